This is an optimization exercise on Yosys and OpenROAD, whose aim is small area, not a production implementation.
Only simulation tests tie the RTL to the original design; equivalence was not proved.
Runs are listed by start time; runs that overlapped did not see each other's results, and the first one shown may already differ from the original design.
Some runs may be left out. An edit can pass the tests and still lose a function that they never use.

File: flow/config.mk
export PLATFORM = sky130hd
export DESIGN_NAME = TopModule
export DESIGN_NICKNAME = TopModule
export VERILOG_FILES = /design/flow/design.v
export SDC_FILE = /design/flow/constraint.sdc
export NUM_CORES = 4
export LEC_CHECK = 0
export CAP_MARGIN = 20
export CORE_MARGIN = 2
export CORE_UTILIZATION = 40
export SLEW_MARGIN = 20
File: flow/constraint.sdc
create_clock -name core_clock -period 10.0 [get_ports {clk}]
set_input_delay 2.0000 -clock core_clock [delete_from_list [all_inputs] [get_ports {clk}]]
set_output_delay 2.0000 -clock core_clock [all_outputs]
set_load 0.01 [all_outputs]
File: flow/design.v
module TopModule(scanline_horizontal,scanline_vertical,player_input,clk,rst,player_win,cpu_win,st,board1,board2,board3,board4,board5,board6,board7,board8,board9,cpu_en,cpu_select,turns,is_full,mode,mo1,mo0);
output [15:0]scanline_horizontal;
output [15:0]scanline_vertical;
output [1:0]board1,board2,board3,board4,board5,board6,board7,board8,board9;
output cpu_en;
output [8:0]cpu_select;
output player_win;
output cpu_win;
output [3:0]st;
output is_full;
output [3:0]turns;
output mo1,mo0;
input [8:0]player_input;
input clk,rst,mode;
wire player_en,player_done,cpu_done,clr,m_clk,ai_tick;
board b(clk,rst,player_input,cpu_select,board1,board2,board3,board4,board5,board6,board7,board8,board9,player_en,cpu_en,player_done,cpu_done,turns,clr);
board_full bf(board1,board2,board3,board4,board5,board6,board7,board8,board9,is_full);
controller ctrl(clk,rst,is_full,player_win,cpu_win,cpu_en,player_en,player_done,cpu_done,st,clr);
win_declarer wd(board1,board2,board3,board4,board5,board6,board7,board8,board9,player_win,cpu_win);
wave_to_scanline wts(board1,board2,board3,board4,board5,board6,board7,board8,board9,scanline_vertical,scanline_horizontal,clk,rst);
gameAI gAI(board1,board2,board3,board4,board5,board6,board7,board8,board9,cpu_en,cpu_select,rst,clk,ai_tick,turns,mode,mo1,mo0);
clkmod cm(clk,m_clk,rst,ai_tick);
endmodule
module board(clk,rst,select_player,select_cpu,board1,board2,board3,board4,board5,board6,board7,board8,board9,enable_player,enable_cpu,player_done,cpu_done,turns,clr);
input rst,clk;
input clr;
input [8:0]select_cpu;
input [8:0]select_player;
input enable_player, enable_cpu;
output reg [1:0]board1;
output reg [1:0]board2;
output reg [1:0]board3;
output reg [1:0]board4;
output reg [1:0]board5;
output reg [1:0]board6;
output reg [1:0]board7;
output reg [1:0]board8;
output reg [1:0]board9;
output reg player_done;
output reg cpu_done;
output reg [3:0]turns;
always@(posedge clk or posedge rst)
begin
	if(rst)
	begin
		board1<=2'b00;
		board2<=2'b00;
		board3<=2'b00;
		board4<=2'b00;
		board5<=2'b00;
		board6<=2'b00;
		board7<=2'b00;
		board8<=2'b00;
		board9<=2'b00;
		turns<=0;
		player_done<=0;
		cpu_done<=1;
	end
	else if(clr)
	begin
		board1<=2'b00;
		board2<=2'b00;
		board3<=2'b00;
		board4<=2'b00;
		board5<=2'b00;
		board6<=2'b00;
		board7<=2'b00;
		board8<=2'b00;
		board9<=2'b00;
		turns<=0;
		player_done<=0;
		cpu_done<=1;
	end
	else 
	begin
		if(select_player[1]==1'b1 && enable_player==1 && board2== 0)
		begin
			board2<={2'b01};
			player_done<=1;
			cpu_done<=0;
			turns<=turns+1;
		end
		else if(select_player[0]==1'b1&& enable_player==1&&board1== 0)
		begin
			board1<={2'b01};
			player_done<=1;
			cpu_done<=0;
			turns<=turns+1;
		end
		else if(select_player[2]==1'b1&& enable_player==1&&board3== 0)
		begin
			board3<={2'b01};
			player_done<=1;
			cpu_done<=0;
			turns<=turns+1;
		end
		else if(select_player[3]==1'b1&& enable_player==1&&board4== 0)
		begin
			board4<={2'b01};
			player_done<=1;
			cpu_done<=0;
			turns<=turns+1;
		end
		else if(select_player[4]==1'b1&& enable_player==1&&board5== 0)
		begin
			board5<={2'b01};
			player_done<=1;
			cpu_done<=0;
			turns<=turns+1;
		end
		else if(select_player[5]==1'b1&& enable_player==1&&board6== 0)
		begin
			board6<={2'b01};
			player_done<=1;
			cpu_done<=0;
			turns<=turns+1;
		end
		else if(select_player[6]==1'b1&& enable_player==1&&board7== 0)
		begin
			board7<={2'b01};
			player_done<=1;
			cpu_done<=0;
			turns<=turns+1;
		end
		else if(select_player[7]==1'b1&& enable_player==1&&board8== 0)
		begin
			board8<={2'b01};
			player_done<=1;
			cpu_done<=0;
			turns<=turns+1;
		end
		else if(select_player[8]==1'b1&& enable_player==1&&board9== 0)
		begin
			board9<={2'b01};
			player_done<=1;
			cpu_done<=0;
			turns<=turns+1;
		end
		else if(select_cpu[0]==1'b1&& enable_cpu==1&&board1== 0)
		begin
			board1<={2'b10};
			cpu_done<=1;
			player_done<=0;
		end
		else if(select_cpu[1]==1'b1&& enable_cpu==1&&board2== 0)
		begin
			board2<={2'b10};
			cpu_done<=1;
			player_done<=0;
		end
		else if(select_cpu[2]==1'b1&& enable_cpu==1&&board3== 0)
		begin
			board3<={2'b10};
			cpu_done<=1;
			player_done<=0;
		end
		else if(select_cpu[3]==1'b1&& enable_cpu==1&&board4== 0)
		begin
			board4<={2'b10};
			cpu_done<=1;
			player_done<=0;
		end
		else if(select_cpu[4]==1'b1&& enable_cpu==1&&board5== 0)
		begin
			board5<={2'b10};
			cpu_done<=1;
			player_done<=0;
		end
		else if(select_cpu[5]==1'b1&& enable_cpu==1&&board6== 0)
		begin
			board6<={2'b10};
			cpu_done<=1;
			player_done<=0;
		end
		else if(select_cpu[6]==1'b1&& enable_cpu==1&&board7== 0)
		begin
			board7<={2'b10};
			cpu_done<=1;
			player_done<=0;
		end
		else if(select_cpu[7]==1'b1&& enable_cpu==1&&board8==0)
		begin
			board8<={2'b10};
			cpu_done<=1;
			player_done<=0;
		end
		else if(select_cpu[8]==1'b1&& enable_cpu==1&&board9==0)
		begin
			board9<={2'b10};
			cpu_done<=1;
			player_done<=0;
		end
		else 
		begin
			board1<=board1;
			board2<=board2;
			board3<=board3;
			board4<=board4;
			board5<=board5;
			board6<=board6;
			board7<=board7;
			board8<=board8;
			board9<=board9;
		end
	end
end
endmodule 
module board_full(board1,board2,board3,board4,board5,board6,board7,board8,board9,is_full);
input [1:0]board1;
input [1:0]board2;
input [1:0]board3;
input [1:0]board4;
input [1:0]board5;
input [1:0]board6;
input [1:0]board7;
input [1:0]board8;
input [1:0]board9;
output is_full;
assign is_full = (board1[0]||board1[1])&&(board2[0]||board2[1])&&(board3[0]||board3[1])&&(board4[0]||board4[1])&&(board5[0]||board5[1])&&(board6[0]||board6[1])&&(board7[0]||board7[1])&&(board8[0]||board8[1])&&(board9[0]||board9[1]);
endmodule
module controller(clk,rst,full,player_win,cpu_win,cpu_input_en,player_input_en,player_done,cpu_done,state,clr);
parameter idle=2'b00;
parameter player=2'b01;
parameter cpu=2'b10;
parameter endgame=2'b11;
input clk,rst,full,player_win,cpu_win,player_done,cpu_done;
output reg cpu_input_en, player_input_en;
output reg[3:0]state;
output reg clr;
reg [1:0]cur_state,nxt_state;
always@(posedge clk or posedge rst)
begin
	if(rst)
	begin
		cur_state<=idle;
	end
	else 
	begin
		cur_state<=nxt_state;
	end
end
always@(posedge clk or posedge rst)
begin
	if(rst)
	begin
		state<=4'b0001;
		nxt_state<=player;
		cpu_input_en<=0;
		player_input_en<=0;
		clr<=1;
	end
	else
	begin
	if(cur_state==idle)
	begin
		state<=4'b0001;
		nxt_state<=player;
		cpu_input_en<=0;
		player_input_en<=0;
		clr<=1;
	end
	if(cur_state==player)
	begin
		clr<=0;
		state<=4'b0010;
		cpu_input_en<=0;
		player_input_en<=1;
		if (full==1 || player_win==1 || cpu_win==1)
		begin
			nxt_state<=endgame;
		end
		if(player_done==1 && full==0 && player_win==0 && cpu_win==0)
		begin
				nxt_state<=cpu;
		end
		if(player_done==0&& full==0 && player_win==0 && cpu_win==0)
		begin
				nxt_state<=player;
		end
	end
	if(cur_state==cpu)
	begin
		clr<=0;
		state<=4'b0100;
		cpu_input_en<=1;
		player_input_en<=0;
		if (full==1 || player_win==1 || cpu_win==1)
		begin
			nxt_state<=endgame;
		end
		if(cpu_done==1 && full==0 && player_win==0 && cpu_win==0)
		begin
			nxt_state<=player;
		end
		if(cpu_done==0&& full==0 && player_win==0 && cpu_win==0)
		begin
			nxt_state<=cpu;
		end
	end
	if(cur_state==endgame)
	begin
		clr<=0;
		state<=4'b1000;
		cpu_input_en<=0;
		player_input_en<=0;
	end
	end
end
endmodule
module win_declarer(board1,board2,board3,board4,board5,board6,board7,board8,board9,playerwin,cpuwin);
input [1:0]board1;
input [1:0]board2;
input [1:0]board3;
input [1:0]board4;
input [1:0]board5;
input [1:0]board6;
input [1:0]board7;
input [1:0]board8;
input [1:0]board9;
output reg playerwin;
output reg cpuwin;
always@(*)
begin
	if(board1[1]==1&&board2[1]==1&&board3[1]==1) 
	begin
		playerwin=0;
		cpuwin=1;
	end
	else if(board4[1]==1&&board5[1]==1&&board6[1]==1)
	begin
		playerwin=0;
		cpuwin=1;
	end
	else if(board7[1]==1&&board8[1]==1&&board9[1]==1) 
	begin
		playerwin=0;
		cpuwin=1;
	end
	else if(board1[1]==1&&board4[1]==1&&board7[1]==1)
	begin
		playerwin=0;
		cpuwin=1;
	end
	else if(board2[1]==1&&board5[1]==1&&board8[1]==1) 
	begin
		playerwin=0;
		cpuwin=1;
	end
	else if(board3[1]==1&&board6[1]==1&&board9[1]==1)
	begin
		playerwin=0;
		cpuwin=1;
	end
	else if(board1[1]==1&&board5[1]==1&&board9[1]==1)
	begin
		playerwin=0;
		cpuwin=1;
	end
	else if(board3[1]==1&&board5[1]==1&&board7[1]==1)
	begin
		playerwin=0;
		cpuwin=1;
	end
	else if(board1[0]==1&&board2[0]==1&&board3[0]==1) 
	begin
		playerwin=1;
		cpuwin=0;
	end
	else if(board4[0]==1&&board5[0]==1&&board6[0]==1)
	begin
		playerwin=1;
		cpuwin=0;
	end
	else if(board7[0]==1&&board8[0]==1&&board9[0]==1) 
	begin
		playerwin=1;
		cpuwin=0;
	end
	else if(board1[0]==1&&board4[0]==1&&board7[0]==1)
	begin
		playerwin=1;
		cpuwin=0;
	end
	else if(board2[0]==1&&board5[0]==1&&board8[0]==1) 
	begin
		playerwin=1;
		cpuwin=0;
	end
	else if(board3[0]==1&&board6[0]==1&&board9[0]==1)
	begin
		playerwin=1;
		cpuwin=0;
	end
	else if(board1[0]==1&&board5[0]==1&&board9[0]==1)
	begin
		playerwin=1;
		cpuwin=0;
	end
	else if(board3[0]==1&&board5[0]==1&&board7[0]==1)
	begin
		playerwin=1;
		cpuwin=0;
	end
	else
	begin
		playerwin=0;
		cpuwin=0;
	end
end
endmodule
module wave_to_scanline (board1,board2,board3,board4,board5,board6,board7,board8,board9,scanline_vertical,scanline_horizontal,clk,rst);
input [1:0]board1;
input [1:0]board2;
input [1:0]board3;
input [1:0]board4;
input [1:0]board5;
input [1:0]board6;
input [1:0]board7;
input [1:0]board8;
input [1:0]board9;
input clk,rst;
output reg[15:0]scanline_horizontal;
output reg[15:0]scanline_vertical;
reg [255:0]canvas;
reg [32:0]idx;
reg[4:0] scanline_counter;
reg [4:0]j;
always@(*)
begin
	canvas=255'b0;
	for(idx=0;idx<16;idx=idx+1)
	begin
		canvas[idx]=1;
	end
	for(idx=80;idx<96;idx=idx+1)
	begin
		canvas[idx]=1;
	end
	for(idx=160;idx<176;idx=idx+1)
	begin
		canvas[idx]=1;
	end
	for(idx=240;idx<256;idx=idx+1)
	begin
		canvas[idx]=1;
	end
	for(idx=0;idx<241;idx=idx+16)
	begin
		canvas[idx]=1;
	end
	for(idx=5;idx<246;idx=idx+16)
	begin
		canvas[idx]=1;
	end
	for(idx=10;idx<251;idx=idx+16)
	begin
		canvas[idx]=1;
	end
	for(idx=15;idx<256;idx=idx+16)
	begin
		canvas[idx]=1;
	end
	if(board1[0]==1)
	begin
		for(idx=17;idx<21;idx=idx+1)
		begin
			canvas[idx]=1;
		end
		for(idx=33;idx<37;idx=idx+1)
		begin
			canvas[idx]=1;
		end
		for(idx=49;idx<53;idx=idx+1)
		begin
			canvas[idx]=1;
		end
		for(idx=65;idx<69;idx=idx+1)
		begin
			canvas[idx]=1;
		end
	end
	if(board2[0]==1)
	begin
		for(idx=22;idx<26;idx=idx+1)
		begin
			canvas[idx]=1;
		end
		for(idx=38;idx<42;idx=idx+1)
		begin
			canvas[idx]=1;
		end
		for(idx=54;idx<58;idx=idx+1)
		begin
			canvas[idx]=1;
		end
		for(idx=70;idx<74;idx=idx+1)
		begin
			canvas[idx]=1;
		end
	end
	if(board3[0]==1)
	begin
		for(idx=27;idx<31;idx=idx+1)
		begin
			canvas[idx]=1;
		end
		for(idx=43;idx<47;idx=idx+1)
		begin
			canvas[idx]=1;
		end
		for(idx=59;idx<63;idx=idx+1)
		begin
			canvas[idx]=1;
		end
		for(idx=75;idx<79;idx=idx+1)
		begin
			canvas[idx]=1;
		end
	end
	if(board4[0]==1)
	begin
		for(idx=97;idx<101;idx=idx+1)
		begin
			canvas[idx]=1;
		end
		for(idx=113;idx<117;idx=idx+1)
		begin
			canvas[idx]=1;
		end
		for(idx=129;idx<133;idx=idx+1)
		begin
			canvas[idx]=1;
		end
		for(idx=145;idx<149;idx=idx+1)
		begin
			canvas[idx]=1;
		end
	end
	if(board5[0]==1)
	begin
		for(idx=102;idx<106;idx=idx+1)
		begin
			canvas[idx]=1;
		end
		for(idx=118;idx<123;idx=idx+1)
		begin
			canvas[idx]=1;
		end
		for(idx=134;idx<138;idx=idx+1)
		begin
			canvas[idx]=1;
		end
		for(idx=150;idx<154;idx=idx+1)
		begin
			canvas[idx]=1;
		end
	end
	if(board6[0]==1)
	begin
		for(idx=107;idx<111;idx=idx+1)
		begin
			canvas[idx]=1;
		end
		for(idx=123;idx<127;idx=idx+1)
		begin
			canvas[idx]=1;
		end
		for(idx=139;idx<143;idx=idx+1)
		begin
			canvas[idx]=1;
		end
		for(idx=155;idx<159;idx=idx+1)
		begin
			canvas[idx]=1;
		end
	end
	if(board7[0]==1)
	begin
		for(idx=177;idx<181;idx=idx+1)
		begin
			canvas[idx]=1;
		end
		for(idx=193;idx<197;idx=idx+1)
		begin
			canvas[idx]=1;
		end
		for(idx=209;idx<213;idx=idx+1)
		begin
			canvas[idx]=1;
		end
		for(idx=225;idx<229;idx=idx+1)
		begin
			canvas[idx]=1;
		end
	end
	if(board8[0]==1)
	begin
		for(idx=182;idx<186;idx=idx+1)
		begin
			canvas[idx]=1;
		end
		for(idx=198;idx<202;idx=idx+1)
		begin
			canvas[idx]=1;
		end
		for(idx=214;idx<218;idx=idx+1)
		begin
			canvas[idx]=1;
		end
		for(idx=230;idx<234;idx=idx+1)
		begin
			canvas[idx]=1;
		end
	end
	if(board9[0]==1)
	begin
		for(idx=187;idx<191;idx=idx+1)
		begin
			canvas[idx]=1;
		end
		for(idx=203;idx<207;idx=idx+1)
		begin
			canvas[idx]=1;
		end
		for(idx=219;idx<223;idx=idx+1)
		begin
			canvas[idx]=1;
		end
		for(idx=235;idx<239;idx=idx+1)
		begin
			canvas[idx]=1;
		end
	end
	if(board1[1]==1)
	begin
		canvas[17]=1;
		canvas[34]=1;
		canvas[51]=1;
		canvas[68]=1;
	end
	if(board2[1]==1)
	begin
		canvas[22]=1;
		canvas[39]=1;
		canvas[56]=1;
		canvas[73]=1;
	end
	if(board3[1]==1)
	begin
		canvas[27]=1;
		canvas[44]=1;
		canvas[61]=1;
		canvas[78]=1;
	end
	if(board4[1]==1)
	begin
		canvas[97]=1;
		canvas[114]=1;
		canvas[131]=1;
		canvas[148]=1;
	end
	if(board5[1]==1)
	begin
		canvas[102]=1;
		canvas[119]=1;
		canvas[136]=1;
		canvas[153]=1;
	end
	if(board6[1]==1)
	begin
		canvas[107]=1;
		canvas[124]=1;
		canvas[141]=1;
		canvas[158]=1;
	end
	if(board7[1]==1)
	begin
		canvas[177]=1;
		canvas[194]=1;
		canvas[211]=1;
		canvas[228]=1;
	end
	if(board8[1]==1)
	begin
		canvas[182]=1;
		canvas[199]=1;
		canvas[216]=1;
		canvas[233]=1;
	end
	if(board9[1]==1)
	begin
		canvas[187]=1;
		canvas[204]=1;
		canvas[221]=1;
		canvas[238]=1;
	end
end
always@(posedge clk or posedge rst)
begin
	if(rst)
	begin
		scanline_vertical<=16'b0000_0000_0000_0000;
		scanline_horizontal<=16'b0000_0000_0000_0000;
		scanline_counter<=5'd0;
	end
	else
	begin
		for(j=0;j<16;j=j+1)
		begin
			scanline_vertical[j[3:0]]<=(scanline_counter==j);
			scanline_horizontal[j[3:0]]<=canvas[{j[3:0],scanline_counter[3:0]}];
		end
		if(scanline_counter+5'd1==16)
			scanline_counter<=5'd0;
		else
			scanline_counter<=scanline_counter+5'd1;
	end
end
endmodule
module gameAI(board1,board2,board3,board4,board5,board6,board7,board8,board9,en,select,rst,clk,tick,turns,mode,mode_out1,mode_out0);
input [1:0]board1;
input [1:0]board2;
input [1:0]board3;
input [1:0]board4;
input [1:0]board5;
input [1:0]board6;
input [1:0]board7;
input [1:0]board8;
input [1:0]board9;
input en,rst,clk,tick;
input mode;
input [3:0]turns;
reg [8:0]outans;
output [8:0]select;
output mode_out1,mode_out0;
assign select = en?outans:9'b0_0000_0000;
assign mode_out1=mode;
assign mode_out0=~mode;
reg[1:0] random;
wire[1:0] random_nxt = random+2'd1;
always@(posedge clk or posedge rst)
begin
if(rst)
	begin
	outans<=9'b0_0000_0000;
	random<=2'b00;
	end
else if(tick)
begin
if(!en)
	begin
	outans<=9'b0_0000_0000;
	random<=random_nxt;
	end
else
	begin
		random<=random_nxt;
		if(turns==1)
		begin
			if(board5[0]==1)
			begin
				outans<={9'b1_0000_0000};
			end
			else
			begin
				outans<={9'b0_0001_0000};
			end
		end
		else 
		begin
			if(mode==1)
				begin
				if((board3[1]&&board2[1]&&(~board1[1])&&(~board1[0]))||(board4[1]&&board7[1]&&(~board1[1])&&(~board1[0]))||(board5[1]&&board9[1]&&(~board1[0])&&(~board1[1])))
				begin
					outans<={9'b0_0000_0001};
				end
				else if((board1[1]&&board3[1]&&(~board2[1])&&(~board2[0]))||(board5[1]&&board8[1]&&(~board2[1])&&(~board2[0])))
				begin
					outans<={9'b0_0000_0010};
				end
				else if((board1[1]&&board2[1]&&(~board3[1])&&(~board3[0]))||(board6[1]&&board9[1]&&(~board3[1])&&(~board3[0]))||(board5[1]&&board7[1]&&(~board3[0])&&(~board3[1])))
				begin
					outans<={9'b0_0000_0100};
				end
				else if((board1[1]&&board7[1]&&(~board4[1])&&(~board4[0]))||(board5[1]&&board6[1]&&(~board4[1])&&(~board4[0])))
				begin
					outans<={9'b0_0000_1000};
				end
				else if((board5[1]&&board4[1]&&(~board6[1])&&(~board6[0]))||(board9[1]&&board3[1]&&(~board6[1])&&(~board6[0])))
				begin
					outans<={9'b0_0010_0000};
				end
				else if((board3[1]&&board5[1]&&(~board7[1])&&(~board7[0]))||(board1[1]&&board4[1]&&(~board7[1])&&(~board7[0]))||(board8[1]&&board9[1]&&(~board7[0])&&(~board7[1])))
				begin
					outans<={9'b0_0100_0000};
				end
				else if((board2[1]&&board5[1]&&(~board8[1])&&(~board8[0]))||(board7[1]&&board9[1]&&(~board8[1])&&(~board8[0])))
				begin
					outans<={9'b0_1000_0000};
				end
				else if((board1[1]&&board7[1]&&(~board4[1])&&(~board4[0]))||(board5[1]&&board6[1]&&(~board4[1])&&(~board4[0]))||(board4[1]&&board7[1]&&(~board1[0])&&(~board1[1])))
				begin
					outans<={9'b0_0000_1000};
				end
				else if((board1[1]&&board9[1]&&(~board5[1])&&(~board5[0]))||(board2[1]&&board8[1]&&(~board5[1])&&(~board5[0]))||(board3[1]&&board7[1]&&(~board5[0])&&(~board5[1]))||(board4[1]&&board6[1]&&(~board5[1])&&(~board5[0]))||(board2[1]&&board8[1]&&(~board5[0])&&(~board5[1])))
				begin
					outans<={9'b0_0001_0000};
				end
				else if((board5[0]&&board9[0]&&(~board1[0])&&(~board1[1]))||(board2[0]&&board3[0]&&(~board1[0])&&(~board1[1]))||(board4[0]&&board7[0]&&(~board1[0])&&(~board1[1])))
				begin
					outans<={9'b0_0000_0001};
				end
				else if((board1[0]&&board3[0]&&(~board2[0])&&(~board2[1]))||(board5[0]&&board8[0]&&(~board2[0])&&(~board2[1])))
				begin
					outans<={9'b0_0000_0010};
				end
				else if((board1[0]&&board2[0]&&(~board3[0])&&(~board3[1]))||(board6[0]&&board9[0]&&(~board3[0])&&(~board3[1]))||(board5[0]&&board7[0]&&(~board3[0])&&(~board3[1])))
				begin
					outans<={9'b0_0000_0100};
				end
				else if((board1[0]&&board7[0]&&(~board4[0])&&(~board4[1]))||(board5[0]&&board6[0]&&(~board4[0])&&(~board4[1])))
				begin
					outans<={9'b0_0000_1000};
				end
				else if((board5[0]&&board4[0]&&(~board6[0])&&(~board6[1]))||(board9[0]&&board3[0]&&(~board6[0])&&(~board6[1])))
				begin
					outans<={9'b0_0010_0000};
				end
				else if((board3[0]&&board5[0]&&(~board7[0])&&(~board7[1]))||(board1[0]&&board4[0]&&(~board7[0])&&(~board7[1]))||(board8[0]&&board9[0]&&(~board7[0])&&(~board7[1])))
				begin
					outans<={9'b0_0100_0000};
				end
				else if((board2[0]&&board5[0]&&(~board8[0])&&(~board8[1]))||(board7[0]&&board9[0]&&(~board8[0])&&(~board8[1])))
				begin
					outans<={9'b0_1000_0000};
				end
				else if((board8[0]&&board7[0]&&(~board9[0])&&(~board9[1]))||(board3[0]&&board6[0]&&(~board9[0])&&(~board9[1]))||(board1[0]&&board5[0]&&(~board9[0])&&(~board9[1])))
				begin
					outans<={9'b1_0000_0000};
				end
				else if(turns==2)
				begin
					if((board1[0]&&board9[0]&&board5[1])||(board3[0]&&board7[0]&&board5[1]))
					begin
						outans<={9'b0_0000_0010};
					end
					if((board1[1]&&board5[0]&&board9[0]))
					begin
						outans<={9'b0_0000_0100};
					end
					if((board1[0]&&board5[0]&&board9[1]))
					begin
						outans<={9'b0_0100_0000};
					end
					if((board3[1]&&board5[0]&&board7[0]))
					begin
						outans<={9'b0_0000_0001};
					end
					if((board3[0]&&board5[0]&&board7[1]))
					begin
						outans<={9'b1_0000_0000};
					end
					if(board5[1]&&board2[0]&&board6[0])
					begin
						outans<={9'b0_0000_0100};
					end
					if(board5[1]&&board2[0]&&board4[0])
					begin
						outans<={9'b0_0000_0001};
					end
					if(board8[0]&&board4[0]&&board5[1])
					begin
						outans<={9'b0_0100_0000};
					end
					if(board8[0]&&board6[0]&&board5[1])
					begin
						outans<={9'b1_0000_0000};
					end
					if(board4[0]&&board5[1]&&board6[0])
					begin
						outans<={9'b0_0000_0010};
					end
					if(board2[0]&&board5[1]&&board8[0])
					begin
						outans<={9'b0_0010_0000};
					end
					if(board1[0]&&board5[1]&&board8[0])
					begin
						outans<={9'b1_0000_0000};
					end
					if(board7[0]&&board5[1]&&board6[0])
					begin
						outans<={9'b0_0000_0100};
					end
					if(board2[0]&&board5[1]&&board9[0])
					begin
						outans<={9'b0_0000_0001};
					end
					if(board3[0]&&board5[1]&&board4[0])
					begin
						outans<={9'b0_0100_0000};
					end
					if(board3[0]&&board5[1]&&board8[0])
					begin
						outans<={9'b0_0100_0000};
					end
					if(board1[0]&&board5[1]&&board6[0])
					begin
						outans<={9'b1_0000_0000};
					end
					if(board2[0]&&board5[1]&&board7[0])
					begin
						outans<={9'b0_0000_0100};
					end
					if(board9[0]&&board5[1]&&board4[0])
					begin
						outans<={9'b0_0000_0001};
					end
				end
				else 
				begin
				if(random_nxt==1)
				begin
					if(board5[0]==0&&board5[1]==0)
					begin
						outans<={9'b0_0001_0000};
					end
					else if(board3[0]==0&&board3[1]==0)
					begin
						outans<={9'b0_0000_0100};
					end
					else if(board7[0]==0&&board7[1]==0)
					begin
						outans<={9'b0_0100_0000};
					end
					else if(board1[0]==0&&board1[1]==0)
					begin
						outans<={9'b0_0000_0001};
					end
					else if(board9[0]==0&&board9[1]==0)
					begin
						outans<={9'b1_0000_0000};
					end
					else if(board4[0]==0&&board4[1]==0)
					begin
						outans<={9'b0_0000_1000};
					end
					else if(board6[0]==0&&board6[1]==0)
					begin
						outans<={9'b0_0010_0000};
					end
					else if(board2[0]==0&&board2[1]==0)
					begin
						outans<={9'b0_0000_0010};
					end
					else if(board8[0]==0&&board8[1]==0)
					begin
						outans<={9'b0_1000_0000};
					end
					else
					begin
						outans<={9'b0_0000_0000};
					end
				end
				else if(random_nxt==2)
				begin
					if(board5[0]==0&&board5[1]==0)
					begin
						outans<={9'b0_0001_0000};
					end
					else if(board7[0]==0&&board7[1]==0)
					begin
						outans<={9'b0_0100_0000};
					end
					else if(board1[0]==0&&board1[1]==0)
					begin
						outans<={9'b0_0000_0001};
					end
					else if(board9[0]==0&&board9[1]==0)
					begin
						outans<={9'b1_0000_0000};
					end
					else if(board3[0]==0&&board3[1]==0)
					begin
						outans<={9'b0_0000_0100};
					end
					else if(board2[0]==0&&board2[1]==0)
					begin
						outans<={9'b0_0000_0010};
					end
					else if(board8[0]==0&&board8[1]==0)
					begin
						outans<={9'b0_1000_0000};
					end
					else if(board4[0]==0&&board4[1]==0)
					begin
						outans<={9'b0_0000_1000};
					end
					else if(board6[0]==0&&board6[1]==0)
					begin
						outans<={9'b0_0010_0000};
					end
					else
					begin
						outans<={9'b0_0000_0000};
					end
				end
				else if(random_nxt==3)
				begin
					if(board5[0]==0&&board5[1]==0)
					begin
						outans<={9'b0_0001_0000};
					end
					else if(board9[0]==0&&board9[1]==0)
					begin
						outans<={9'b1_0000_0000};
					end
					else if(board3[0]==0&&board3[1]==0)
					begin
						outans<={9'b0_0000_0100};
					end
					else if(board7[0]==0&&board7[1]==0)
					begin
						outans<={9'b0_0100_0000};
					end
					else if(board1[0]==0&&board1[1]==0)
					begin
						outans<={9'b0_0000_0001};
					end
					else if(board2[0]==0&&board2[1]==0)
					begin
						outans<={9'b0_0000_0010};
					end
					else if(board4[0]==0&&board4[1]==0)
					begin
						outans<={9'b0_0000_1000};
					end
					else if(board6[0]==0&&board6[1]==0)
					begin
						outans<={9'b0_0010_0000};
					end
					else if(board8[0]==0&&board8[1]==0)
					begin
						outans<={9'b0_1000_0000};
					end
					else
					begin
						outans<={9'b0_0000_0000};
					end
				end
				else if(random_nxt==0)
				begin
					if(board5[0]==0&&board5[1]==0)
					begin
						outans<={9'b0_0001_0000};
					end
					else if(board1[0]==0&&board1[1]==0)
					begin
						outans<={9'b0_0000_0001};
					end
					else if(board3[0]==0&&board3[1]==0)
					begin
						outans<={9'b0_0000_0100};
					end
					else if(board9[0]==0&&board9[1]==0)
					begin
						outans<={9'b1_0000_0000};
					end
					else if(board7[0]==0&&board7[1]==0)
					begin
						outans<={9'b0_0100_0000};
					end
					else if(board4[0]==0&&board4[1]==0)
					begin
						outans<={9'b0_0000_1000};
					end
					else if(board6[0]==0&&board6[1]==0)
					begin
						outans<={9'b0_0010_0000};
					end
					else if(board2[0]==0&&board2[1]==0)
					begin
						outans<={9'b0_0000_0010};
					end
					else if(board8[0]==0&&board8[1]==0)
					begin
						outans<={9'b0_1000_0000};
					end
					else
					begin
						outans<={9'b0_0000_0000};
					end
				end
			end
			end
			else if(mode==0)
			begin
				if((board5[0]&&board9[0]&&(~board1[0])&&(~board1[1]))||(board2[0]&&board3[0]&&(~board1[0])&&(~board1[1]))||(board4[0]&&board7[0]&&(~board1[0])&&(~board1[1])))
				begin
					outans<={9'b0_0000_0001};
				end
				else if((board1[0]&&board3[0]&&(~board2[0])&&(~board2[1]))||(board5[0]&&board8[0]&&(~board2[0])&&(~board2[1])))
				begin
					outans<={9'b0_0000_0010};
				end
				else if((board1[0]&&board2[0]&&(~board3[0])&&(~board3[1]))||(board6[0]&&board9[0]&&(~board3[0])&&(~board3[1]))||(board5[0]&&board7[0]&&(~board3[0])&&(~board3[1])))
				begin
					outans<={9'b0_0000_0100};
				end
				else if((board1[0]&&board7[0]&&(~board4[0])&&(~board4[1]))||(board5[0]&&board6[0]&&(~board4[0])&&(~board4[1])))
				begin
					outans<={9'b0_0000_1000};
				end
				else if((board5[0]&&board4[0]&&(~board6[0])&&(~board6[1]))||(board9[0]&&board3[0]&&(~board6[0])&&(~board6[1])))
				begin
					outans<={9'b0_0010_0000};
				end
				else if((board3[0]&&board5[0]&&(~board7[0])&&(~board7[1]))||(board1[0]&&board4[0]&&(~board7[0])&&(~board7[1]))||(board8[0]&&board9[0]&&(~board7[0])&&(~board7[1])))
				begin
					outans<={9'b0_0100_0000};
				end
				else if((board2[0]&&board5[0]&&(~board8[0])&&(~board8[1]))||(board7[0]&&board9[0]&&(~board8[0])&&(~board8[1])))
				begin
					outans<={9'b0_1000_0000};
				end
				else if((board8[0]&&board7[0]&&(~board9[0])&&(~board9[1]))||(board3[0]&&board6[0]&&(~board9[0])&&(~board9[1]))||(board1[0]&&board5[0]&&(~board9[0])&&(~board9[1])))
				begin
					outans<={9'b1_0000_0000};
				end
				else if((board3[1]&&board2[1]&&(~board1[1])&&(~board1[0]))||(board4[1]&&board7[1]&&(~board1[1])&&(~board1[0]))||(board5[1]&&board9[1]&&(~board1[0])&&(~board1[1])))
				begin
					outans<={9'b0_0000_0001};
				end
				else if((board1[1]&&board3[1]&&(~board2[1])&&(~board2[0]))||(board5[1]&&board8[1]&&(~board2[1])&&(~board2[0])))
				begin
					outans<={9'b0_0000_0010};
				end
				else if((board1[1]&&board2[1]&&(~board3[1])&&(~board3[0]))||(board6[1]&&board9[1]&&(~board3[1])&&(~board3[0]))||(board5[1]&&board7[1]&&(~board3[0])&&(~board3[1])))
				begin
					outans<={9'b0_0000_0100};
				end
				else if((board1[1]&&board7[1]&&(~board4[1])&&(~board4[0]))||(board5[1]&&board6[1]&&(~board4[1])&&(~board4[0])))
				begin
					outans<={9'b0_0000_1000};
				end
				else if((board5[1]&&board4[1]&&(~board6[1])&&(~board6[0]))||(board9[1]&&board3[1]&&(~board6[1])&&(~board6[0])))
				begin
					outans<={9'b0_0010_0000};
				end
				else if((board3[1]&&board5[1]&&(~board7[1])&&(~board7[0]))||(board1[1]&&board4[1]&&(~board7[1])&&(~board7[0]))||(board8[1]&&board9[1]&&(~board7[0])&&(~board7[1])))
				begin
					outans<={9'b0_0100_0000};
				end
				else if((board2[1]&&board5[1]&&(~board8[1])&&(~board8[0]))||(board7[1]&&board9[1]&&(~board8[1])&&(~board8[0])))
				begin
					outans<={9'b0_1000_0000};
				end
				else if((board1[1]&&board7[1]&&(~board4[1])&&(~board4[0]))||(board5[1]&&board6[1]&&(~board4[1])&&(~board4[0]))||(board4[1]&&board7[1]&&(~board1[0])&&(~board1[1])))
				begin
					outans<={9'b0_0000_1000};
				end
				else if((board1[1]&&board9[1]&&(~board5[1])&&(~board5[0]))||(board2[1]&&board8[1]&&(~board5[1])&&(~board5[0]))||(board3[1]&&board7[1]&&(~board5[0])&&(~board5[1]))||(board4[1]&&board6[1]&&(~board5[1])&&(~board5[0]))||(board2[1]&&board8[1]&&(~board5[0])&&(~board5[1])))
				begin
					outans<={9'b0_0001_0000};
				end
				else if(turns==2)
				begin
					if((board1[0]&&board9[0]&&board5[1])||(board3[0]&&board7[0]&&board5[1]))
					begin
						outans<={9'b0_0000_0010};
					end
					if((board1[1]&&board5[0]&&board9[0]))
					begin
						outans<={9'b0_0000_0100};
					end
					if((board1[0]&&board5[0]&&board9[1]))
					begin
						outans<={9'b0_0100_0000};
					end
					if((board3[1]&&board5[0]&&board7[0]))
					begin
						outans<={9'b0_0000_0001};
					end
					if((board3[0]&&board5[0]&&board7[1]))
					begin
						outans<={9'b1_0000_0000};
					end
					if(board5[1]&&board2[0]&&board6[0])
					begin
						outans<={9'b0_0000_0100};
					end
					if(board5[1]&&board2[0]&&board4[0])
					begin
						outans<={9'b0_0000_0001};
					end
					if(board8[0]&&board4[0]&&board5[1])
					begin
						outans<={9'b0_0100_0000};
					end
					if(board8[0]&&board6[0]&&board5[1])
					begin
						outans<={9'b1_0000_0000};
					end
					if(board4[0]&&board5[1]&&board6[0])
					begin
						outans<={9'b0_0000_0010};
					end
					if(board2[0]&&board5[1]&&board8[0])
					begin
						outans<={9'b0_0010_0000};
					end
					if(board1[0]&&board5[1]&&board8[0])
					begin
						outans<={9'b1_0000_0000};
					end
					if(board7[0]&&board5[1]&&board6[0])
					begin
						outans<={9'b0_0000_0100};
					end
					if(board2[0]&&board5[1]&&board9[0])
					begin
						outans<={9'b0_0000_0001};
					end
					if(board3[0]&&board5[1]&&board4[0])
					begin
						outans<={9'b0_0100_0000};
					end
					if(board3[0]&&board5[1]&&board8[0])
					begin
						outans<={9'b0_0100_0000};
					end
					if(board1[0]&&board5[1]&&board6[0])
					begin
						outans<={9'b1_0000_0000};
					end
					if(board2[0]&&board5[1]&&board7[0])
					begin
						outans<={9'b0_0000_0100};
					end
					if(board9[0]&&board5[1]&&board4[0])
					begin
						outans<={9'b0_0000_0001};
					end
				end
				else 
				begin
					if(board1[0]==0&&board1[1]==0)
					begin
						outans<={9'b0_0000_0001};
					end
					else if(board2[0]==0&&board2[1]==0)
					begin
						outans<={9'b0_0000_0010};
					end
					else if(board3[0]==0&&board3[1]==0)
					begin
						outans<={9'b0_0000_0100};
					end
					else if(board4[0]==0&&board4[1]==0)
					begin
						outans<={9'b0_0000_1000};
					end
					else if(board5[0]==0&&board5[1]==0)
					begin
						outans<={9'b0_0001_0000};
					end
					else if(board6[0]==0&&board6[1]==0)
					begin
						outans<={9'b0_0010_0000};
					end
					else if(board7[0]==0&&board7[1]==0)
					begin
						outans<={9'b0_0100_0000};
					end
					else if(board8[0]==0&&board8[1]==0)
					begin
						outans<={9'b0_1000_0000};
					end
					else if(board9[0]==0&&board9[1]==0)
					begin
						outans<={9'b1_0000_0000};
					end
					else
					begin
						outans<={9'b0_0000_0000};
					end
				end
			end
		end
	end
end
end
endmodule
module clkmod(clk,fout,rst,tick);
input clk,rst;
output reg fout;
output tick;
reg [6:0]out;
assign tick = (out==4'b00001) && !fout;
always@(posedge clk or posedge rst)
begin
if(rst==1)
begin
fout<=0;
out<=4'b1111;  
end
else if(rst==0)
begin
if(out==4'b00001)
begin
fout<=~fout;
out<=6'b111111;
end
else
out<=out-1;
end
end
endmodule
File: flow/run.sh
#!/bin/bash
# synth_recipe.tcl (not shown) runs the flow's synth.tcl, then flattens the netlist and writes it again
# the make line also repeats each setting of config.mk as NAME=value (left out here)
make -C /OpenROAD-flow-scripts/flow DESIGN_CONFIG=/design/flow/config.mk WORK_HOME=/design/flow/orfs CLKGATE_MAP_FILE= SYNTH_SCRIPT=/design/flow/synth_recipe.tcl finish
==> results of run 1 <==
area by class of cell:
cell class	count	area (um^2)	share of cell area
clock buffer	10	239	0.0315
clock inverter	6	53.8	0.00710
inverter	33	125	0.0165
multi-input combinational	627	3810	0.503
sequential	85	2140	0.282
tap	216	270	0.0357
timing repair buffer	98	946	0.125
registers in the layout, summed over array words and instances (netlist names):
name and cells:
ctrl.cur_state 2, b.board5 2, wts.scanline_horizontal 13, wts.scanline_counter 5, ctrl.nxt_state 2, b.board2 2
b.board6 2, b.board4 2, b.board7 2, ctrl.state 4, cm.fout 1, gAI.random 2
wts.scanline_vertical 16, b.board9 2, b.board3 2, b.board8 2, b.player_done 1, cm.out 7
b.turns 4, b.board1 2, gAI.outans 9, b.cpu_done 1
cells in the final DEF, fill, tap and decap left out, drive strengths merged, types with 6 or more instances in the layout:
cell type	n
a211oi	9
a21o	10
a21oi	53
a221oi	7
a222oi	8
a22o	7
a22oi	12
a31oi	22
and2	12
and3	8
buf	14
clkbuf	10
clkdlybuf4s50	84
clkinv	7
dfrtp	78
dfstp	7
ha	13
inv	31
nand2	76
nand2b	9
nand3	26
nand4	12
nor2	110
nor3	16
nor4	15
nor4bb	6
o2111ai	6
o21ai	52
o221ai	6
o22ai	14
or2	12
or3	9
logic make-up after synthesis:
group,count (synthesis)
other,1
flip-flops,85
AND/OR/NAND/NOR,328
AO/OA/AOI/OAI,269
buffers and inverters,104
multiplexers,6
XOR/XNOR,10
adder cells (fa/ha/maj),13
layer usage:
metal | GRT usage | wire length (um) | up-vias | part of all wire
met5 | 0 | 0 | - | 0
met4 | 0.109 | 916 | 0 | 0.038
met3 | 0.0582 | 2070 | 67 | 0.086
met2 | 0.452 | 10900 | 396 | 0.45
met1 | 0.395 | 10200 | 3306 | 0.42
li1 | - | - | 3094 | -
through the flow:
stage,std cells,utilization,worst slack [ns]
2_1_floorplan,816,-,5.49
3_3_place_gp,1059,0.460,4.02
3_5_place_dp,1059,0.460,3.96
4_1_cts,1075,0.479,3.95
5_1_grt,1075,0.479,3.85
6_report,1075,0.479,3.91
worst max-delay path: stages:
cell             delay (ns)
clkdlybuf4s50_1        1.03
clkinv_1               0.47
clkdlybuf4s50_1        0.59
worst max-delay path by stage:
stage / to / start / cells after the start
2_1_floorplan: mo0 / mode / 2
3_3_place_gp: mo0 / mode / 3
3_5_place_dp: mo0 / mode / 3
4_1_cts: mo0 / mode / 3
5_1_grt: mo0 / mode / 3
6_report: mo0 / mode / 3
==> impl_results.md, run 1 <==
* Post-CTS repair timing setup buffer count at 0
* Insertion delay of the later-clocked pin in the worst-skew pair at ~0.35 ns
* Largest area contributor in the netlist: dfrtp_1
* Routed wirelength normalized by instance count at 22.4 um
* DP Area at roughly 7300 um^2
* Largest net degree at the start of global routing at 59
* Launching element type of the critical path: input pin
* Io pins at 85
* Maximum level of the CTS H-tree at 3
* TritonCTS sink count at 85
* Number of port buffers at 84
* Ys flop type: dfrtp_1
* Multiplexer area fraction after synthesis at 0.00950
* Setup TNS Final at 0 ns
* CTS Hold Bufs at 0
* RSZ-0062 raised after global routing: no
* Global Route Usage Sum at 0.289
* Total Die Area at 17,200 um^2
* Initial DRC Count at 761
* Antenna Violating Nets Remaining at 0
* Per-cell via count in the routed design at ~6.4
* Aggregate global routing overflow at 0
* Number of nets in the layout at roughly 900
* Netlist cell types at 82
* Post-cts sizing count at 0
* Post-synthesis cell area at 6460 um^2
* Number of flip-flops and latches in the synthesized netlist at 85
* Final critical path time including I/O delays and setup at 6.09 ns
* First drt pass iteration count at 6
* Final hold viol count at 0
* Kind of critical path: input pin to primary output
* Max-slew violation total from the final report at 0
* Clock Tree Root: clkbuf_16
* TritonCTS clock tree: yes
* Min-delay src: ctrl.nxt_state[1]
* Asr flop ratio synth at 1.00
* Fraction of the mapped netlist area in compound gates at 0.292
* R2R cell count at 7
* Basic-gate share of the synthesized area counting and, or, nand and nor cells at 0.249
* Worst reg2reg startpoint: b.board2[1]
* Layout Cell Area excl Fill at roughly 7600 um^2
* WL final at 24.1 mm
* Combinational family with the most area after synthesis: compound AO/OA/AOI/OAI gates
* Initial core utilization at 0.408
* Most used standard cell by instance count after synthesis: nor2_1
* Area Overhead vs Synth at 17.4%
* Routability congestion estimate at roughly 0.96
* Post-synthesis xor/xnor area fraction at 0.0136
* Min Hold Slack at ~0.38 ns
* Clock Path Buffers at 2
* Capture endpoint of the worst hold path: ctrl.cur_state[1]
* Via count of the first global-routing pass at 6,448
* Most used standard cells in the synthesized netlist: nor2_1, dfrtp_1, nand2_1, a21oi_1, o21ai_0
* Diode insertion count for antenna repair at 0
* Slew of the pin with the lowest slew margin at 0.957 ns
* Synthesized instance count at approximately 820
* Mean Syn Cell Area at 7.91 um^2
* Fill cells at 1,555
* Top cells by area, synth: dfrtp_1, nor2_1, nand2_1, a21oi_1, o21ai_0
* Yosys top cell area share at 0.302
* Warnings from Yosys at 6
* Number of antenna violations at the first check in global routing at 0
* Maximum achievable frequency at 164 MHz
* Chip width at 131 um
* Core area at 15,800 um^2
* Class of the tightest hold or removal check: flip-flop to flip-flop
* Sequential-to-total area share from yosys stat at 0.331
* Share of the clock period used by the worst path after layout at 0.609
* Number of enable-type register cells in the synthesized netlist at 0
* Count of final setup violators at 0
* Height of the die at 131 um
* Global-route wire length before repair at 37.5 mm
* Slack of the worst reg-to-reg path at 6.38 ns
* Row Count at 46
* Crit path DAT at 4.09 ns
* Share of final-layout standard cells stronger than drive strength 1 at 0.0757
* Clk slew on worst S/H paths at 0.07 ns
* Adder-cell share of the synthesized area at 0.0252
* Endpoint class of the critical path: primary output
* Post-DP HPWL at 17.4 mm
* Final routed DRC violation total at 0
* WHS Path Cells at 0
* Clock skew at 0.0155 ns
* Status: complete, no violations
* Inserted Clock Buffers at 9
* Req. time, crit path at 8.00 ns
* Reported max-cap violation count at 0
* Slew HR at 0.360
* Detailed-route via count at 6,863
* Critical Path Fanout Max at 22
* Worst r2r dst: gAI.outans[8]
Power of run 1 is not shown: the default activity estimate is doubtful for this run.
==> run 2: changes to the inputs <==
==> flow/design.v (replaced) <==
module TopModule(scanline_horizontal,scanline_vertical,player_input,clk,rst,player_win,cpu_win,st,board1,board2,board3,board4,board5,board6,board7,board8,board9,cpu_en,cpu_select,turns,is_full,mode,mo1,mo0);
output [15:0]scanline_horizontal;
output [15:0]scanline_vertical;
output [1:0]board1,board2,board3,board4,board5,board6,board7,board8,board9;
output cpu_en;
output [8:0]cpu_select;
output player_win;
output cpu_win;
output [3:0]st;
output is_full;
output [3:0]turns;
output mo1,mo0;
input [8:0]player_input;
input clk,rst,mode;
localparam [3:0] C1 = 4'b0000;
localparam [3:0] C2 = 4'b0001;
localparam [3:0] C3 = 4'b0010;
localparam [3:0] C4 = 4'b0100;
localparam [3:0] C5 = 4'b0101;
localparam [3:0] C6 = 4'b0110;
localparam [3:0] C7 = 4'b1000;
localparam [3:0] C8 = 4'b1001;
localparam [3:0] C9 = 4'b1010;
localparam [3:0] CN = 4'b1111;
function [3:0] code; input [3:0] k;  
  case (k) 4'd0: code = C1; 4'd1: code = C2; 4'd2: code = C3; 4'd3: code = C4; 4'd4: code = C5; 4'd5: code = C6; 4'd6: code = C7; 4'd7: code = C8; 4'd8: code = C9; default: code = CN; endcase
endfunction
reg [8:0] O, X;           
reg [3:0] turns;
reg pd;                   
wire [8:0] F = ~(O | X);   
assign board1 = {X[0],O[0]};
assign board2 = {X[1],O[1]};
assign board3 = {X[2],O[2]};
assign board4 = {X[3],O[3]};
assign board5 = {X[4],O[4]};
assign board6 = {X[5],O[5]};
assign board7 = {X[6],O[6]};
assign board8 = {X[7],O[7]};
assign board9 = {X[8],O[8]};
reg [1:0] nxt, cur, S;    
wire pe = (S == 2'b01);
assign cpu_en = (S == 2'b10);
assign st = {S == 2'b11, cpu_en, pe, S == 2'b00};
wire [8:0] pr = player_input & F;
wire [8:0] pp;
assign pp[1] = pr[1];
assign pp[0] = pr[0] & ~pr[1];
genvar gi;
generate for (gi = 2; gi < 9; gi = gi + 1) begin : pprio
  assign pp[gi] = pr[gi] & ~(|pr[gi-1:0]);
end endgenerate
wire pm = pe & (|pr);
reg [3:0] oi;
reg [8:0] oa;
always @(*) begin
  oa = 9'd0;
  case (oi)
    C1: oa[0] = 1'b1; C2: oa[1] = 1'b1; C3: oa[2] = 1'b1;
    C4: oa[3] = 1'b1; C5: oa[4] = 1'b1; C6: oa[5] = 1'b1;
    C7: oa[6] = 1'b1; C8: oa[7] = 1'b1; C9: oa[8] = 1'b1;
    default: ;
  endcase
end
assign cpu_select = cpu_en ? oa : 9'd0;
wire [8:0] cmv = cpu_select & F;
wire cm = |cmv;
always @(posedge clk or posedge rst)
  if (rst) begin
    O <= 9'd0; X <= 9'd0; turns <= 4'd0; pd <= 1'b0;
  end else begin
    if (pe) O <= O | pp;
    X <= X | cmv;
    if (pm) turns <= turns + 4'd1;
    if (pm) pd <= 1'b1;
    else if (cm) pd <= 1'b0;
  end
wire o1=O[0],o2=O[1],o3=O[2],o4=O[3],o5=O[4],o6=O[5],o7=O[6],o8=O[7],o9=O[8];
wire x1=X[0],x2=X[1],x3=X[2],x4=X[3],x5=X[4],x6=X[5],x7=X[6],x8=X[7],x9=X[8];
wire f1=F[0],f2=F[1],f3=F[2],f4=F[3],f5=F[4],f6=F[5],f7=F[6],f8=F[7],f9=F[8];
wire xl = (x1&x2&x3)|(x4&x5&x6)|(x7&x8&x9)|(x1&x4&x7)|(x2&x5&x8)|(x3&x6&x9)|(x1&x5&x9)|(x3&x5&x7);
wire ol = (o1&o2&o3)|(o4&o5&o6)|(o7&o8&o9)|(o1&o4&o7)|(o2&o5&o8)|(o3&o6&o9)|(o1&o5&o9)|(o3&o5&o7);
assign cpu_win = xl;
assign player_win = ol & ~xl;
assign is_full = ~(|F);
wire E = xl | ol | is_full;
always @(posedge clk or posedge rst)
  if (rst) begin
    nxt <= 2'b01; cur <= 2'b00; S <= 2'b00;
  end else begin
    nxt <= {E | pd, E | ~pd};
    cur <= nxt;
    S <= cur;
  end
wire V = |cur;            
reg [5:0] L;
reg fo;
wire lx = &L;
wire tick = lx & ~fo;
always @(posedge clk or posedge rst)
  if (rst) begin
    L <= 6'b110110; fo <= 1'b0;
  end else begin
    L <= {L[4:0], L[5]^L[4]};
    if (lx) fo <= ~fo;
  end
reg [1:0] r;              
wire [8:0] W, B;
assign W[0] = f1 & ((x2&x3)|(x4&x7)|(x5&x9));
assign W[1] = f2 & ((x1&x3)|(x5&x8));
assign W[2] = f3 & ((x1&x2)|(x6&x9)|(x5&x7));
assign W[3] = f4 & ((x1&x7)|(x5&x6));
assign W[4] = f5 & ((x1&x9)|(x2&x8)|(x3&x7)|(x4&x6));
assign W[5] = f6 & ((x4&x5)|(x3&x9));
assign W[6] = f7 & ((x3&x5)|(x1&x4)|(x8&x9));
assign W[7] = f8 & ((x2&x5)|(x7&x9));
assign W[8] = 1'b0;
assign B[0] = f1 & ((o2&o3)|(o4&o7)|(o5&o9));
assign B[1] = f2 & ((o1&o3)|(o5&o8));
assign B[2] = f3 & ((o1&o2)|(o6&o9)|(o5&o7));
assign B[3] = f4 & ((o1&o7)|(o5&o6));
assign B[4] = 1'b0;
assign B[5] = f6 & ((o4&o5)|(o3&o9));
assign B[6] = f7 & ((o3&o5)|(o1&o4)|(o8&o9));
assign B[7] = f8 & ((o2&o5)|(o7&o9));
assign B[8] = f9 & ((o7&o8)|(o3&o6)|(o1&o5));
reg [3:0] wi, bi, si, ri, fi;
always @(*) begin
  if (W[0]) wi = C1; else if (W[1]) wi = C2; else if (W[2]) wi = C3; else if (W[3]) wi = C4;
  else if (W[5]) wi = C6; else if (W[6]) wi = C7; else if (W[7]) wi = C8; else wi = C5;
  if (B[0]) bi = C1; else if (B[1]) bi = C2; else if (B[2]) bi = C3; else if (B[3]) bi = C4;
  else if (B[5]) bi = C6; else if (B[6]) bi = C7; else if (B[7]) bi = C8; else bi = C9;
end
wire aW = |W, aB = |B;
wire [8:0] SP;
assign SP[0] = (x3&o5&o7) | (x5&o2&o4) | (x5&o2&o9) | (x5&o9&o4);
assign SP[1] = (x5&o1&o9) | (x5&o3&o7) | (x5&o4&o6);
assign SP[2] = (x1&o5&o9) | (x5&o2&o6) | (x5&o7&o6) | (x5&o2&o7);
assign SP[3] = 1'b0;
assign SP[4] = 1'b0;
assign SP[5] = (x5&o2&o8);
assign SP[6] = (x9&o1&o5) | (x5&o8&o4) | (x5&o3&o4) | (x5&o3&o8);
assign SP[7] = 1'b0;
assign SP[8] = (x7&o3&o5) | (x5&o8&o6) | (x5&o1&o8) | (x5&o1&o6);
wire aSP = |SP;
always @(*) begin
  si = 4'd0;
  if (SP[0]) si = si | C1;
  if (SP[1]) si = si | C2;
  if (SP[2]) si = si | C3;
  if (SP[5]) si = si | C6;
  if (SP[6]) si = si | C7;
  if (SP[8]) si = si | C9;
end
function [3:0] ffo;
  input [8:0] f;
  input [35:0] ord;   
  integer i;
  begin
    ffo = CN;
    for (i = 0; i <= 8; i = i + 1)
      if (f[ord[4*i +: 4]]) ffo = code(ord[4*i +: 4]);
  end
endfunction
always @(*) begin
  case (r)
    2'd1: ri = ffo(F, {4'd4,4'd2,4'd6,4'd0,4'd8,4'd3,4'd5,4'd1,4'd7});
    2'd2: ri = ffo(F, {4'd4,4'd6,4'd0,4'd8,4'd2,4'd1,4'd7,4'd3,4'd5});
    2'd3: ri = ffo(F, {4'd4,4'd8,4'd2,4'd6,4'd0,4'd1,4'd3,4'd5,4'd7});
    default: ri = ffo(F, {4'd4,4'd0,4'd2,4'd8,4'd6,4'd3,4'd5,4'd1,4'd7});
  endcase
  fi = ffo(F, {4'd0,4'd1,4'd2,4'd3,4'd4,4'd5,4'd6,4'd7,4'd8});
end
wire t1 = (turns == 4'd1);
wire t2 = (turns == 4'd2);
reg [3:0] nv;
reg hold;
always @(*) begin
  hold = 1'b0;
  if (!cpu_en) nv = CN;
  else if (t1) nv = o5 ? C9 : C5;
  else if (mode ? aW : aB) nv = mode ? wi : bi;
  else if (mode ? aB : aW) nv = mode ? bi : wi;
  else if (t2) begin nv = si; hold = ~aSP; end
  else nv = mode ? ri : fi;
end
always @(posedge clk or posedge rst)
  if (rst) begin
    oi <= CN; r <= 2'd1;
  end else if (tick) begin
    r <= r + 2'd1;
    if (!hold) oi <= nv;
  end
reg [1:0] hi, lo;
reg [1:0] hin, lon;
always @(*)
  if (hi == 2'd3) begin hin = lo; lon = 2'd0; end
  else if (lo == 2'd3) begin hin = 2'd3; lon = hi + 2'd1; end
  else begin hin = hi; lon = lo + 2'd1; end
always @(posedge clk or posedge rst)
  if (rst) begin
    hi <= 2'd3; lo <= 2'd3;
  end else begin
    hi <= hin; lo <= lon;
  end
wire [3:0] hd = {hi==2'd3, hi==2'd2, hi==2'd1, hi==2'd0};
wire [3:0] ld = {lo==2'd3, lo==2'd2, lo==2'd1, lo==2'd0};
wire [3:0] hv = V ? hd : 4'd0;
assign scanline_vertical = {hv[3]&ld[3], hv[2]&ld[3], hv[2]&ld[2], hv[2]&ld[1], hv[2]&ld[0],
                            hv[3]&ld[2], hv[1]&ld[3], hv[1]&ld[2], hv[1]&ld[1], hv[1]&ld[0],
                            hv[3]&ld[1], hv[0]&ld[3], hv[0]&ld[2], hv[0]&ld[1], hv[0]&ld[0],
                            hv[3]&ld[0]};
wire [3:0] hdn = {hin==2'd3, hin==2'd2, hin==2'd1, hin==2'd0};
reg [2:0] mg, mx;
always @(posedge clk or posedge rst)
  if (rst) begin
    mg <= 3'd0; mx <= 3'd0;
  end else begin
    mg[0] <= hdn[3] | (hdn[0]&o1) | (hdn[1]&o2) | (hdn[2]&o3);
    mg[1] <= hdn[3] | (hdn[0]&o4) | (hdn[1]&o5) | (hdn[2]&o6);
    mg[2] <= hdn[3] | (hdn[0]&o7) | (hdn[1]&o8) | (hdn[2]&o9);
    mx[0] <= (hdn[0]&x1) | (hdn[1]&x2) | (hdn[2]&x3);
    mx[1] <= (hdn[0]&x4) | (hdn[1]&x5) | (hdn[2]&x6);
    mx[2] <= (hdn[0]&x7) | (hdn[1]&x8) | (hdn[2]&x9);
  end
wire [3:0] h0 = {4{mg[0]}} | ({4{mx[0]}} & ld);
wire [3:0] h1 = {4{mg[1]}} | ({4{mx[1]}} & ld);
wire [3:0] h2 = {4{mg[2]}} | ({4{mx[2]}} & ld);
assign scanline_horizontal = {V, h2, V, h1, V, h0, V};
assign mo1 = mode;
assign mo0 = ~mode;
endmodule
==> run 2 against run 1 <==
Clock skew about the same. Final cell count is 40% lower. Maximum frequency is 14% higher. First-iteration DRC count shrank 43%. Flip-flop and latch count fell by 33. Critical path type unchanged. Area after synthesis shrank 40%. Worst hold slack got worse by 0.021 ns. Non-clock buffer count fell by 8. Clock-buffer cell count is 5 lower. Highest routed layer unchanged.
==> impl_results.md, run 2 <==
* Post-DP HPWL at 8.89 mm (-49%)
* Chip width at 102 um (-22%)
* Asr flop ratio synth at 1.00 (unchanged)
* Worst r2r dst: oi[1]
* Most used standard cell by instance count after synthesis: nor2_1
* Capture endpoint of the worst hold path: L[5]
* Warnings from Yosys at 1 (-5)
* Min Hold Slack at 0.359 ns (-0.0210 ns)
* Core utilization of the finished layout at 0.504 (+0.0254)
* Via count of the first global-routing pass at 3,660 (-43%)
* RSZ-0062 raised after global routing: no
* Maximum level of the CTS H-tree at 2 (-1)
* Routability congestion estimate at 0.977 (+2.2%)
* Leading registers by flop count: O (9), X (9), L (6)
* Top library cells by usage in the layout, fill and taps aside: clkdlybuf4s50_1, nor2_1, dfrtp_1, nand2_1, a21oi_1
* Post-cts sizing count at 0 (unchanged)
* Row Count at 35 (-24%)
* Number of port buffers at 84 (unchanged)
* Maximum achievable frequency at 187 MHz (+14%)
* TritonCTS sink count at 52 (-39%)
* Multi-input gate area in the final layout at 2100 um^2 (-45%)
* Post-CTS repair timing setup buffer count at 0 (unchanged)
* Top cells by area, synth: dfrtp_1, dfstp_2, nor2_1, buf_4, nand2_1
* First drt pass iteration count at 6 (unchanged)
* Final hold viol count at 0 (unchanged)
* Endpoint class of the critical path: primary output
* Aggregate global routing overflow at 0 (unchanged)
* Height of the die at 102 um (-22%)
* Clock skew at 0.0150 ns (-0.000471 ns)
* Ys flop type: dfrtp_1
* Clock Path Buffers at 2 (unchanged)
* Slew of the pin with the lowest slew margin at 0.896 ns (-0.0611 ns)
* TritonCTS clock tree: yes
* Kind of critical path: input pin to primary output
* Class of the tightest hold or removal check: flip-flop to flip-flop
* Mean Syn Cell Area at 8.11 um^2 (+2.5%)
* Number of antenna violations at the first check in global routing at 0 (unchanged)
* Status: complete, no violations
* Max-slew violation total from the final report at 0 (unchanged)
* Most used standard cells in the synthesized netlist: nor2_1, dfrtp_1, nand2_1, buf_4, a21oi_1
* Final critical path time including I/O delays and setup at 5.36 ns (-0.731 ns)
* Routed wirelength normalized by instance count at 18.9 um (-16%)
* Worst reg2reg startpoint: O[4]
* Core area at 9280 um^2 (-41%)
* Initial core utilization at 0.414 (+0.00611)
* Inserted Clock Buffers at 5 (-4)
* Number of nets in the layout at 535 (-39%)
* Synthesized instance count at 474 (-42%)
* Io pins at 85 (unchanged)
* Clk slew on worst S/H paths at 0.11 ns (+0.04 ns)
* Number of flip-flops and latches in the synthesized netlist at 52 (-39%)
* Setup TNS Final at 0 ns (unchanged)
* Diode insertion count for antenna repair at 0 (unchanged)
* Crit path DAT at 3.36 ns (-0.73 ns)
* Antenna Violating Nets Remaining at 0 (unchanged)
* Sequential-to-total area share from yosys stat at 0.343 (+0.0123)
* Share of final-layout standard cells stronger than drive strength 1 at 0.0872 (+0.0115)
* Detailed-route via count at 3,840 (-44%)
* Insertion delay of the later-clocked pin in the worst-skew pair at 0.32 ns (-0.03 ns)
* Min-delay src: L[4]
* Req. time, crit path at 8.00 ns (about the same)
* Final routed DRC violation total at 0 (unchanged)
* Slew HR at 0.402 (+0.0424)
* Critical Path Fanout Max at 9 (-59%)
* Global Route Usage Sum at 0.238 (-0.0509)
* Per-cell via count in the routed design at 5.95 (-6.7%)
* Reported max-cap violation count at 0 (unchanged)
* Post-synthesis cell area at 3840 um^2 (-40%)
* Total Die Area at 10,400 um^2 (-39%)
* Netlist cell types at 62 (-24%)
* Initial DRC Count at 435 (-43%)
* WHS Path Cells at 0 (unchanged)
* Slack of the worst reg-to-reg path at 7.15 ns (+0.77 ns)
* Largest area contributor in the netlist: dfrtp_1
* Fill cells at 919 (-41%)
* Largest net degree at the start of global routing at 53 (-10%)
* R2R cell count at 7 (unchanged)
* Area Overhead vs Synth at 21.8%
* CTS Hold Bufs at 0 (unchanged)
* Most common cell after layout, fill and taps aside: clkdlybuf4s50_1
* Clock Tree Root: clkbuf_8
* Yosys top cell area share at 0.247 (-0.0549)
* Launching element type of the critical path: input pin
* Global-route wire length before repair at 19.3 mm (-49%)
* Number of enable-type register cells in the synthesized netlist at 0 (unchanged)
* Count of final setup violators at 0 (unchanged)
* Share of the clock period used by the worst path after layout at 0.536 (-0.0731)
* Area occupied by registers at 1320 um^2 (-38%)
* WL final at 12.2 mm (-49%)
==> run 2: area by class of cell <==
cell class	count	area share
Timing Repair Buffer	90	0.189
Inverter	25	0.0203
Clock inverter	3	0.00989
Clock buffer	5	0.0147
Sequential cell	52	0.282
Tap cell	129	0.0345
Multi-Input combinational cell	341	0.450
==> run 2: cell families (layout without fill, tap and decap cells) <==
family | count (synthesis) | in the layout | synth area share
buffers and inverters | 81 | 123 | 0.109
adder cells (fa/ha/maj) | 11 | 11 | 0.0339
XOR/XNOR | 4 | 4 | 0.00911
multiplexers | 7 | 7 | 0.0182
flip-flops | 52 | 52 | 0.343
AND/OR/NAND/NOR | 171 | 171 | 0.212
AO/OA/AOI/OAI | 148 | 148 | 0.275
==> run 2: stage by stage <==
stage               setup slack [ns]  cells  area (um^2)
floorplan                       5.83    474         3840
global placement                4.68    637         4560
detailed placement              4.65    637         4560
CTS                             4.65    645         4680
global route                    4.58    645         4680
finish                          4.64    645         4680
==> run 2: layer usage <==
metal,track usage,up-vias,part of all wire
met5,0,-,0
met4,0.105,0,0.037
met3,0.0417,34,0.077
met2,0.355,192,0.44
met1,0.339,1828,0.44
li1,-,1786,-
==> run 2: worst max path at each step <==
stage,cells past startpoint,slack (ns),end,from
floorplan,1,5.83,mo0,mode
global placement,3,4.68,mo0,mode
detailed placement,3,4.65,mo0,mode
CTS,3,4.65,mo0,mode
global route,3,4.58,mo0,mode
finish,3,4.64,mo0,mode
==> run 2: critical path, cell delays in order <==
cell	delay, ns
clkdlybuf4s50_1	0.56
clkinv_1	0.25
clkdlybuf4s50_1	0.55
Power of run 2 is not shown: the default activity estimate is doubtful for this run.
==> run 3: changes to the inputs <==
==> flow/flow/run.sh (new file) <==
#!/bin/bash
# Own layout flow: the standard flow (standard.sh) with three changes:
#  - synthesis is the standard flow's synthesis script with only the ABC mapping script replaced (flow/own.abc,
#    area-oriented mapping); the Yosys front end, register mapping, flattening and renaming are unchanged,
#  - ports are buffered with sky130_fd_sc_hd__buf_1 instead of the default buffer cell,
#  - clock tree synthesis without dummy loads.
set -euo pipefail
W=$(pwd)
F=$W/flow
# synthesis: ORFS synth.tcl with the abc call pointed at flow/own.abc
sed 's|log_cmd abc {\*}\$abc_args|log_cmd abc -script '"$F"'/own.abc {*}[lrange $abc_args 2 end]|' \
  "$FLOW_HOME/scripts/synth.tcl" > "$W/own_synth_body.tcl"
grep -q "own.abc" "$W/own_synth_body.tcl"
sed 's|source \$::env(SCRIPTS_DIR)/synth.tcl|source '"$W"'/own_synth_body.tcl|' "$W/synth_recipe.tcl" > "$W/own_synth.tcl"
grep -q "own_synth_body" "$W/own_synth.tcl"
sed 's|SYNTH_SCRIPT=[^ ]*|SYNTH_SCRIPT='"$W"'/own_synth.tcl|' "$W/standard.sh" > "$W/own_standard.sh"
grep -q "own_synth.tcl" "$W/own_standard.sh"
export BUFFER_PORTS_ARGS="-buffer_cell sky130_fd_sc_hd__buf_1"
if [[ -f $F/cts_args ]]; then export CTS_ARGS="$(cat $F/cts_args)"; fi
bash "$W/own_standard.sh" finish > "$W/flow.log" 2>&1
==> flow/flow/cts_args (new file) <==
-sink_clustering_enable -repair_clock_nets -dont_use_dummy_load
==> flow/flow/own.abc (new file) <==
strash
&get -n
&deepsyn -I 4 -J 50
&put
dch -f
map -a
topo
==> flow/standard.sh (new file) <==
#!/bin/bash
# synth_recipe.tcl (not shown) runs the flow's synth.tcl, then flattens the netlist and writes it again
# the make line also repeats each setting of config.mk as NAME=value (left out here)
make -C /OpenROAD-flow-scripts/flow DESIGN_CONFIG=/design/flow/config.mk WORK_HOME=/design/flow/orfs CLKGATE_MAP_FILE= SYNTH_SCRIPT=/design/flow/synth_recipe.tcl "${@:-finish}"
removed: flow/run.sh
==> run 3 against run 2 <==
Final cell count grew 3.3%. Design area shrank 18%. Maximum frequency grew 20%. Sequential share of layout area grew 6.1 points. Utilization shrank 5.7 points. Critical endpoint unchanged. Critical path type unchanged. Critical path depth is the same. Synthesized cell count grew 4.2%. Via count shrank 2.7%. Register-to-register slack lost 1.0 ns.
==> impl_results.md, run 3 <==
* Post-cts sizing count at 0 (unchanged)
* Area Overhead vs Synth at 9.68%
* Slack of the worst reg-to-reg path at 6.14 ns (-1.01 ns)
* Fill cells at 918 (-0.11%)
* WHS Path Cells at 0 (unchanged)
* Aggregate global routing overflow at 0 (unchanged)
* Io pins at 85 (unchanged)
* Diode insertion count for antenna repair at 0 (unchanged)
* Sequential-to-total area share from yosys stat at 0.376 (+0.0333)
* Number of nets in the layout at 580 (+8.4%)
* Number of port buffers at 84 (unchanged)
* Most common cell after layout, fill and taps aside: nand2_1
* Synthesized instance count at 494 (+4.2%)
* TritonCTS sink count at 52 (unchanged)
* Per-cell via count in the routed design at 5.61 (-5.8%)
* Largest area contributor in the netlist: dfrtp_1
* Req. time, crit path at 8.00 ns (about the same)
* Asr flop ratio synth at 1.00 (unchanged)
* Insertion delay of the later-clocked pin in the worst-skew pair at 0.30 ns (-0.02 ns)
* Number of antenna violations at the first check in global routing at 0 (unchanged)
* Post-DP HPWL at 8.82 mm (-0.80%)
* RSZ-0062 raised after global routing: no
* Leading registers by flop count: O (9), X (9), L (6)
* Inserted Clock Buffers at 5 (unchanged)
* Yosys top cell area share at 0.271 (+0.0240)
* Setup TNS Final at 0 ns (unchanged)
* Final hold viol count at 0 (unchanged)
* Initial core utilization at 0.408 (-0.00633)
* Worst r2r dst: oi[2]
* Final routed DRC violation total at 0 (unchanged)
* Worst reg2reg startpoint: X[2]
* Slew HR at 0.426 (+0.0232)
* Clock Path Buffers at 2 (unchanged)
* Clk slew on worst S/H paths at 0.09 ns (-0.02 ns)
* Most used standard cell by instance count after synthesis: nand2_1
* Capture endpoint of the worst hold path: cur[1]
* CTS Hold Bufs at 0 (unchanged)
* Routability congestion estimate at 0.988 (+1.1%)
* Crit path DAT at 2.48 ns (-0.88 ns)
* Top library cells by usage in the layout, fill and taps aside: nand2_1, buf_1, nor2_1, clkinv_1
* First drt pass iteration count at 5 (-1)
* Detailed-route via count at 3,735 (-2.7%)
* Most used standard cells in the synthesized netlist: nand2_1, clkinv_1, nor2_1, dfrtp_1, o21ai_0
* Final critical path time including I/O delays and setup at 4.48 ns (-0.881 ns)
* Antenna Violating Nets Remaining at 0 (unchanged)
* Ys flop type: dfrtp_1
* Share of the clock period used by the worst path after layout at 0.448 (-0.0881)
* Global-route wire length before repair at 18.0 mm (-6.5%)
* Slew of the pin with the lowest slew margin at 0.861 ns (-0.0348 ns)
* Row Count at 34 (-2.9%)
* Initial DRC Count at 358 (-18%)
* Critical Path Fanout Max at 7 (-2)
* Maximum achievable frequency at 223 MHz (+20%)
* Top cells by area, synth: dfrtp_1, dfstp_2, nand2_1, clkinv_1, nor2_1
* Status: complete, no violations
* Warnings from Yosys at 1 (unchanged)
* Post-CTS repair timing setup buffer count at 0 (unchanged)
* Endpoint class of the critical path: primary output
* TritonCTS clock tree: yes
* Min-delay src: nxt[1]
* WL final at 11.0 mm (-9.4%)
* Post-synthesis cell area at 3500 um^2 (-8.9%)
* Max-slew violation total from the final report at 0 (unchanged)
* Clock Tree Root: clkbuf_8
* R2R cell count at 18 (+11)
* Core area at 8590 um^2 (-7.4%)
* Global Route Usage Sum at 0.232 (-0.00557)
* Routed wirelength normalized by instance count at 16.6 um (-12%)
* Mean Syn Cell Area at 7.09 um^2 (-13%)
* Share of final-layout standard cells stronger than drive strength 1 at 0.0430 (-0.0442)
* Launching element type of the critical path: input pin
* Maximum level of the CTS H-tree at 2 (unchanged)
* Largest net degree at the start of global routing at 53 (unchanged)
* Via count of the first global-routing pass at 3,498 (-4.4%)
* Total Die Area at 9520 um^2 (-8.5%)
* Height of the die at 97.6 um (-4.4%)
* Reported max-cap violation count at 0 (unchanged)
* Netlist cell types at 32 (-48%)
* Number of flip-flops and latches in the synthesized netlist at 52 (unchanged)
* Number of enable-type register cells in the synthesized netlist at 0 (unchanged)
* Count of final setup violators at 0 (unchanged)
* Class of the tightest hold or removal check: flip-flop to flip-flop
* Chip width at 97.6 um (-4.4%)
* Kind of critical path: input pin to primary output
* Clock skew at 0.0152 ns (+0.000175 ns)
[run 3: worst max-delay path: stages]
cell      delay, ns
buf_1          0.25
clkinv_1       0.10
buf_1          0.13
[run 3: cells by family (layout without fill, tap and decap cells)]
group / Yosys count / count (layout) / synth area share
AND/OR/NAND/NOR: 207 / 207 / 0.240
AO/OA/AOI/OAI: 120 / 120 / 0.208
buffers and inverters: 103 / 167 / 0.137
flip-flops: 52 / 52 / 0.376
adder cells (fa/ha/maj): 8 / 8 / 0.0286
XOR/XNOR: 4 / 4 / 0.0100
[run 3: worst max path at each step]
stage | endpoint | from | slack [ns]
global route | mo0 | mode | 5.45
global placement | mo0 | mode | 5.54
finish | mo0 | mode | 5.52
floorplan | mo1 | mode | 5.88
CTS | mo0 | mode | 5.52
detailed placement | mo0 | mode | 5.52
[run 3: cell type report]
cell class / count / area [um^2] / share of cell area
Clock buffer: 5 / 68.8 / 0.0179
Sequential cell: 52 / 1320 / 0.343
Tap cell: 108 / 135 / 0.0352
Inverter: 78 / 294 / 0.0765
Timing Repair Buffer: 84 / 315 / 0.0821
Multi-Input combinational cell: 339 / 1710 / 0.445
[run 3: through the flow]
step,hold WS (ns),util,cell area (um^2),setup WS [ns],std cells
3_3_place_gp,0.336,0.438,3770,5.54,661
2_1_floorplan,0.331,-,3500,5.88,494
3_5_place_dp,0.348,0.438,3770,5.52,661
5_1_grt,0.373,0.447,3840,5.45,666
6_report,0.363,0.447,3840,5.52,666
4_1_cts,0.371,0.446,3830,5.52,666
[run 3: layer usage]
layer	up-vias	wire [um]	share of wire	track usage
li1	1779	-	-	-
met1	1725	4870	0.44	0.324
met5	-	0	0	0
met3	27	939	0.085	0.0410
met2	204	4990	0.45	0.372
met4	0	245	0.022	0.0641
Power of run 3 is not shown: the default activity estimate is doubtful for this run.
==> run 4: changes to the inputs <==
--- a/flow/design.v
+++ b/flow/design.v
@@ -27,7 +27,7 @@
 endfunction
 reg [8:0] O, X;           
-reg [3:0] turns;
 reg pd;                   
 wire [8:0] F = ~(O | X);   
+assign turns = O[0]+O[1]+O[2]+O[3]+O[4]+O[5]+O[6]+O[7]+O[8];
 assign board1 = {X[0],O[0]};
 assign board2 = {X[1],O[1]};
@@ -68,9 +68,8 @@
 always @(posedge clk or posedge rst)
   if (rst) begin
-    O <= 9'd0; X <= 9'd0; turns <= 4'd0; pd <= 1'b0;
+    O <= 9'd0; X <= 9'd0; pd <= 1'b0;
   end else begin
     if (pe) O <= O | pp;
     X <= X | cmv;
-    if (pm) turns <= turns + 4'd1;
     if (pm) pd <= 1'b1;
     else if (cm) pd <= 1'b0;
@@ -96,14 +95,14 @@
 reg [5:0] L;
 reg fo;
-wire lx = &L;
+wire lx = (L == 6'b110011);
 wire tick = lx & ~fo;
 always @(posedge clk or posedge rst)
   if (rst) begin
-    L <= 6'b110110; fo <= 1'b0;
-  end else begin
-    L <= {L[4:0], L[5]^L[4]};
+    L <= 6'b000000; fo <= 1'b0;
+  end else begin
+    L <= {L[4:0], ~(L[5]^L[4])};
     if (lx) fo <= ~fo;
   end
-reg [1:0] r;              
+reg [1:0] q;              
 wire [8:0] W, B;
 assign W[0] = f1 & ((x2&x3)|(x4&x7)|(x5&x9));
@@ -164,8 +163,8 @@
 endfunction
 always @(*) begin
-  case (r)
-    2'd1: ri = ffo(F, {4'd4,4'd2,4'd6,4'd0,4'd8,4'd3,4'd5,4'd1,4'd7});
-    2'd2: ri = ffo(F, {4'd4,4'd6,4'd0,4'd8,4'd2,4'd1,4'd7,4'd3,4'd5});
-    2'd3: ri = ffo(F, {4'd4,4'd8,4'd2,4'd6,4'd0,4'd1,4'd3,4'd5,4'd7});
+  case (q)
+    2'd0: ri = ffo(F, {4'd4,4'd2,4'd6,4'd0,4'd8,4'd3,4'd5,4'd1,4'd7});
+    2'd1: ri = ffo(F, {4'd4,4'd6,4'd0,4'd8,4'd2,4'd1,4'd7,4'd3,4'd5});
+    2'd2: ri = ffo(F, {4'd4,4'd8,4'd2,4'd6,4'd0,4'd1,4'd3,4'd5,4'd7});
     default: ri = ffo(F, {4'd4,4'd0,4'd2,4'd8,4'd6,4'd3,4'd5,4'd1,4'd7});
   endcase
@@ -187,10 +186,11 @@
 always @(posedge clk or posedge rst)
   if (rst) begin
-    oi <= CN; r <= 2'd1;
+    oi <= CN; q <= 2'd0;
   end else if (tick) begin
-    r <= r + 2'd1;
+    q <= q + 2'd1;
     if (!hold) oi <= nv;
   end
-reg [1:0] hi, lo;
+reg [1:0] hib, lob;        
+wire [1:0] hi = ~hib, lo = ~lob;
 reg [1:0] hin, lon;
 always @(*)
@@ -200,7 +200,7 @@
 always @(posedge clk or posedge rst)
   if (rst) begin
-    hi <= 2'd3; lo <= 2'd3;
-  end else begin
-    hi <= hin; lo <= lon;
+    hib <= 2'd0; lob <= 2'd0;
+  end else begin
+    hib <= ~hin; lob <= ~lon;
   end
 wire [3:0] hd = {hi==2'd3, hi==2'd2, hi==2'd1, hi==2'd0};
==> flow/flow/own.abc (replaced) <==
strash
&get -n
&deepsyn -I 4 -J 50
&dch -f
&nf -R 1000 -p -F 8 -A 4 -a
&put
topo
--- a/flow/config.mk
+++ b/flow/config.mk
@@ -9,3 +9,4 @@
 export CORE_MARGIN = 2
 export CORE_UTILIZATION = 40
+export GPL_TIMING_DRIVEN = 0
 export SLEW_MARGIN = 20
==> run 4 against run 3 <==
Still clean. Worst hold slack worse by 0.0015 ns. Sequential share of layout area down 4.1 points. Via count down 1.6%. Non-clock buffer count up 26. Die area down 1.1%. Global-route usage up 0.71 points. First-iteration DRC count up 24%. Critical path depth up 6. Design area up 4.1%. Synthesized cell count down 12%. Final cell count down 5.4%. Maximum frequency down 28%. Critical path type is now flip-flop to primary output. Largest cell class unchanged.
==> impl_results.md, run 4 <==
* Status: complete, no violations
* Top cells by area, synth: dfrtp_1, nor2_1, nand2_1, buf_4, a21oi_1
* R2R cell count at 17 (-1)
* Mean Syn Cell Area at 7.96 um^2 (+12%)
* Req. time, crit path at 8.00 ns (about the same)
* Final Instance Count excl. Fillers at 630 (-5.4%)
* Post-CTS repair timing setup buffer count at 0 (unchanged)
* Clock skew at 0.0199 ns (+0.00469 ns)
* Diode insertion count for antenna repair at 0 (unchanged)
* Endpoint class of the critical path: primary output
* Cell mode on critical path: fa_1
* Crit-path max cell delay at 0.72 ns (+0.47 ns)
* Most used standard cell by instance count after synthesis: nor2_1
* Global-route wire length before repair at 18.2 mm (+1.1%)
* Worst r2r dst: oi[0]
* Number of enable-type register cells in the synthesized netlist at 0 (unchanged)
* Capture endpoint of the worst hold path: cur[1]
* Detailed-route via count at 3,677 (-1.6%)
* Share of the clock period used by the worst path after layout at 0.619 (+0.171)
* Crit path DAT at 4.19 ns (+1.71 ns)
* Post-synthesis cell area at 3460 um^2 (-1.1%)
* Per-cell via count in the routed design at 5.84 (+4.1%)
* Class of the tightest hold or removal check: flip-flop to flip-flop
* Sequential-to-total area share from yosys stat at 0.349 (-0.0278)
* Slew HR at 0.343 (-0.0821)
* Max-slew violation total from the final report at 0 (unchanged)
* DP Area at 3930 um^2 (+4.4%)
* Final hold viol count at 0 (unchanged)
* Post-cts sizing count at 0 (unchanged)
* Initial DRC Count at 445 (+24%)
* Global Route Usage Sum at 0.240 (+0.00712)
* Insertion delay of the later-clocked pin in the worst-skew pair at 0.31 ns (about the same)
* Most common cell after layout, fill and taps aside: buf_1
* Post-DP HPWL at 8.42 mm (-4.5%)
* Count of final setup violators at 0 (unchanged)
* TritonCTS sink count at 48 (-7.7%)
* Yosys top cell area share at 0.311 (+0.0393)
* Maximum achievable frequency at 162 MHz (-28%)
* Routability congestion estimate at 0.910 (-7.8%)
* CTS Hold Bufs at 0 (unchanged)
* Worst reg2reg startpoint: O[1]
* Final critical path time including I/O delays and setup at 6.19 ns (+1.71 ns)
* Antenna Violating Nets Remaining at 0 (unchanged)
* Routed wirelength normalized by instance count at 18.2 um (+9.9%)
* Core utilization of the finished layout at 0.482 (+0.0348)
* Layout Cell Area excl Fill at 4000 um^2 (+4.1%)
* Via count of the first global-routing pass at 3,454 (-1.3%)
* Asr flop ratio synth at 1.00 (unchanged)
* Setup TNS Final at 0 ns (unchanged)
* First drt pass iteration count at 5 (unchanged)
* Number of antenna violations at the first check in global routing at 0 (unchanged)
* Ys flop type: dfrtp_1
* Inserted Clock Buffers at 5 (unchanged)
* Launching element type of the critical path: flip-flop
* Number of flip-flops and latches in the synthesized netlist at 48 (-7.7%)
* Top library cells by usage in the layout, fill and taps aside: buf_1, nor2_1, nand2_1, dfrtp_1, a21oi_1
* Clock Path Buffers at 2 (unchanged)
* Worst path slowest cell: dfrtp_1
* Largest net degree at the start of global routing at 30 (-43%)
* Share of final-layout standard cells stronger than drive strength 1 at 0.0705 (+0.0275)
* Clock Tree Root: clkbuf_8
* Core area at 8300 um^2 (-3.4%)
* Initial core utilization at 0.417 (+0.00962)
* Slack of the worst reg-to-reg path at 4.13 ns (-2.01 ns)
* Io pins at 85 (unchanged)
* Chip width at 97.1 um (-0.55%)
* RSZ-0062 raised after global routing: no
* Kind of critical path: flip-flop to primary output
* Reported max-cap violation count at 0 (unchanged)
* Number of port buffers at 84 (unchanged)
* Maximum level of the CTS H-tree at 2 (unchanged)
* Leading registers by flop count: O (9), X (9), L (6)
* Series of cell instances along the critical path: clkinv_1, fa_1, fa_1, fa_1, clkinv_1, fa_1, fa_1, xor2_1, buf_1
* Warnings from Yosys at 1 (unchanged)
* WL final at 11.5 mm (+3.9%)
* Final routed DRC violation total at 0 (unchanged)
* Slew of the pin with the lowest slew margin at 0.981 ns (+0.121 ns)
* Total Die Area at 9420 um^2 (-1.1%)
* Row Count at 33 (-2.9%)
* Clk slew on worst S/H paths at 0.10 ns (about the same)
* Height of the die at 97.1 um (-0.55%)
* Largest area contributor in the netlist: dfrtp_1
* Aggregate global routing overflow at 0 (unchanged)
* Fill cells at 897 (-2.3%)
* Min-delay src: nxt[1]
* Netlist cell types at 52 (+63%)
* WHS Path Cells at 0 (unchanged)
* Synthesized instance count at 435 (-12%)
* Most used standard cells in the synthesized netlist: nor2_1, nand2_1, dfrtp_1, a21oi_1
* Number of nets in the layout at 552 (-4.8%)
* TritonCTS clock tree: yes
* Area Overhead vs Synth at 15.5%
* Critical Path Fanout Max at 14 (+7)
* Placed cell count at 625 (-5.4%)
## run 4: how the worst max path moves through the flow
stage          start  endpoint  slack, ns
2_1_floorplan   O[0]  turns[2]       4.65
3_3_place_gp    O[1]  turns[2]       4.19
3_5_place_dp    O[1]  turns[2]       4.20
4_1_cts         O[1]  turns[2]       3.83
5_1_grt         O[1]  turns[2]       3.60
6_report        O[1]  turns[2]       3.81
## run 4: final cells by class
cell class                 count  area, um^2  share of cell area
multi-input combinational    337        1970               0.494
buffer                        25         188              0.0469
inverter                      25        95.1              0.0238
sequential                    48        1210               0.302
clock buffer                   5        68.8              0.0172
tap                          105         131              0.0328
timing repair buffer          85         335              0.0838
## run 4: logic make-up after synthesis
kind of cell,share of synthesized area
AOI/OAI and AO/OA,0.230
xor gates and xnor gates,0.00506
adders and majority gates,0.0578
buffers and inverters,0.0813
DFF,0.349
and+or+nand+nor,0.277
## run 4: through the flow
stage / setup WS [ns] / hold WS (ns)
2_1_floorplan: 4.65 / 0.331
3_3_place_gp: 4.19 / 0.334
3_5_place_dp: 4.20 / 0.341
4_1_cts: 3.83 / 0.365
5_1_grt: 3.60 / 0.374
6_report: 3.81 / 0.362
## run 4: routing by layer
metal | vias to the layer above | global-route usage | wire length [um]
met5 | - | 0 | 0
met4 | 0 | 0.0953 | 405
met3 | 35 | 0.0367 | 722
met2 | 172 | 0.386 | 5420
met1 | 1750 | 0.324 | 4940
li1 | 1720 | - | -
## run 4: worst max-delay path, delay by kind of cell, from the launching register on
| kind | cells | cell delay, ns |
|---|---|---|
| xor gates and xnor gates | 1 | 0.18 |
| DFF | 1 | 0.72 |
| buffers and inverters | 3 | 0.59 |
| adders and majority gates | 5 | 2.40 |
Power of run 4 is not shown: the default activity estimate is doubtful for this run.
==> run 5: changes to the inputs <==
==> flow/flow/run.sh (replaced) <==
#!/bin/bash
# Own layout flow: the standard flow (standard.sh) with these changes:
#  - synthesis is the standard flow's synthesis script (synth_recipe.tcl and ORFS synth.tcl) with the ABC script
#    replaced by flow/own.abc (deeper, area-oriented) and without ORFS's full-adder extraction, so
#    ABC maps all combinational logic; the Yosys front end, register mapping, flattening and
#    renaming are unchanged,
#  - ports are buffered with sky130_fd_sc_hd__buf_1,
#  - clock tree synthesis without dummy loads (flow/cts_args).
set -euo pipefail
W=$(pwd)
F=$W/flow
awk -v abc="$F/own.abc" '
  /^# Technology mapping of adders/ { skip = 1; found++ }
  /^# Technology mapping of latches/ { skip = 0 }
  skip { next }
  /log_cmd abc \{\*\}\$abc_args/ { sub(/log_cmd abc \{\*\}\$abc_args/, "log_cmd abc -script " abc " {*}[lrange $abc_args 2 end]"); found++ }
  { print }
  END { if (found != 2) exit 1 }
' "$FLOW_HOME/scripts/synth.tcl" > "$W/own_synth_body.tcl"
sed 's|source \$::env(SCRIPTS_DIR)/synth.tcl|source '"$W"'/own_synth_body.tcl|' "$W/synth_recipe.tcl" > "$W/own_synth.tcl"
grep -q "own_synth_body" "$W/own_synth.tcl"
sed 's|SYNTH_SCRIPT=[^ ]*|SYNTH_SCRIPT='"$W"'/own_synth.tcl|' "$W/standard.sh" > "$W/own_standard.sh"
grep -q "own_synth.tcl" "$W/own_standard.sh"
export BUFFER_PORTS_ARGS="-buffer_cell sky130_fd_sc_hd__buf_1"
export REMOVE_ABC_BUFFERS=1
export CTS_ARGS="$(cat "$F/cts_args")"
bash "$W/own_standard.sh" finish > "$W/flow.log" 2>&1
==> run 5 against run 4 <==
Still clean. Critical path depth is 1 lower. Synthesized cell count fell by 4.1%. Flip-flop and latch count did not move. Via count fell by 6.4%. Wire length decreased by 12%. Global-route usage decreased by 1.7 points. Maximum frequency is 35% higher. Critical path type unchanged. Critical endpoint is now turns[1]. Largest cell class unchanged.
==> impl_results.md, run 5 <==
* Detailed-route via count at 3,443 (-6.4%)
* Post-CTS repair timing setup buffer count at 0 (unchanged)
* Largest net degree at the start of global routing at 35 (+17%)
* Series of cell instances along the critical path: xor2_1, xor2_1, nand3_1, o21ai_0, maj3_1, nand2b_1, xnor2_1, buf_1
* Worst reg2reg startpoint: O[3]
* Top library cells by usage in the layout, fill and taps aside: buf_1, nand2_1, nor2_1, dfrtp_1, a21oi_1
* Buffering stage count on the worst path with inverters included at 1 (-2)
* Area occupied by registers at 1210 um^2 (unchanged)
* Top cells by area, synth: dfrtp_1, nand2_1, nor2_1, buf_4, a21oi_1
* Clock Path Buffers at 2 (unchanged)
* Worst path depth at 8 (-1)
* Number of enable-type register cells in the synthesized netlist at 0 (unchanged)
* Max-slew violation total from the final report at 0 (unchanged)
* Crit path DAT at 2.57 ns (-1.62 ns)
* Status: complete, no violations
* Clk slew on worst S/H paths at 0.10 ns (about the same)
* Initial core utilization at 0.407 (-0.0108)
* Ys flop type: dfrtp_1
* Final routed DRC violation total at 0 (unchanged)
* Min Hold Slack at 0.356 ns (-0.00577 ns)
* Row Count at 33 (unchanged)
* Launching element type of the critical path: flip-flop
* Io pins at 85 (unchanged)
* Netlist cell types at 45 (-13%)
* Warnings from Yosys at 1 (unchanged)
* Aggregate global routing overflow at 0 (unchanged)
* Asr flop ratio synth at 1.00 (unchanged)
* Synthesized instance count at 417 (-4.1%)
* Min-delay src: nxt[1]
* Final critical path time including I/O delays and setup at 4.57 ns (-1.62 ns)
* Routability congestion estimate at 0.969 (+6.5%)
* Worst path top cell family by delay: flip-flops
* Post-cts sizing count at 0 (unchanged)
* TritonCTS clock tree: yes
* R2R cell count at 15 (-2)
* Maximum level of the CTS H-tree at 2 (unchanged)
* RSZ-0062 raised after global routing: no
* Number of antenna violations at the first check in global routing at 0 (unchanged)
* Clock Tree Root: clkbuf_8
* Worst r2r dst: oi[3]
* Multi-input gate area in the final layout at 1890 um^2 (-4.3%)
* Inserted Clock Buffers at 5 (unchanged)
* CTS Hold Bufs at 0 (unchanged)
* Share of final-layout standard cells stronger than drive strength 1 at 0.0249 (-0.0456)
* Most common cell after layout, fill and taps aside: buf_1
* Core utilization of the finished layout at 0.449 (-0.0325)
* Post-DP HPWL at 7.57 mm (-10%)
* Largest area contributor in the netlist: dfrtp_1
* Diode insertion count for antenna repair at 0 (unchanged)
* WL final at 10.2 mm (-12%)
* Reported max-cap violation count at 0 (unchanged)
* Global-route wire length before repair at 15.6 mm (-15%)
* Layout Cell Area excl Fill at 3660 um^2 (-8.6%)
* Crit-path max cell delay at 0.78 ns (+0.06 ns)
* Slack of the worst reg-to-reg path at 6.18 ns (+2.05 ns)
* WHS Path Cells at 0 (unchanged)
* Req. time, crit path at 8.00 ns (about the same)
* Per-cell via count in the routed design at 5.87 (+0.50%)
* Share of the clock period used by the worst path after layout at 0.457 (-0.162)
* Global Route Usage Sum at 0.223 (-0.0166)
* Core area at 8130 um^2 (-2.0%)
* Leading registers by flop count: O (9), X (9), L (6)
* Count of final setup violators at 0 (unchanged)
* Fill cells at 822 (-8.4%)
* Insertion delay of the later-clocked pin in the worst-skew pair at 0.31 ns (about the same)
* Post-synthesis cell area at 3310 um^2 (-4.5%)
* Worst path slowest cell: dfrtp_1
* Mean Syn Cell Area at 7.93 um^2 (-0.39%)
* Most used standard cell by instance count after synthesis: nand2_1
* Maximum achievable frequency at 219 MHz (+35%)
* Capture point of the critical path: turns[1]
* Slew HR at 0.386 (+0.0427)
* Class of the tightest hold or removal check: flip-flop to flip-flop
* TritonCTS sink count at 48 (unchanged)
* Initial DRC Count at 300 (-33%)
* Most used standard cells in the synthesized netlist: nand2_1, nor2_1, dfrtp_1, a21oi_1, buf_4
* Routed wirelength normalized by instance count at 17.3 um (-5.1%)
* Height of the die at 94.9 um (-2.2%)
* First drt pass iteration count at 5 (unchanged)
* Slew of the pin with the lowest slew margin at 0.917 ns (-0.0639 ns)
* Total Die Area at 9010 um^2 (-4.3%)
* Number of nets in the layout at 496 (-10%)
* Yosys top cell area share at 0.325 (+0.0147)
* Number of port buffers at 84 (unchanged)
* Endpoint class of the critical path: primary output
* Kind of critical path: flip-flop to primary output
* Sequential-to-total area share from yosys stat at 0.365 (+0.0165)
* DP Area at 3590 um^2 (-8.8%)
* Chip width at 94.9 um (-2.2%)
* Critical Path Fanout Max at 20 (+6)
* Worst Setup SP: O[4]
* Setup TNS Final at 0 ns (unchanged)
* Area Overhead vs Synth at 10.6%
* Via count of the first global-routing pass at 3,027 (-12%)
* Number of flip-flops and latches in the synthesized netlist at 48 (unchanged)
* Antenna Violating Nets Remaining at 0 (unchanged)
* Cell mode on critical path: xor2_1
* Clock skew at 0.0241 ns (+0.00419 ns)
* Final hold viol count at 0 (unchanged)
[run 5: cell types whose count changed after synthesis, sizes merged, moves of 4 or more]
cell,delta
clkinv,-19
a22o,+4
nor3,+4
nand2,+5
o22ai,-4
fa,-5
o211ai,+4
ha,-8
a31o,+4
o21ai,-9
xor2,+5
[run 5: logic make-up (layout without fill, tap and decap cells)]
| group | Yosys count | in the layout | synth area share |
|---|---|---|---|
| AND/OR/NAND/NOR | 212 | 212 | 0.297 |
| flip-flops | 48 | 48 | 0.365 |
| buffers and inverters | 31 | 96 | 0.0636 |
| adder cells (fa/ha/maj) | 2 | 2 | 0.00605 |
| XOR/XNOR | 9 | 9 | 0.0238 |
| AO/OA/AOI/OAI | 115 | 115 | 0.244 |
[run 5: worst min-delay path by stage]
stage / slack [ns] / to
6_report: 0.36 / cur[1]
2_1_floorplan: 0.33 / cur[1]
5_1_grt: 0.37 / cur[1]
3_5_place_dp: 0.34 / cur[1]
4_1_cts: 0.36 / cur[1]
3_3_place_gp: 0.33 / cur[1]
[run 5: area by class of cell]
type,instances,share of cell area
Multi-Input combinational cell,338,0.517
Sequential cell,48,0.330
Timing Repair Buffer,85,0.0917
Tap cell,105,0.0359
Clock buffer,5,0.0188
Inverter,6,0.00650
[run 5: per-layer routing]
metal	global-route usage	wire (um)	vias to the layer above	part of all wire
met2	0.353	4630	143	0.46
met1	0.323	4650	1649	0.46
li1	-	-	1638	-
met4	0.0483	151	0	0.015
met5	0	0	-	0
met3	0.0327	725	13	0.071
[run 5: through the flow]
| step | std cells | setup slack, ns |
|---|---|---|
| 5_1_grt | 587 | 5.19 |
| 4_1_cts | 587 | 5.43 |
| 2_1_floorplan | 392 | 5.92 |
| 3_3_place_gp | 581 | 5.44 |
| 6_report | 587 | 5.43 |
| 3_5_place_dp | 582 | 5.46 |
[run 5: worst register-to-register path, delay by kind of cell (launching register included)]
family          cells  cell delay, ns
compound gates      6            1.20
flops               1            0.55
simple gates        9            2.01
Power of run 5 is not shown: the default activity estimate is doubtful for this run.
==> run 6: changes to the inputs <==
--- a/flow/design.v
+++ b/flow/design.v
@@ -29,5 +29,5 @@
 reg pd;                   
 wire [8:0] F = ~(O | X);   
-assign turns = O[0]+O[1]+O[2]+O[3]+O[4]+O[5]+O[6]+O[7]+O[8];
+reg [3:0] turns;
 assign board1 = {X[0],O[0]};
 assign board2 = {X[1],O[1]};
@@ -68,8 +68,9 @@
 always @(posedge clk or posedge rst)
   if (rst) begin
-    O <= 9'd0; X <= 9'd0; pd <= 1'b0;
+    O <= 9'd0; X <= 9'd0; pd <= 1'b0; turns <= 4'd0;
   end else begin
     if (pe) O <= O | pp;
     X <= X | cmv;
+    if (pm) turns <= turns + 4'd1;
     if (pm) pd <= 1'b1;
     else if (cm) pd <= 1'b0;
@@ -133,13 +134,17 @@
 wire aW = |W, aB = |B;
 wire [8:0] SP;
-assign SP[0] = (x3&o5&o7) | (x5&o2&o4) | (x5&o2&o9) | (x5&o9&o4);
-assign SP[1] = (x5&o1&o9) | (x5&o3&o7) | (x5&o4&o6);
-assign SP[2] = (x1&o5&o9) | (x5&o2&o6) | (x5&o7&o6) | (x5&o2&o7);
+wire t1m = (o2&o4)|(o2&o9)|(o4&o9);
+wire t3m = (o2&o6)|(o2&o7)|(o6&o7);
+wire t7m = (o3&o4)|(o3&o8)|(o4&o8);
+wire t9m = (o1&o6)|(o1&o8)|(o6&o8);
+assign SP[0] = (x3&o5&o7) | (x5&t1m);
+assign SP[1] = x5&((o1&o9)|(o3&o7)|(o4&o6));
+assign SP[2] = (x1&o5&o9) | (x5&t3m);
 assign SP[3] = 1'b0;
 assign SP[4] = 1'b0;
 assign SP[5] = (x5&o2&o8);
-assign SP[6] = (x9&o1&o5) | (x5&o8&o4) | (x5&o3&o4) | (x5&o3&o8);
+assign SP[6] = (x9&o1&o5) | (x5&t7m);
 assign SP[7] = 1'b0;
-assign SP[8] = (x7&o3&o5) | (x5&o8&o6) | (x5&o1&o8) | (x5&o1&o6);
+assign SP[8] = (x7&o3&o5) | (x5&t9m);
 wire aSP = |SP;
 always @(*) begin
@@ -212,16 +217,17 @@
                             hv[3]&ld[0]};
 wire [3:0] hdn = {hin==2'd3, hin==2'd2, hin==2'd1, hin==2'd0};
-reg [2:0] mg, mx;
-always @(posedge clk or posedge rst)
-  if (rst) begin
-    mg <= 3'd0; mx <= 3'd0;
-  end else begin
-    mg[0] <= hdn[3] | (hdn[0]&o1) | (hdn[1]&o2) | (hdn[2]&o3);
-    mg[1] <= hdn[3] | (hdn[0]&o4) | (hdn[1]&o5) | (hdn[2]&o6);
-    mg[2] <= hdn[3] | (hdn[0]&o7) | (hdn[1]&o8) | (hdn[2]&o9);
-    mx[0] <= (hdn[0]&x1) | (hdn[1]&x2) | (hdn[2]&x3);
-    mx[1] <= (hdn[0]&x4) | (hdn[1]&x5) | (hdn[2]&x6);
-    mx[2] <= (hdn[0]&x7) | (hdn[1]&x8) | (hdn[2]&x9);
-  end
+reg [2:0] mgb, mxb;        
+always @(posedge clk or posedge rst)
+  if (rst) begin
+    mgb <= 3'b111; mxb <= 3'b111;
+  end else begin
+    mgb[0] <= ~(hdn[3] | (hdn[0]&o1) | (hdn[1]&o2) | (hdn[2]&o3));
+    mgb[1] <= ~(hdn[3] | (hdn[0]&o4) | (hdn[1]&o5) | (hdn[2]&o6));
+    mgb[2] <= ~(hdn[3] | (hdn[0]&o7) | (hdn[1]&o8) | (hdn[2]&o9));
+    mxb[0] <= ~((hdn[0]&x1) | (hdn[1]&x2) | (hdn[2]&x3));
+    mxb[1] <= ~((hdn[0]&x4) | (hdn[1]&x5) | (hdn[2]&x6));
+    mxb[2] <= ~((hdn[0]&x7) | (hdn[1]&x8) | (hdn[2]&x9));
+  end
+wire [2:0] mg = ~mgb, mx = ~mxb;
 wire [3:0] h0 = {4{mg[0]}} | ({4{mx[0]}} & ld);
 wire [3:0] h1 = {4{mg[1]}} | ({4{mx[1]}} & ld);
==> flow/flow/own.abc (replaced) <==
strash
&get -n
&deepsyn -I 6 -J 80
&dch -f
&nf -R 1000 -p -F 8 -A 4 -a
&put
topo
==> run 6 against run 5 <==
Final cell count decreased by 2.9%. First-iteration DRC count increased by 7.0%. Critical endpoint is now mo0. Clock skew decreased by 0.0087 ns. Via count decreased by 3.7%. Non-clock buffer count unchanged. Critical path type is now input pin to primary output. Die area decreased by 0.62%. Worst hold slack got worse by 0.0012 ns. Synthesized cell count decreased by 4.1%. Register-to-register slack improved by 0.47 ns. Global-route usage increased by 0.40 points. Sequential share of layout area increased by 3.2 points.
==> impl_results.md, run 6 <==
* Number of antenna violations at the first check in global routing at 0 (unchanged)
* Capture point of the critical path: mo0
* Worst path slowest cell: buf_1
* Routed wirelength normalized by instance count at 17.1 um (-1.4%)
* Slew HR at 0.371 (-0.0156)
* Sequential-to-total area share from yosys stat at 0.400 (+0.0351)
* Yosys top cell area share at 0.312 (-0.0131)
* Reported max-cap violation count at 0 (unchanged)
* Final routed DRC violation total at 0 (unchanged)
* Clock Path Buffers at 2 (unchanged)
* Asr flop ratio synth at 1.00 (unchanged)
* Fill cells at 842 (+2.4%)
* Diode insertion count for antenna repair at 0 (unchanged)
* WL final at 9.72 mm (-4.3%)
* Launching element type of the critical path: input pin
* Area Overhead vs Synth at 10.6% (about the same)
* Post-cts sizing count at 0 (unchanged)
* Chip width at 94.6 um (-0.31%)
* Number of port buffers at 84 (unchanged)
* Worst Setup SP: mode
* Number of nets in the layout at 479 (-3.4%)
* Post-DP HPWL at 7.04 mm (-7.0%)
* Critical Path Fanout Max at 7 (-65%)
* Number of flip-flops and latches in the synthesized netlist at 52 (+8.3%)
* Most used standard cells in the synthesized netlist: nor2_1, dfrtp_1, nand2_1, a21oi_1, o21ai_0
* Detailed-route via count at 3,316 (-3.7%)
* Endpoint class of the critical path: primary output
* Area occupied by registers at 1320 um^2 (+8.9%)
* Slew of the pin with the lowest slew margin at 0.931 ns (+0.0136 ns)
* Largest net degree at the start of global routing at 30 (-14%)
* Global Route Usage Sum at 0.227 (+0.00403)
* Maximum achievable frequency at 219 MHz (+0.27%)
* Worst reg2reg startpoint: O[3]
* Warnings from Yosys at 1 (unchanged)
* Maximum level of the CTS H-tree at 2 (unchanged)
* Row Count at 33 (unchanged)
* Worst r2r dst: oi[1]
* R2R cell count at 12 (-3)
* Height of the die at 94.6 um (-0.31%)
* Number of enable-type register cells in the synthesized netlist at 0 (unchanged)
* Initial core utilization at 0.406 (-0.000554)
* Buffering stage count on the worst path with inverters included at 3 (+2)
* TritonCTS sink count at 52 (+8.3%)
* Per-cell via count in the routed design at 5.82 (-0.82%)
* Routability congestion estimate at 0.901 (-7.0%)
* Post-CTS repair timing setup buffer count at 0 (unchanged)
* Insertion delay of the later-clocked pin in the worst-skew pair at 0.31 ns (about the same)
* Clock skew at 0.0154 ns (-0.00870 ns)
* CTS Hold Bufs at 0 (unchanged)
* Cell mode on critical path: buf_1
* Io pins at 85 (unchanged)
* Req. time, crit path at 8.00 ns (about the same)
* First drt pass iteration count at 5 (unchanged)
* Largest area contributor in the netlist: dfrtp_1
* Share of final-layout standard cells stronger than drive strength 1 at 0.0387 (+0.0138)
* Top cells by area, synth: dfrtp_1, dfstp_2, nor2_1, buf_4, nand2_1
* Setup TNS Final at 0 ns (unchanged)
* Aggregate global routing overflow at 0 (unchanged)
* Leading registers by flop count: O (9), X (9), L (6)
* Final Instance Count excl. Fillers at 570 (-2.9%)
* Top library cells by usage in the layout, fill and taps aside: buf_1, nor2_1, dfrtp_1, nand2_1
* Antenna Violating Nets Remaining at 0 (unchanged)
* Worst path depth at 3 (-5)
* Post-synthesis cell area at 3290 um^2 (-0.64%)
* Netlist cell types at 46 (+2.2%)
* Crit path DAT at 2.56 ns (about the same)
* Most used standard cell by instance count after synthesis: nor2_1
* Initial DRC Count at 321 (+7.0%)
* Mean Syn Cell Area at 8.21 um^2 (+3.6%)
* TritonCTS clock tree: yes
* Global-route wire length before repair at 15.7 mm (+0.71%)
* Share of the clock period used by the worst path after layout at 0.456 (-0.00125)
* Class of the tightest hold or removal check: flip-flop to flip-flop
* Count of final setup violators at 0 (unchanged)
* Inserted Clock Buffers at 5 (unchanged)
* Multi-input gate area in the final layout at 1750 um^2 (-7.2%)
* Ys flop type: dfrtp_1
* Series of cell instances along the critical path: buf_1, clkinv_1, buf_1
* Via count of the first global-routing pass at 3,003 (-0.79%)
* Max-slew violation total from the final report at 0 (unchanged)
* RSZ-0062 raised after global routing: no
* Slack of the worst reg-to-reg path at 6.65 ns (+0.47 ns)
* Clk slew on worst S/H paths at 0.09 ns (about the same)
* Placed cell count at 565 (-2.9%)
* Core area at 8090 um^2 (-0.51%)
* Final hold viol count at 0 (unchanged)
* Most common cell after layout, fill and taps aside: buf_1
* Status: complete, no violations
* Clock Tree Root: clkbuf_8
* Crit-path max cell delay at 0.25 ns (-0.53 ns)
* Synthesized instance count at 400 (-4.1%)
* Final critical path time including I/O delays and setup at 4.56 ns (-0.0125 ns)
* Worst path top cell family by delay: buffers and inverters
* Kind of critical path: input pin to primary output
* Total Die Area at 8950 um^2 (-0.62%)
## run 6: worst min path at each step
stage | start | depth (start not counted) | to
2_1_floorplan | nxt[1] | 0 | cur[1]
3_3_place_gp | nxt[1] | 0 | cur[1]
3_5_place_dp | nxt[1] | 0 | cur[1]
4_1_cts | nxt[1] | 0 | cur[1]
5_1_grt | nxt[1] | 0 | cur[1]
6_report | nxt[1] | 0 | cur[1]
## run 6: final cells by class
class,count,area share
Tap cell,105,0.0361
Multi-Input combinational cell,315,0.482
Inverter,8,0.00861
Timing Repair Buffer,85,0.0923
Sequential cell,52,0.362
Clock buffer,5,0.0189
## run 6: metal layers
layer	vias up	GRT usage	part of all wire
li1	1572	-	-
met1	1577	0.297	0.44
met2	147	0.373	0.47
met3	20	0.0319	0.063
met4	0	0.101	0.026
met5	-	0	0
## run 6: per-stage QoR
step	worst slack (ns)	hold slack (ns)	area [um^2]	utilization
floorplan	5.91	0.331	3100	-
global placement	5.45	0.335	3540	0.438
detailed placement	5.44	0.335	3570	0.441
CTS	5.43	0.357	3630	0.449
global route	5.39	0.377	3630	0.449
finish	5.44	0.355	3630	0.449
## run 6: worst reg2reg max path: stages (launching register included)
cell,delay (ns)
dfrtp_1,0.56
nor2_1,0.72
and3_1,0.28
o21bai_1,0.11
a311oi_1,0.28
nor2b_1,0.23
nand2_1,0.14
nor2_1,0.23
a21boi_0,0.28
nand2_1,0.14
a21oi_1,0.06
o21ai_0,0.13
o21a_1,0.14
## run 6: kinds of logic after synthesis
kind of cell | Yosys count | synth area share
buf+inv | 33 | 0.0663
compound gates | 121 | 0.246
xor+xnor | 6 | 0.0160
simple gates | 188 | 0.271
flops | 52 | 0.400
Power of run 6 is not shown: the default activity estimate is doubtful for this run.
==> run 7: changes to the inputs <==
==> flow/flow/own.abc (replaced) <==
strash
&get -n
&deepsyn -I 6 -J 80
&dch -f
&nf -R 1000 -p -F 8 -A 4 -a
&put
strash
&get -n
&deepsyn -I 4 -J 50
&dch -f
&nf -R 1000 -p -F 8 -A 4 -a
&put
topo
==> run 7 against run 6 <==
Still clean on timing, DRC and antenna. Worst setup slack lost 0.051 ns. Critical path depth is the same. Utilization increased by 1.5 points. Die area shrank 0.43%. Wire length is 5.5% higher. Via count up 1.4%. Register-to-register slack got worse by 0.10 ns. Sequential share of layout area is 0.13 points higher. Area after synthesis shrank 0.46%. Maximum frequency shrank 1.1%. Synthesized cell count fell by 1.3%. Flip-flop and latch count unchanged. Critical path type unchanged. Largest cell class unchanged.
==> impl_results.md, run 7 <==
* Worst path slowest cell: buf_1
* Clock Path Buffers at 2 (unchanged)
* Number of nets in the layout at 474 (-1.0%)
* Setup TNS Final at 0 ns (unchanged)
* Global-route wire length before repair at 16.0 mm (+2.0%)
* Count of final setup violators at 0 (unchanged)
* Endpoint class of the critical path: primary output
* Sequential-to-total area share from yosys stat at 0.402 (+0.00184)
* Reported max-cap violation count at 0 (unchanged)
* Aggregate global routing overflow at 0 (unchanged)
* Per-cell via count in the routed design at 5.99 (+2.9%)
* Inserted Clock Buffers at 5 (unchanged)
* Max-slew violation total from the final report at 0 (unchanged)
* Core area at 7810 um^2 (-3.5%)
* Buffering stage count on the worst path with inverters included at 3 (unchanged)
* Final routed DRC violation total at 0 (unchanged)
* Netlist cell types at 48 (+4.3%)
* Mean Syn Cell Area at 8.28 um^2 (+0.80%)
* Height of the die at 94.4 um (-0.22%)
* First drt pass iteration count at 5 (unchanged)
* Total Die Area at 8920 um^2 (-0.43%)
* Slew of the pin with the lowest slew margin at 0.933 ns (+0.00152 ns)
* TritonCTS sink count at 52 (unchanged)
* Class of the tightest hold or removal check: flip-flop to flip-flop
* Via count of the first global-routing pass at 2,926 (-2.6%)
* Ys flop type: dfrtp_1
* Routed wirelength normalized by instance count at 18.3 um (+7.0%)
* Share of the clock period used by the worst path after layout at 0.461 (+0.00508)
* Final hold viol count at 0 (unchanged)
* Maximum level of the CTS H-tree at 2 (unchanged)
* Clock skew at 0.0224 ns (+0.00698 ns)
* Insertion delay of the later-clocked pin in the worst-skew pair at 0.30 ns (about the same)
* Number of enable-type register cells in the synthesized netlist at 0 (unchanged)
* Series of cell instances along the critical path: buf_1, clkinv_1, buf_1
* Placed cell count at 557 (-1.4%)
* Clk slew on worst S/H paths at 0.09 ns (about the same)
* Clock Tree Root: clkbuf_8
* Launching element type of the critical path: input pin
* WHS Path Cells at 0 (unchanged)
* Share of final-layout standard cells stronger than drive strength 1 at 0.0413 (+0.00259)
* Final critical path time including I/O delays and setup at 4.61 ns (+0.0508 ns)
* R2R cell count at 13 (+1)
* Worst path top cell family by delay: buffers and inverters
* Slew HR at 0.376 (+0.00544)
* RSZ-0062 raised after global routing: no
* Chip width at 94.4 um (-0.22%)
* Routability congestion estimate at 0.980 (+8.7%)
* Layout Cell Area excl Fill at 3620 um^2 (-0.34%)
* Initial DRC Count at 299 (-6.9%)
* Yosys top cell area share at 0.314 (+0.00143)
* Warnings from Yosys at 1 (unchanged)
* Antenna Violating Nets Remaining at 0 (unchanged)
* Crit path DAT at 2.61 ns (+0.05 ns)
* Final Instance Count excl. Fillers at 562 (-1.4%)
* Cell mode on critical path: buf_1
* Critical Path Fanout Max at 7 (unchanged)
* Post-DP HPWL at 7.46 mm (+6.0%)
* Maximum achievable frequency at 217 MHz (-1.1%)
* Initial core utilization at 0.419 (+0.0129)
* Fill cells at 807 (-4.2%)
* DP Area at 3550 um^2 (-0.35%)
* Largest net degree at the start of global routing at 30 (unchanged)
* Number of antenna violations at the first check in global routing at 0 (unchanged)
* Most common cell after layout, fill and taps aside: buf_1
* Post-synthesis cell area at 3270 um^2 (-0.46%)
* WL final at 10.3 mm (+5.5%)
* Most used standard cells in the synthesized netlist: nor2_1, dfrtp_1, nand2_1, o21ai_0, a21oi_1
* Crit-path max cell delay at 0.26 ns (about the same)
* Req. time, crit path at 8.00 ns (about the same)
* Area Overhead vs Synth at 10.7%
* Number of flip-flops and latches in the synthesized netlist at 52 (unchanged)
* Synthesized instance count at 395 (-1.3%)
* Detailed-route via count at 3,364 (+1.4%)
* Leading registers by flop count: O (9), X (9), L (6)
* Io pins at 85 (unchanged)
* Worst path depth at 3 (unchanged)
* Top cells by area, synth: dfrtp_1, dfstp_2, nor2_1, buf_4, nand2_1
* Number of port buffers at 84 (unchanged)
* Row Count at 32 (-3.0%)
* TritonCTS clock tree: yes
* Post-cts sizing count at 0 (unchanged)
* Asr flop ratio synth at 1.00 (unchanged)
* Diode insertion count for antenna repair at 0 (unchanged)
* Most used standard cell by instance count after synthesis: nor2_1
* Top library cells by usage in the layout, fill and taps aside: buf_1, nor2_1, dfrtp_1, nand2_1, o21ai_0
* CTS Hold Bufs at 0 (unchanged)
* Post-CTS repair timing setup buffer count at 0 (unchanged)
* Status: complete, no violations
* Global Route Usage Sum at 0.230 (+0.00337)
* Kind of critical path: input pin to primary output
* Largest area contributor in the netlist: dfrtp_1
[run 7: cell types whose count changed after synthesis, sizes merged, moves of 2 or more]
cell / before / now
a41o: 0 / 5
a21oi: 29 / 26
a22o: 8 / 5
a31o: 6 / 3
a32o: 0 / 3
o21bai: 4 / 1
nand3: 20 / 22
nor2: 62 / 60
o21ai: 29 / 27
o22ai: 2 / 4
[run 7: area by class of cell]
type | instances | area [um^2] | share of cell area
Clock buffer | 5 | 68.8 | 0.0190
Tap cell | 102 | 128 | 0.0352
Sequential cell | 52 | 1320 | 0.363
Timing Repair Buffer | 85 | 335 | 0.0926
Inverter | 9 | 35.0 | 0.00967
Multi-Input combinational cell | 309 | 1740 | 0.480
[run 7: final timing paths]
check	startpoint	end	slack (ns)
hold / removal	nxt[1]	cur[1]	0.37
min in group asynchronous	rst	turns[3]	1.66
setup reg to reg	X[4]	oi[1]	6.55
max in group asynchronous	rst	oi[0]	7.77
setup / recovery	mode	mo0	5.39
hold reg to reg	nxt[1]	cur[1]	0.37
[run 7: worst register-to-register path: stages, from the launching register on]
cell      delay (ns)
dfrtp_1         0.84
clkinv_1        0.41
nor2_1          0.20
o21a_1          0.16
a31oi_1         0.06
and3_1          0.22
nand2b_1        0.09
a211o_1         0.18
nor2_1          0.12
a21boi_0        0.54
nand2_1         0.11
a21oi_1         0.19
o21ai_0         0.13
o21a_1          0.15
[run 7: kinds of logic after synthesis]
family	count (synthesis)	synth area share
AND/OR/NAND/NOR	184	0.266
AO/OA/AOI/OAI	119	0.248
buffers and inverters	34	0.0677
flip-flops	52	0.402
XOR/XNOR	6	0.0161
[run 7: stage by stage]
stage,setup slack (ns),hold slack [ns],util
after global placement,5.39,0.335,0.452
after global routing,5.32,0.384,0.464
after detailed placement,5.40,0.350,0.455
final,5.39,0.366,0.464
after CTS,5.39,0.375,0.464
after floorplan,5.90,0.331,-
[run 7: routing by layer]
metal	global-route usage	routed length (um)	vias to the layer above
met5	0	0	-
met4	0.0580	101	0
met3	0.0263	625	14
met2	0.363	4740	136
met1	0.339	4800	1642
li1	-	-	1572
Power of run 7 is not shown: the default activity estimate is doubtful for this run.
==> run 8: changes to the inputs <==
--- a/flow/config.mk
+++ b/flow/config.mk
@@ -10,3 +10,3 @@
 export CORE_UTILIZATION = 40
 export GPL_TIMING_DRIVEN = 0
-export SLEW_MARGIN = 20
+export SLEW_MARGIN = 0
==> run 8 against run 7 <==
Global-route usage is essentially flat. Critical path type unchanged. Utilization is 0.27 points lower. Still clean on timing, DRC and antenna. Flip-flop and latch count did not move.
==> impl_results.md, run 8 <==
* Critical Path Fanout Max at 7 (unchanged)
* Series of cell instances along the critical path: buf_1, clkinv_1, buf_1
* R2R cell count at 12 (-1)
* Clock Path Buffers at 2 (unchanged)
* Warnings from Yosys at 1 (unchanged)
* Routability congestion estimate at 0.980 (unchanged)
* Initial DRC Count at 333 (+11%)
* Antenna Violating Nets Remaining at 0 (unchanged)
* Leading registers by flop count: O (9), X (9), L (6)
* Ys flop type: dfrtp_1
* Global-route wire length before repair at 15.9 mm (-0.73%)
* Worst reg2reg startpoint: X[2]
* Clock Tree Root: clkbuf_8
* Row Count at 32 (unchanged)
* Netlist cell types at 48 (unchanged)
* Most used standard cell by instance count after synthesis: nor2_1
* Diode insertion count for antenna repair at 0 (unchanged)
* Detailed-route via count at 3,350 (-0.42%)
* Top cells by area, synth: dfrtp_1, dfstp_2, nor2_1, buf_4, nand2_1
* TritonCTS clock tree: yes
* Routed wirelength normalized by instance count at 18.3 um (about the same)
* DP Area at 3530 um^2 (-0.60%)
* Reported max-cap violation count at 0 (unchanged)
* Crit path DAT at 2.60 ns (about the same)
* Fraction of the mapped netlist area in compound gates at 0.248 (unchanged)
* Final routed DRC violation total at 0 (unchanged)
* Clk slew on worst S/H paths at 0.09 ns (about the same)
* Adder-cell share of the synthesized area at 0 (unchanged)
* Most used standard cells in the synthesized netlist: nor2_1, dfrtp_1, nand2_1, o21ai_0, a21oi_1
* Via count of the first global-routing pass at 2,947 (+0.72%)
* Placed cell count at 557 (unchanged)
* Number of flip-flops and latches in the synthesized netlist at 52 (unchanged)
* Fill cells at 797 (-1.2%)
* CTS Hold Bufs at 0 (unchanged)
* Largest net degree at the start of global routing at 53 (+77%)
* Crit-path max cell delay at 0.25 ns (about the same)
* Max-slew violation total from the final report at 0 (unchanged)
* Worst path top cell family by delay: buffers and inverters
* WHS Path Cells at 0 (unchanged)
* Layout Cell Area excl Fill at 3600 um^2 (-0.59%)
* Insertion delay of the later-clocked pin in the worst-skew pair at 0.31 ns (about the same)
* Asr flop ratio synth at 1.00 (unchanged)
* Most common cell after layout, fill and taps aside: buf_1
* Post-synthesis xor/xnor area fraction at 0.0161 (unchanged)
* Final hold viol count at 0 (unchanged)
* Number of antenna violations at the first check in global routing at 0 (unchanged)
* Post-DP HPWL at 7.37 mm (-1.2%)
* TritonCTS sink count at 52 (unchanged)
* Clock skew at 0.0257 ns (+0.00336 ns)
* Class of the tightest hold or removal check: flip-flop to flip-flop
* First drt pass iteration count at 7 (+2)
* Number of enable-type register cells in the synthesized netlist at 0 (unchanged)
* Core area at 7810 um^2 (unchanged)
* Min-delay src: cur[0]
* Io pins at 85 (unchanged)
* Height of the die at 94.4 um (unchanged)
* Status: complete, no violations
* Setup TNS Final at 0 ns (unchanged)
* Inserted Clock Buffers at 5 (unchanged)
* Final Instance Count excl. Fillers at 562 (unchanged)
* RSZ-0062 raised after global routing: no
* Global Route Usage Sum at 0.230 (-0.000469)
* Number of port buffers at 84 (unchanged)
* Endpoint class of the critical path: primary output
* Maximum level of the CTS H-tree at 2 (unchanged)
* Count of final setup violators at 0 (unchanged)
* Synthesized instance count at 395 (unchanged)
* Post-synthesis cell area at 3270 um^2 (unchanged)
* Final critical path time including I/O delays and setup at 4.60 ns (-0.0117 ns)
* Launching element type of the critical path: input pin
* Number of nets in the layout at 474 (unchanged)
* Buffering stage count on the worst path with inverters included at 3 (unchanged)
* Yosys top cell area share at 0.314 (unchanged)
* Top library cells by usage in the layout, fill and taps aside: buf_1, nor2_1, dfrtp_1, nand2_1, o21ai_0
* Area Overhead vs Synth at 10.1%
* Initial core utilization at 0.419 (unchanged)
* Combinational family with the most area after synthesis: simple AND/OR/NAND/NOR gates
* Share of final-layout standard cells stronger than drive strength 1 at 0.0391 (-0.00217)
* Largest area contributor in the netlist: dfrtp_1
* Basic-gate share of the synthesized area counting and, or, nand and nor cells at 0.266 (unchanged)
* Aggregate global routing overflow at 0 (unchanged)
* Multiplexer area fraction after synthesis at 0 (unchanged)
* Post-cts sizing count at 0 (unchanged)
* Kind of critical path: input pin to primary output
* Per-cell via count in the routed design at 5.96 (-0.42%)
* Sequential-to-total area share from yosys stat at 0.402 (unchanged)
* Worst Setup SP: mode
* Slew of the pin with the lowest slew margin at 0.956 ns (+0.0238 ns)
* Share of the clock period used by the worst path after layout at 0.460 (-0.00117)
* Chip width at 94.4 um (unchanged)
* Slew HR at 0.360 (-0.0160)
* Cell mode on critical path: buf_1
* Mean Syn Cell Area at 8.28 um^2 (unchanged)
* Post-CTS repair timing setup buffer count at 0 (unchanged)
* Total Die Area at 8920 um^2 (unchanged)
* Capture endpoint of the worst hold path: S[0]
* Worst path slowest cell: buf_1
* Req. time, crit path at 8.00 ns (about the same)
* Slack of the worst reg-to-reg path at 6.54 ns (about the same)
* Worst r2r dst: oi[1]
* Maximum achievable frequency at 217 MHz (+0.25%)
* WL final at 10.3 mm (about the same)
[run 8: cell types whose count changed in the layout (fill, tap and decap cells not counted)]
cell / before / now
nor4b_2: 1 / 0
buf_2: 0 / 1
nor4b_1: 2 / 3
buf_12: 1 / 0
[run 8: cells by family after synthesis]
family | count (synthesis)
and+or+nand+nor | 184
DFF | 52
xor gates and xnor gates | 6
buffers and inverters | 34
AOI/OAI and AO/OA | 119
[run 8: stage by stage]
step | hold WS [ns] | worst slack [ns] | utilization
finish | 0.372 | 5.40 | 0.461
global route | 0.385 | 5.32 | 0.461
global placement | 0.335 | 5.39 | 0.452
detailed placement | 0.350 | 5.40 | 0.452
CTS | 0.375 | 5.39 | 0.461
floorplan | 0.331 | 5.90 | -
[run 8: how the worst max path moves through the flow]
| stage | end | depth (start not counted) | slack (ns) |
|---|---|---|---|
| 6_report | mo0 | 3 | 5.40 |
| 5_1_grt | mo0 | 3 | 5.32 |
| 4_1_cts | mo0 | 3 | 5.39 |
| 3_5_place_dp | mo0 | 3 | 5.40 |
| 3_3_place_gp | mo0 | 3 | 5.39 |
| 2_1_floorplan | mo0 | 1 | 5.90 |
[run 8: final cells by class]
cell class              count  area, um^2  area share
repair buffers             85         320      0.0890
well taps                 102         128      0.0354
clock buffers               5        68.8      0.0191
multi-input cells         309        1730       0.482
inverters                   9        35.0     0.00973
flip-flops and latches     52        1320       0.365
[run 8: worst register-to-register path, cell delays in order (launching register included)]
cell and delay, ns:
dfrtp_1 0.54, nor2_1 0.80, o21a_1 0.27, a31oi_1 0.07, and3_1 0.24, nand2b_1 0.09
a211o_1 0.18, nor2_1 0.12, a21boi_0 0.54, nand2_1 0.11, a21oi_1 0.18, o21ai_0 0.13
o21a_1 0.13
[run 8: layer usage]
layer | share of wire | up-vias | wire length (um) | track usage
met1 | 0.46 | 1607 | 4710 | 0.327
met2 | 0.46 | 155 | 4680 | 0.365
li1 | - | 1573 | - | -
met5 | 0 | - | 0 | 0
met4 | 0.019 | 0 | 195 | 0.0640
met3 | 0.066 | 15 | 676 | 0.0351
Power of run 8 is not shown: the default activity estimate is doubtful for this run.
==> run 9: changes to the inputs <==
--- a/flow/flow/own.abc
+++ b/flow/flow/own.abc
@@ -11,3 +11,9 @@
 &nf -R 1000 -p -F 8 -A 4 -a
 &put
+strash
+&get -n
+&deepsyn -I 4 -J 50
+&dch -f
+&nf -R 1000 -p -F 8 -A 4 -a
+&put
 topo
==> run 9 against run 8 <==
Maximum frequency grew 1.6%. Via count grew 0.90%. Global-route usage up 0.64 points. Flip-flop and latch count did not move. Design area is 0.31% higher. Synthesized cell count is 2.0% higher. Largest cell class unchanged. Critical path type unchanged. First-iteration DRC count increased by 19%. Highest routed layer unchanged. Area after synthesis is 0.38% higher.
==> impl_results.md, run 9 <==
* Number of port buffers at 84 (unchanged)
* Via count of the first global-routing pass at 3,114 (+5.7%)
* Largest area contributor in the netlist: dfrtp_1
* R2R cell count at 11 (-1)
* Initial core utilization at 0.406 (-0.0132)
* DP Area at 3540 um^2 (+0.32%)
* Critical Path Fanout Max at 8 (+1)
* Clk slew on worst S/H paths at 0.09 ns (about the same)
* Setup TNS Final at 0 ns (unchanged)
* Final hold viol count at 0 (unchanged)
* Crit path DAT at 2.53 ns (-0.07 ns)
* Sequential-to-total area share from yosys stat at 0.401 (-0.00153)
* TritonCTS sink count at 52 (unchanged)
* Ys flop type: dfrtp_1
* Final routed DRC violation total at 0 (unchanged)
* Placed cell count at 567 (+1.8%)
* Kind of critical path: input pin to primary output
* Status: complete, no violations
* WL final at 10.3 mm (+0.11%)
* Slew HR at 0.356 (-0.00437)
* Most used standard cell by instance count after synthesis: nor2_1
* Initial DRC Count at 397 (+19%)
* Clock Path Buffers at 2 (unchanged)
* Share of the clock period used by the worst path after layout at 0.453 (-0.00726)
* Routability congestion estimate at 0.951 (-2.9%)
* Yosys top cell area share at 0.313 (-0.00120)
* Largest net degree at the start of global routing at 53 (unchanged)
* First drt pass iteration count at 6 (-1)
* Mean Syn Cell Area at 8.15 um^2 (-1.6%)
* WHS Path Cells at 0 (unchanged)
* Maximum level of the CTS H-tree at 2 (unchanged)
* Layout Cell Area excl Fill at 3610 um^2 (+0.31%)
* Top cells by area, synth: dfrtp_1, dfstp_2, nor2_1, buf_4, nand2_1
* Diode insertion count for antenna repair at 0 (unchanged)
* Fill cells at 846 (+6.1%)
* RSZ-0062 raised after global routing: no
* Synthesized instance count at 403 (+2.0%)
* Per-cell via count in the routed design at 5.91 (-0.87%)
* Final Instance Count excl. Fillers at 572 (+1.8%)
* Reported max-cap violation count at 0 (unchanged)
* Core area at 8090 um^2 (+3.7%)
* Area occupied by registers at 1320 um^2 (unchanged)
* Post-CTS repair timing setup buffer count at 0 (unchanged)
* Inserted Clock Buffers at 5 (unchanged)
* Maximum achievable frequency at 221 MHz (+1.6%)
* Chip width at 94.6 um (+0.18%)
* Slew of the pin with the lowest slew margin at 0.963 ns (+0.00653 ns)
* Io pins at 85 (unchanged)
* Multi-input gate area in the final layout at 1740 um^2 (+0.51%)
* Endpoint class of the critical path: primary output
* Netlist cell types at 44 (-8.3%)
* Launching element type of the critical path: input pin
* Aggregate global routing overflow at 0 (unchanged)
* TritonCTS clock tree: yes
* Count of final setup violators at 0 (unchanged)
* Max-slew violation total from the final report at 0 (unchanged)
* Insertion delay of the later-clocked pin in the worst-skew pair at 0.31 ns (about the same)
* Row Count at 33 (+3.1%)
* Worst r2r dst: oi[3]
* Asr flop ratio synth at 1.00 (unchanged)
* Height of the die at 94.6 um (+0.18%)
* Post-synthesis cell area at 3280 um^2 (+0.38%)
* Top library cells by usage in the layout, fill and taps aside: buf_1, nor2_1, nand2_1, dfrtp_1, a21oi_1
* Share of final-layout standard cells stronger than drive strength 1 at 0.0364 (-0.00273)
* Min-delay src: cur[1]
* Most used standard cells in the synthesized netlist: nor2_1, nand2_1, dfrtp_1, a21oi_1, buf_4
* Antenna Violating Nets Remaining at 0 (unchanged)
* Number of flip-flops and latches in the synthesized netlist at 52 (unchanged)
* Leading registers by flop count: O (9), X (9), L (6)
* Slack of the worst reg-to-reg path at 6.57 ns (+0.03 ns)
* Global Route Usage Sum at 0.236 (+0.00641)
* Post-DP HPWL at 7.23 mm (-1.8%)
* Clock Tree Root: clkbuf_8
* Class of the tightest hold or removal check: flip-flop to flip-flop
* Final critical path time including I/O delays and setup at 4.53 ns (-0.0726 ns)
* Req. time, crit path at 8.00 ns (about the same)
* Global-route wire length before repair at 16.4 mm (+3.7%)
* Warnings from Yosys at 1 (unchanged)
* Clock skew at 0.0263 ns (+0.000602 ns)
* Routed wirelength normalized by instance count at 18.0 um (-1.6%)
* CTS Hold Bufs at 0 (unchanged)
* Detailed-route via count at 3,380 (+0.90%)
* Most common cell after layout, fill and taps aside: buf_1
* Capture endpoint of the worst hold path: S[1]
* Number of enable-type register cells in the synthesized netlist at 0 (unchanged)
* Worst reg2reg startpoint: O[3]
* Area Overhead vs Synth at 10.0% (about the same)
* Number of antenna violations at the first check in global routing at 0 (unchanged)
* Post-cts sizing count at 0 (unchanged)
* Total Die Area at 8950 um^2 (+0.36%)
* Number of nets in the layout at 481 (+1.5%)
-- run 9: cells by family (layout without fill, tap and decap cells) --
family	after synthesis	in the layout	share of synthesized area
and+or+nand+nor	199	199	0.282
xor gates and xnor gates	6	6	0.0160
buffers and inverters	35	99	0.0686
DFF	52	52	0.401
AOI/OAI and AO/OA	111	111	0.233
-- run 9: stage by stage --
stage,setup WS (ns),hold slack (ns),util
floorplan,5.92,0.331,-
global placement,5.44,0.332,0.438
detailed placement,5.44,0.345,0.438
CTS,5.45,0.375,0.446
global route,5.38,0.381,0.446
finish,5.47,0.373,0.446
-- run 9: critical path: stages --
cell and delay [ns]:
buf_1 0.29, clkinv_1 0.10, buf_1 0.13
-- run 9: layer usage --
metal / vias up / global-route usage / part of all wire
li1: 1588 / - / -
met1: 1581 / 0.339 / 0.44
met2: 196 / 0.371 / 0.47
met3: 15 / 0.0319 / 0.085
met4: 0 / 0.0737 / 0.011
met5: - / 0 / 0
-- run 9: worst max path at each step --
stage	slack, ns	from	to	depth (start not counted)
after floorplan	5.92	mode	mo0	1
after global placement	5.44	mode	mo0	3
after detailed placement	5.44	mode	mo0	3
after CTS	5.45	mode	mo0	3
after global routing	5.38	O[0]	is_full	5
final	5.47	mode	mo0	3
-- run 9: layout make-up --
type                       count  area share
timing repair buffer          84      0.0873
tap                          105      0.0364
clock buffer                   5      0.0191
multi-input combinational    316       0.483
sequential                    52       0.364
inverter                      10      0.0107
Power of run 9 is not shown: the default activity estimate is doubtful for this run.
==> run 10: changes to the inputs <==
==> flow/flow/own.abc (replaced) <==
strash
&get -n
&deepsyn -I 6 -J 80
&dch -f
&nf -R 1000 -p -F 12 -A 8 -a -E 10
&put
strash
&get -n
&deepsyn -I 4 -J 50
&dch -f
&nf -R 1000 -p -F 12 -A 8 -a
&put
topo
==> run 10 against run 9 <==
Still clean on timing, DRC and antenna. First-iteration DRC count grew 29%. Clock-buffer cell count stayed put. Register-to-register slack barely moved. Flip-flop and latch count is the same. Via count is 1.1% lower. Synthesized cell count decreased by 3.5%. Critical path depth stayed put. Utilization rose by 1.3 points. Worst setup slack worse by 0.042 ns. Critical path type unchanged. Critical endpoint unchanged.
==> impl_results.md, run 10 <==
* Number of antenna violations at the first check in global routing at 0 (unchanged)
* Most used standard cell by instance count after synthesis: nor2_1
* Chip width at 94.3 um (-0.34%)
* Via count of the first global-routing pass at 2,983 (-4.2%)
* Io pins at 85 (unchanged)
* Worst reg2reg startpoint: O[3]
* Slew HR at 0.397 (+0.0414)
* Routed wirelength normalized by instance count at 18.3 um (+2.0%)
* Largest area contributor in the netlist: dfrtp_1
* Post-CTS repair timing setup buffer count at 0 (unchanged)
* Maximum achievable frequency at 219 MHz (-0.92%)
* Crit-path max cell delay at 0.23 ns (-0.06 ns)
* Endpoint class of the critical path: primary output
* Crit path DAT at 2.57 ns (+0.04 ns)
* Worst path slowest cell: buf_1
* Total Die Area at 8890 um^2 (-0.69%)
* Clk slew on worst S/H paths at 0.08 ns (about the same)
* Launching element type of the critical path: input pin
* TritonCTS clock tree: yes
* Mean Syn Cell Area at 8.38 um^2 (+2.8%)
* CTS Hold Bufs at 0 (unchanged)
* Height of the die at 94.3 um (-0.34%)
* Row Count at 32 (-3.0%)
* Kind of critical path: input pin to primary output
* Class of the tightest hold or removal check: flip-flop to flip-flop
* R2R cell count at 10 (-1)
* Netlist cell types at 46 (+4.5%)
* Leading registers by flop count: O (9), X (9), L (6)
* Share of final-layout standard cells stronger than drive strength 1 at 0.0396 (+0.00325)
* Ys flop type: dfrtp_1
* Final critical path time including I/O delays and setup at 4.57 ns (+0.0419 ns)
* WHS Path Cells at 0 (unchanged)
* Top cells by area, synth: dfrtp_1, dfstp_2, nor2_1, buf_4, nand2_1
* Most used standard cells in the synthesized netlist: nor2_1, nand2_1, dfrtp_1, o21ai_0, a21oi_1
* RSZ-0062 raised after global routing: no
* Number of enable-type register cells in the synthesized netlist at 0 (unchanged)
* Antenna Violating Nets Remaining at 0 (unchanged)
* Aggregate global routing overflow at 0 (unchanged)
* Status: complete, no violations
* Synthesized instance count at 389 (-3.5%)
* Max-slew violation total from the final report at 0 (unchanged)
* Critical Path Fanout Max at 7 (-1)
* Worst path top cell family by delay: buffers and inverters
* Warnings from Yosys at 1 (unchanged)
* Sequential-to-total area share from yosys stat at 0.403 (+0.00292)
* Post-cts sizing count at 0 (unchanged)
* Initial DRC Count at 511 (+29%)
* First drt pass iteration count at 6 (unchanged)
* Post-DP HPWL at 7.27 mm (+0.44%)
* Setup TNS Final at 0 ns (unchanged)
* Core area at 7810 um^2 (-3.5%)
* Fill cells at 823 (-2.7%)
* Yosys top cell area share at 0.315 (+0.00228)
* Cell mode on critical path: buf_1
* WL final at 10.2 mm (-0.87%)
* Maximum level of the CTS H-tree at 2 (unchanged)
* Req. time, crit path at 8.00 ns (about the same)
* Slack of the worst reg-to-reg path at 6.57 ns (about the same)
* Insertion delay of the later-clocked pin in the worst-skew pair at 0.31 ns (about the same)
* Inserted Clock Buffers at 5 (unchanged)
* Final hold viol count at 0 (unchanged)
* Buffering stage count on the worst path with inverters included at 3 (unchanged)
* Post-synthesis cell area at 3260 um^2 (-0.72%)
* Number of nets in the layout at 468 (-2.7%)
* Final routed DRC violation total at 0 (unchanged)
* Capture endpoint of the worst hold path: cur[1]
* Number of flip-flops and latches in the synthesized netlist at 52 (unchanged)
* Global-route wire length before repair at 15.9 mm (-3.5%)
* Detailed-route via count at 3,343 (-1.1%)
* Global Route Usage Sum at 0.232 (-0.00416)
* Min-delay src: nxt[1]
* Clock skew at 0.0234 ns (-0.00291 ns)
* Diode insertion count for antenna repair at 0 (unchanged)
* Number of port buffers at 84 (unchanged)
* Share of the clock period used by the worst path after layout at 0.457 (+0.00419)
* Clock Tree Root: clkbuf_8
* Per-cell via count in the routed design at 6.01 (+1.8%)
* Most common cell after layout, fill and taps aside: buf_1
* Series of cell instances along the critical path: buf_1, clkinv_1, buf_1
* Area Overhead vs Synth at 10.1%
* Largest net degree at the start of global routing at 53 (unchanged)
* Count of final setup violators at 0 (unchanged)
* Reported max-cap violation count at 0 (unchanged)
* Top library cells by usage in the layout, fill and taps aside: buf_1, nor2_1, nand2_1, dfrtp_1, o21ai_0
* Asr flop ratio synth at 1.00 (unchanged)
* Routability congestion estimate at 0.967 (+1.6%)
* Worst r2r dst: oi[0]
* Initial core utilization at 0.417 (+0.0118)
* Clock Path Buffers at 2 (unchanged)
* Slew of the pin with the lowest slew margin at 0.904 ns (-0.0585 ns)
* TritonCTS sink count at 52 (unchanged)
-- run 10: cell type report --
type                    instances  area, um^2  share of cell area
well taps                     102         128              0.0356
flip-flops and latches         52        1320               0.366
repair buffers                 85         320              0.0892
inverters                       8        31.3             0.00871
multi-input cells             304        1730               0.481
clock buffers                   5        68.8              0.0192
-- run 10: worst register-to-register path: stages (launching register included) --
cell and delay, ns:
dfrtp_1 0.56, nor2_1 0.68, and3_1 0.28, o41ai_1 0.08, a311o_1 0.30, nor2_1 0.12, nand2_1 0.13, a21boi_0 0.48
a21oi_1 0.08, a2111oi_0 0.45, o22a_1 0.20
-- run 10: metrics by stage --
stage	hold slack, ns	std cells	cell area [um^2]	worst slack, ns	util
5_1_grt	0.357	556	3590	5.32	0.460
4_1_cts	0.360	555	3580	5.40	0.459
3_5_place_dp	0.346	550	3520	5.41	0.450
6_report	0.355	556	3590	5.43	0.460
3_3_place_gp	0.335	550	3510	5.41	0.450
2_1_floorplan	0.331	364	3070	5.90	-
-- run 10: how the worst max path moves through the flow --
| stage | endpoint | from | slack (ns) | cells past startpoint |
|---|---|---|---|---|
| after global placement | mo0 | mode | 5.41 | 3 |
| after CTS | mo0 | mode | 5.40 | 3 |
| after floorplan | mo0 | mode | 5.90 | 1 |
| after detailed placement | mo0 | mode | 5.41 | 3 |
| final | mo0 | mode | 5.43 | 3 |
| after global routing | mo0 | mode | 5.32 | 3 |
-- run 10: metal layers --
layer  vias up  GRT usage  part of all wire
met3        17     0.0337             0.079
met2       192      0.377              0.46
met4         0     0.0616             0.017
met5         -          0                 0
met1      1579      0.324              0.44
li1       1555          -                 -
-- run 10: logic make-up after synthesis --
logic type             after synthesis  synth area share
AND/OR/NAND/NOR                    172             0.252
flip-flops                          52             0.403
XOR/XNOR                             6            0.0161
AO/OA/AOI/OAI                      126             0.262
buffers and inverters               33            0.0668
Power of run 10 is not shown: the default activity estimate is doubtful for this run.

==> what the ideal ports hide <==
How much do the figures lean on ideal ports? The routed layouts below were timed once more, with nothing changed but the port constraints.
Step 1, drivers: a clkbuf_16 drives clk and a buf_2 each remaining input, both assumed.
Step 2 also shifts input and output timing later by t, the mid clock arrival at the registers, as if the neighbouring blocks saw the same clock.
Slacks: no drivers / after step 1 / after step 2; pairs: no drivers / after step 1.
run	shift t [ns]	setup slack, ns	worst setup path after step 2	latest minus earliest clock arrival (ns)	slew at the worst register clock pin (ns)
run 1	0.390	3.909 / 3.887 / 3.887	input to output	0.016 / 0.016	0.07 / 0.07
run 2	0.349	4.640 / 4.615 / 4.615	input to output	0.015 / 0.016	0.11 / 0.11
run 3	0.326	5.521 / 5.499 / 5.499	input to output	0.015 / 0.015	0.09 / 0.09
run 4	0.331	3.810 / 3.778 / 4.109	register to output	0.020 / 0.020	0.10 / 0.10
run 5	0.325	5.428 / 5.398 / 5.430	input to output	0.024 / 0.024	0.10 / 0.10
run 6	0.336	5.441 / 5.420 / 5.420	input to output	0.015 / 0.015	0.09 / 0.09
run 7	0.314	5.390 / 5.366 / 5.366	input to output	0.022 / 0.022	0.09 / 0.09
run 8	0.321	5.401 / 5.378 / 5.378	input to output	0.026 / 0.026	0.09 / 0.09
run 9	0.331	5.474 / 5.453 / 5.453	input to output	0.027 / 0.027	0.10 / 0.10
run 10	0.329	5.432 / 5.408 / 5.408	input to output	0.023 / 0.024	0.10 / 0.10
After both steps setup and hold are still met in every run listed. For run 2, which loses most, drivers alone change the setup slack by -0.025 ns; drivers and shift together by -0.025 ns.
